Source: an optimization exercise on an open RTL-to-GDS flow (aim: small area, a short achievable clock period and few clock cycles per item). Production flows keep margins and buffers that such runs may drop.
Function was checked by simulation only, so behaviour that the tests miss may differ from the original.
Order is by start time. A run may have started before the one above it ended, and the first run may already hold edits.
The series may have gaps, and a smaller design here may also do less where the tests do not look.
Power figures rest on the tool's default switching activity, not on a simulated workload.

File: design.v
module fir_cmem(
   input clk,
   input WEN,                     
   input [5:0] WA,                
   input [15:0] D,                
   input [5:0] RA,                
   output [15:0] Q                
);
   reg [15:0] mem [0:63];
   always @(posedge clk) begin
      if (WEN) begin
         mem[WA] <= D;
      end
   end
   assign Q = mem[RA];
endmodule
module fir_shift_imem (
	input wire clk,
	input wire rstn,
	input wire shift,		 
	input wire [15:0] data_in,
	input wire [5:0] read_addr,	 
	output reg [15:0] data_out	 
);
	reg [15:0] imem[0:63];
	integer i;
	always @(posedge clk or negedge rstn) begin
		if (!rstn) begin
			for (i = 0; i < 64; i = i + 1) begin
				imem[i] <= 16'b0;
			end
		end else begin
			if (shift) begin
				for (i = 63; i > 0; i = i - 1) begin
					imem[i] <= imem[i-1];
				end
				imem[0] <= data_in;
			end
		end
	end
	always @(*) begin
		data_out = imem[read_addr];
	end
endmodule
module fir_alu (
    input clk,
    input rstn,                     
    input mac_en,                   
    input mac_last,                 
    input signed [15:0] x_in,       
    input signed [15:0] cmem_coef,  
    output reg [15:0] y_float       
);
    reg signed [37:0] acc_sum;           
    reg signed [37:0] fx_value;
    localparam SIGN_BIT_POSITION = 15;
    localparam EXPONENT_BITS = 5;
    localparam MANTISSA_BITS = 10;
    localparam EXPONENT_BIAS = 15;
    reg sign_bit;
    reg [4:0] exponent;
    reg [9:0] mantissa;
    reg [37:0] abs_value;
    reg [37:0] shifted_value;
    integer j;
    reg found;  
    always @(posedge clk or negedge rstn) begin
        if (!rstn) begin
            acc_sum <= 0;
            fx_value <= 0;
        end else if (mac_en) begin
	    if (mac_last) begin
		fx_value <= acc_sum + (x_in * cmem_coef);
		acc_sum <= 0;
	    end else begin
		acc_sum <= acc_sum + (x_in * cmem_coef);
	    end
        end
    end
    always @(*) begin
        begin
            sign_bit = 1'b0;
            abs_value = 38'd0;
            exponent = 5'd0;
            found = 1'b0;
            shifted_value = 38'd0;
            mantissa = 10'd0;
            if (fx_value == 0) begin
                y_float = 16'b0;
            end else begin
                sign_bit = fx_value[37];
                abs_value = fx_value[37] ? -fx_value : fx_value;  
                exponent = 0;
                found = 0;  
                for (j = 0; j < 38; j = j + 1) begin
                    if (abs_value[j] == 1'b1) begin
                        exponent = j;  
                        found = 1;
                    end
                end
                shifted_value = abs_value << (38 - exponent);
                mantissa = shifted_value[37:28];  
                exponent = exponent - 20 + 15;
                y_float = {sign_bit, exponent[4:0], mantissa[9:0]};
            end
        end
    end
endmodule
module fir_core(
	input clk,
	input rstn,	 
	input [15:0] din,  
	input valid_in,
	output wire in_ready,  
	input [5:0] caddr, 
	input [15:0] cin,  
	input cload,
	output wire [15:0] dout,  
	output reg valid_out
);
	wire [15:0] Q;			 
	wire [15:0] data_out;		 
	wire [15:0] y_float;		 
	reg  [5:0]  mac_counter;	 
	wire accept;
	reg state;
	localparam IDLE		= 1'b0,	 
		   PROCESS	= 1'b1;	 
	assign in_ready = (state == IDLE);
	assign accept = valid_in && in_ready;
	always @(posedge clk or negedge rstn) begin
		if (!rstn) begin
			mac_counter <= 0;
			valid_out <= 0;
			state <= IDLE;
		end else begin
			valid_out <= 0;
			case (state)
				IDLE: begin
					if (accept) begin
						state <= PROCESS;
						mac_counter <= 0;
					end
				end
				PROCESS: begin
					mac_counter <= mac_counter + 1;
					if (mac_counter == 63) begin
						state <= IDLE;
						valid_out <= 1;
					end
				end
			endcase
		end
	end
	assign dout = y_float;
	fir_cmem u_cmem (
		.clk(clk),
		.WEN(cload),
		.WA(caddr),
		.D(cin),
		.RA(mac_counter),
		.Q(Q)
	);
	fir_shift_imem u_imem (
		.clk(clk),
		.rstn(rstn),
		.shift(accept),
		.data_in(din),
		.read_addr(mac_counter),
		.data_out(data_out)
	);
	fir_alu u_alu (
		.clk(clk),
		.rstn(rstn),
		.mac_en(state == PROCESS),
		.mac_last(mac_counter == 63),
		.x_in(data_out),
		.cmem_coef(Q),
		.y_float(y_float)
	);
endmodule
File: run.sh
#!/bin/bash
# synth_recipe.tcl (not shown) runs the flow's synth.tcl, then flattens the netlist and writes it again
# the make line also repeats each setting of config.mk as NAME=value (left out here)
make -C /OpenROAD-flow-scripts/flow DESIGN_CONFIG=/design/flow/config.mk WORK_HOME=/design/flow/orfs CLKGATE_MAP_FILE= SYNTH_SCRIPT=/design/flow/synth_recipe.tcl finish
File: config.mk
export PLATFORM = sky130hd
export DESIGN_NAME = fir_core
export DESIGN_NICKNAME = fir_core
export VERILOG_FILES = /design/flow/design.v
export SDC_FILE = /design/flow/constraint.sdc
export NUM_CORES = 4
export LEC_CHECK = 0
export CAP_MARGIN = 20
export CORE_MARGIN = 2
export CORE_UTILIZATION = 40
export SLEW_MARGIN = 20
File: constraint.sdc
create_clock -name core_clock -period 15.0 [get_ports {clk}]
set_input_delay 3.0000 -clock core_clock [delete_from_list [all_inputs] [get_ports {clk}]]
set_output_delay 3.0000 -clock core_clock [all_outputs]
set_load 0.01 [all_outputs]
==> results of run 1 <==
## layout make-up
cell class | count | area, µm²
flip-flops and latches | 2132 | 58500
diodes | 8 | 20.0
repair buffers | 312 | 2620
multi-input cells | 6092 | 41200
clock inverters | 111 | 1340
clock buffers | 288 | 5960
inverters | 330 | 1240
well taps | 3366 | 4210
fillers | 23000 | 140000
## path summary, 6_finish.rpt
path | slack (ns) | end | cells after the start
max | 1.66 | u_alu.acc_sum[37] | 43
min in group asynchronous | 2.18 | u_imem.imem[21][4] | 1
min reg2reg | 0.45 | u_imem.imem[61][15] | 2
max in group asynchronous | 9.95 | u_alu.acc_sum[28] | 4
max reg2reg | 1.66 | u_alu.acc_sum[37] | 43
min | 0.45 | u_imem.imem[61][15] | 2
## metrics by stage
| step | setup slack [ns] | std cells | area [µm²] |
|---|---|---|---|
| after floorplan | 0.922 | 9073 | 103000 |
| after global placement | 1.41 | 12200 | 108000 |
| after detailed placement | 1.68 | 12200 | 108000 |
| after CTS | 1.65 | 12600 | 115000 |
| after global routing | 0.716 | 12600 | 115000 |
| final | 1.66 | 12600 | 115000 |
## routing by layer
| metal | global-route usage (%) | up-vias | routed length [µm] |
|---|---|---|---|
| met5 | 0 | - | 80 |
| met4 | 10.1 | 14 | 15000 |
| met3 | 5.79 | 795 | 32100 |
| met2 | 36.3 | 3720 | 140000 |
| met1 | 34.1 | 36900 | 132000 |
| li1 | - | 31500 | - |
## cell usage in the layout, fill, tap and decap left out, types with 41 or more instances in the layout
cell / Yosys / final
sky130_fd_sc_hd__fa_1: 264 / 264
sky130_fd_sc_hd__mux4_2: 339 / 339
sky130_fd_sc_hd__o21ai_0: 125 / 119
sky130_fd_sc_hd__nand3_1: 79 / 79
sky130_fd_sc_hd__xor2_1: 41 / 41
sky130_fd_sc_hd__clkbuf_1: 428 / 45
sky130_fd_sc_hd__xnor2_1: 70 / 70
sky130_fd_sc_hd__buf_4: 5 / 248
sky130_fd_sc_hd__a221oi_1: 98 / 98
sky130_fd_sc_hd__clkdlybuf4s50_1: 0 / 42
sky130_fd_sc_hd__nor3_1: 48 / 46
sky130_fd_sc_hd__nor2_2: 0 / 81
sky130_fd_sc_hd__a21oi_1: 93 / 93
sky130_fd_sc_hd__a22oi_1: 289 / 289
sky130_fd_sc_hd__mux2i_1: 52 / 45
sky130_fd_sc_hd__inv_1: 328 / 327
sky130_fd_sc_hd__nor2_1: 365 / 271
sky130_fd_sc_hd__edfxtp_1: 1024 / 1024
sky130_fd_sc_hd__ha_1: 127 / 126
sky130_fd_sc_hd__dfrtp_1: 1108 / 1102
sky130_fd_sc_hd__a22o_1: 102 / 102
sky130_fd_sc_hd__nand2_1: 3290 / 3289
sky130_fd_sc_hd__or2_2: 93 / 93
sky130_fd_sc_hd__nand4_1: 90 / 90
sky130_fd_sc_hd__clkbuf_16: 0 / 217
## logic make-up (layout without fill, tap and decap cells)
logic type / after synthesis / count (layout) / synth area share [%]
and+or+nand+nor: 4151 / 4151 / 16.4
adders and majority gates: 391 / 391 / 6.70
xor gates and xnor gates: 114 / 114 / 0.995
DFF: 2132 / 2132 / 57.0
muxes: 414 / 414 / 8.20
buffers and inverters: 849 / 1041 / 3.24
other: 0 / 8 / 0
AOI/OAI and AO/OA: 1022 / 1022 / 7.51
## registers in the layout (all words and copies together) (netlist names)
signal,count
mac_counter,6
state,1
u_alu.acc_sum,38
u_alu.fx_value,38
u_cmem.mem,1024
u_imem.imem,1024
valid_out,1
## worst max-delay path, delay by kind of cell (launching register included)
kind,cells,cell delay [ns]
AO/OA/AOI/OAI,16,3.93
flip-flops,1,0.99
adder cells (fa/ha/maj),9,4.08
XOR/XNOR,2,0.39
multiplexers,1,0.84
AND/OR/NAND/NOR,8,2.05
buffers and inverters,7,0.87
==> Flow_metrics.wiki, run 1 <==
{| class="wikitable"
! Metric !! Value
|-
| Post-route worst hold slack || approximately 0.45 ns
|-
| Nets || 9517
|-
| Startpoint of the worst register-to-register path || mac_counter[0]
|-
| Final count of negative-setup-slack endpoints || 0
|-
| Share of async-settable or async-resettable flops after synthesis || 52.0%
|-
| Number of placement rows || roughly 190
|-
| H-tree Lvls || 4
|-
| Sequential share of the synthesized area || roughly 57%
|-
| DR WL/cell || 25.3 µm
|-
| Total die area || 261000 µm²
|-
| Final count of pins violating max slew || 0
|-
| Number of design-rule violations left by the first detailed-router iteration || 10300
|-
| Utilization after layout || 45.2%
|-
| Combined area of all synthesized cells || between 100000 and 150000 µm²
|-
| Worst Clk Skew || around 0.09 ns
|-
| Clock latency reported for the late side of the worst-skew pair || 0.89 ns
|-
| Post-layout minimum cycle time || 13.34 ns
|-
| Width of the chip || about 510 µm
|-
| Run status || finished clean
|-
| Commonest cells in the synthesized netlist || 3290 x sky130_fd_sc_hd__nand2_1, 1108 x sky130_fd_sc_hd__dfrtp_1, 1024 x sky130_fd_sc_hd__edfxtp_1
|-
| Number of endpoints with negative hold slack in the final report || 0
|-
| Total via count in the routed design || about 73000
|-
| Hold WC Path Type || reg2reg
|-
| Flip-flop and latch count after synthesis || 2132
|-
| Post-synth top area cell || sky130_fd_sc_hd__edfxtp_1
|-
| Largest cells by area after synthesis || sky130_fd_sc_hd__edfxtp_1 30%, sky130_fd_sc_hd__dfrtp_1 27%, sky130_fd_sc_hd__nand2_1 12%, sky130_fd_sc_hd__mux4_2 7.4%, sky130_fd_sc_hd__fa_1 5.1%
|-
| Final worst path period share || 88.9%
|-
| Clock tree from TritonCTS || done
|-
| Global-route usage over all layers || 24.3%
|-
| Number of enable flip-flop cells after synthesis || 1024
|-
| Bufs on Longest Clock Path || 3
|-
| Vertical die dimension || 511 µm
|-
| Worst path max stage delay || around 0.99 ns
|-
| Input/output buffers || a little under 60
|-
| Number of global-route vias before repair || 70900
|-
| RSZ-0062 raised after global routing || false
|-
| Core area || 255000 µm²
|-
| Top cell type's share of synthesized area || 30.0%
|-
| Headroom to the max-slew limit || 22.8%
|-
| Via density || 5.78
|-
| Number of sinks handled by clock tree synthesis || 2132
|-
| Share of cells above drive strength 1 || 13.2%
|-
| Inserted Clock Buffers || 216
|-
| Signal arrival time at the worst endpoint || about 14 ns
|-
| Register clock-pin slew on the reported worst setup and hold paths || 0.06 ns
|-
| Number of max-capacitance violations reported || 0
|-
| Number of top-level pins || 60
|-
| PostCTS Resize Cnt || 0
|-
| # hold bufs at CTS || 0
|-
| Maximum clock frequency || approximately 75 MHz
|-
| Total wire length after detailed routing || 319 mm
|-
| Count of unique library cells instantiated by Yosys || 108
|-
| Total gr overflow || 0
|-
| Post-DP HPWL || 204 mm
|-
| Count of mapped cells out of synthesis || between 9000 and 10000
|-
| Synth-to-layout area growth || 12.1%
|-
| Most used flip-flop cell after synthesis || sky130_fd_sc_hd__dfrtp_1
|-
| CP Data Required Time || 15.74 ns
|-
| Initial core utilization || between 40% and 50%
|-
| Critical Path Slowest Stage Cell || sky130_fd_sc_hd__dfrtp_4
|-
| Highest fanout seen on the critical path || 41
|-
| Pre-Repair DR Iteration Count || 8
|-
| First-pass GRT wire length || 474 mm
|-
| Final routed DRC violation total || 0
|-
| Buffer type at the clock tree root || sky130_fd_sc_hd__clkbuf_16
|-
| Syn avg cell area || 11.3 µm²
|-
| Sum of negative setup slack || 0 ns
|-
| CP Launch Type || flip-flop
|-
| Worst-margin pin slew || 1.16 ns
|-
| Min-delay src || u_imem.imem[60][15]
|-
| Crit Path Category || reg2reg
|-
| Kind of capture point of the worst setup path || flip-flop
|-
| Count of yosys warnings during synthesis || 5
|-
| Number of antenna violations at the first check in global routing || 13
|-
| Launch point of the worst path || mac_counter[0]
|-
| Most frequently used cell type in the post-synthesis netlist || sky130_fd_sc_hd__nand2_1
|-
| Maximum number of pins on one net before global-route repair || 228
|-
| Antenna-violating nets left || 0
|-
| Setup repair bufs after CTS || 0
|-
| Final GP Congestion || 0.962
|}
Testbench counts, summed over its fixed seeds: cycles 133,128, items 2,048.
Power of run 1 is not shown: default switching activity piles up to over one toggle a cycle in this logic, so the estimate is an artifact.
## Run 2: large edit since run 1, in outline
design.v: 181 -> 9336 lines; modules unchanged: 0
  fir_cmem: edited, 16 -> 16 lines
  dadec: new, 5 lines
  da2: new, 3 lines
  da2p: new, 3 lines
  da3: new, 4 lines
  dan: new, 3 lines
  fir_shift_imem: edited, 28 -> 33 lines
  fa: new, 4 lines
  ha: new, 4 lines
  fir_alu_s1: new, 7569 lines, shown in part
  fir_alu_s2: new, 1447 lines, not shown
  fir_alu_s3: new, 113 lines
  fir_alu_s4: new, 4 lines
  fir_alu_add: new, 7 lines
  fir_alu: edited, 64 -> 19 lines
  fir_core: edited, 73 -> 102 lines
==> module fir_cmem as of run 2 <==
module fir_cmem(
   input WEN,
   input [5:0] WA,
   input [15:0] D,
   input [1023:0] C,     
   output [63:0] WE,
   output [16:0] S
);
   genvar k;
   generate for (k = 0; k < 64; k = k + 1) begin : g_we
      assign WE[k] = WEN && (WA == k);
   end endgenerate
   wire [5:0] pa = {WA[5:1], ~WA[0]};
   wire [15:0] partner = C[16*pa +: 16];
   assign S = {D[15], D} + {partner[15], partner};
endmodule
==> module dadec as of run 2 <==
module dadec(input xa, input xb, output sa, output sb, output sab);
	assign sa = xa & ~xb;
	assign sb = ~xa & xb;
	assign sab = xa & xb;
endmodule
==> module da2 as of run 2 <==
module da2(input sa, input sb, input sab, input [1:0] ca, input [1:0] cb, input [1:0] cab, output [1:0] n);
	assign n = ~(({2{sa}} & ca) | ({2{sb}} & cb) | ({2{sab}} & cab));
endmodule
==> module da2p as of run 2 <==
module da2p(input sa, input sb, input sab, input [1:0] ca, input [1:0] cb, input [1:0] cab, output [1:0] v);
	assign v = ({2{sa}} & ca) | ({2{sb}} & cb) | ({2{sab}} & cab);
endmodule
==> module da3 as of run 2 <==
module da3(input sa, input sb, input sab, input [2:0] ca, input [2:0] cb, input [2:0] cab, output [2:0] n);
	assign n[1:0] = ~(({2{sa}} & ca[1:0]) | ({2{sb}} & cb[1:0]) | ({2{sab}} & cab[1:0]));
	assign n[2] = (sa & ca[2]) | (sb & cb[2]) | (sab & cab[2]);
endmodule
==> module dan as of run 2 <==
module dan(input sa, input sb, input sab, input ca, input cb, input cab, output n);
	assign n = ~((sa & ca) | (sb & cb) | (sab & cab));
endmodule
==> module fir_shift_imem as of run 2 <==
module fir_shift_imem (
	input [1023:0] x_flat,	 
	input [1023:0] c_flat,	 
	input [543:0] s_flat,	 
	output [8703:0] pp
);
	genvar p, t, j;
	generate for (p = 0; p < 32; p = p + 1) begin : g_pair
		wire [15:0] xa = x_flat[32*p +: 16], xb = x_flat[32*p+16 +: 16];
		wire [16:0] ca = {c_flat[32*p+15], c_flat[32*p +: 16]};
		wire [16:0] cb = {c_flat[32*p+31], c_flat[32*p+16 +: 16]};
		wire [16:0] cs = s_flat[17*p +: 17];
		for (t = 0; t < 16; t = t + 1) begin : g_bit
			wire sa, sb, sab;
			dadec u_d (.xa(xa[t]), .xb(xb[t]), .sa(sa), .sb(sb), .sab(sab));
			if (t < 15) begin : g_pos
				for (j = 0; j < 14; j = j + 2) begin : g_j
					da2 u (.sa(sa), .sb(sb), .sab(sab), .ca(ca[j +: 2]), .cb(cb[j +: 2]), .cab(cs[j +: 2]),
					       .n(pp[272*p + 17*t + j +: 2]));
				end
				da3 u3 (.sa(sa), .sb(sb), .sab(sab), .ca(ca[16:14]), .cb(cb[16:14]), .cab(cs[16:14]),
				        .n(pp[272*p + 17*t + 14 +: 3]));
			end else begin : g_neg
				for (j = 0; j < 16; j = j + 2) begin : g_j
					da2p u (.sa(sa), .sb(sb), .sab(sab), .ca(ca[j +: 2]), .cb(cb[j +: 2]), .cab(cs[j +: 2]),
					        .v(pp[272*p + 17*t + j +: 2]));
				end
				dan u3 (.sa(sa), .sb(sb), .sab(sab), .ca(ca[16]), .cb(cb[16]), .cab(cs[16]),
				        .n(pp[272*p + 17*t + 16]));
			end
		end
	end endgenerate
endmodule
==> module fa as of run 2 <==
module fa(input a, input b, input ci, output s, output co);
  assign s = a ^ b ^ ci;
  assign co = (a & b) | (a & ci) | (b & ci);
endmodule
==> module ha as of run 2 <==
module ha(input a, input b, output s, output co);
  assign s = a ^ b;
  assign co = a & b;
endmodule
==> module fir_alu_s1 as of run 2, first 36 of 7569 lines <==
module fir_alu_s1(input [8703:0] pp, output [1547:0] t1_d);
  wire [271:0] p0 = pp[271:0];
  wire [271:0] p1 = pp[543:272];
  wire [271:0] p2 = pp[815:544];
  wire [271:0] p3 = pp[1087:816];
  wire [271:0] p4 = pp[1359:1088];
  wire [271:0] p5 = pp[1631:1360];
  wire [271:0] p6 = pp[1903:1632];
  wire [271:0] p7 = pp[2175:1904];
  wire [271:0] p8 = pp[2447:2176];
  wire [271:0] p9 = pp[2719:2448];
  wire [271:0] p10 = pp[2991:2720];
  wire [271:0] p11 = pp[3263:2992];
  wire [271:0] p12 = pp[3535:3264];
  wire [271:0] p13 = pp[3807:3536];
  wire [271:0] p14 = pp[4079:3808];
  wire [271:0] p15 = pp[4351:4080];
  wire [271:0] p16 = pp[4623:4352];
  wire [271:0] p17 = pp[4895:4624];
  wire [271:0] p18 = pp[5167:4896];
  wire [271:0] p19 = pp[5439:5168];
  wire [271:0] p20 = pp[5711:5440];
  wire [271:0] p21 = pp[5983:5712];
  wire [271:0] p22 = pp[6255:5984];
  wire [271:0] p23 = pp[6527:6256];
  wire [271:0] p24 = pp[6799:6528];
  wire [271:0] p25 = pp[7071:6800];
  wire [271:0] p26 = pp[7343:7072];
  wire [271:0] p27 = pp[7615:7344];
  wire [271:0] p28 = pp[7887:7616];
  wire [271:0] p29 = pp[8159:7888];
  wire [271:0] p30 = pp[8431:8160];
  wire [271:0] p31 = pp[8703:8432];
  wire s1,c1,s2,c2,s3,c3,s4,c4,s5,c5,s6,c6,s7,c7,s8,c8,s9,c9,s10,c10,s11,c11,s12,c12,s13,c13,s14,c14,s15,c15,s16,c16,s17,c17,s18,c18,s19,c19,s20,c20;
  wire s21,c21,s22,c22,s23,c23,s24,c24,s25,c25,s26,c26,s27,c27,s28,c28,s29,c29,s30,c30,s31,c31,s32,c32,s33,c33,s34,c34,s35,c35,s36,c36,s37,c37,s38,c38,s39,c39,s40,c40;
  wire s41,c41,s42,c42,s43,c43,s44,c44,s45,c45,s46,c46,s47,c47,s48,c48,s49,c49,s50,c50,s51,c51,s52,c52,s53,c53,s54,c54,s55,c55,s56,c56,s57,c57,s58,c58,s59,c59,s60,c60;
==> module fir_alu_s3 as of run 2 <==
module fir_alu_s3(input [173:0] t2, output [73:0] t3_d);
  wire s8550,c8550,s8551,c8551,s8552,c8552,s8553,c8553,s8554,c8554,s8555,c8555,s8556,c8556,s8557,c8557,s8558,c8558,s8559,c8559,s8560,c8560,s8561,c8561,s8562,c8562,s8563,c8563,s8564,c8564,s8565,c8565,s8566,c8566,s8567,c8567,s8568,c8568,s8569,c8569;
  wire s8570,c8570,s8571,c8571,s8572,c8572,s8573,c8573,s8574,c8574,s8575,c8575,s8576,c8576,s8577,c8577,s8578,c8578,s8579,c8579,s8580,c8580,s8581,c8581,s8582,c8582,s8583,c8583,s8584,c8584,s8585,c8585,s8586,c8586,s8587,c8587,s8588,c8588,s8589,c8589;
  wire s8590,c8590,s8591,c8591,s8592,c8592,s8593,c8593,hs2,hc2,s8594,c8594,s8595,c8595,s8596,c8596,s8597,c8597,s8598,c8598,s8599,c8599,s8600,c8600,s8601,c8601,s8602,c8602,s8603,c8603,s8604,c8604,s8605,c8605,s8606,c8606,s8607,c8607,s8608,c8608;
  wire s8609,c8609,s8610,c8610,s8611,c8611,s8612,c8612,s8613,c8613,s8614,c8614,s8615,c8615,s8616,c8616,s8617,c8617,s8618,c8618,s8619,c8619,s8620,c8620,s8621,c8621,s8622,c8622,s8623,c8623,s8624,c8624,s8625,c8625,s8626,c8626,s8627,c8627,s8628,c8628;
  wire s8629,c8629,s8630,c8630,s8631,c8631,s8632,c8632,s8633,c8633,s8634,c8634,s8635,c8635,s8636,c8636,s8637,c8637,s8638,c8638,s8639,c8639,s8640,c8640,s8641,c8641,s8642,c8642,s8643,c8643,s8644,c8644,s8645,c8645,s8646,c8646,s8647,c8647,s8648,c8648;
  wire s8649,c8649,hs3,hc3,hs4,hc4,hs5,hc5;
  fa f8550(t2[16],t2[17],t2[18],s8550,c8550);
  fa f8551(t2[20],t2[21],t2[22],s8551,c8551);
  fa f8552(t2[23],t2[24],t2[25],s8552,c8552);
  fa f8553(t2[26],t2[27],c8551,s8553,c8553);
  fa f8554(t2[28],t2[29],t2[30],s8554,c8554);
  fa f8555(t2[31],c8552,s8554,s8555,c8555);
  fa f8556(t2[32],t2[33],t2[34],s8556,c8556);
  fa f8557(t2[35],t2[36],t2[37],s8557,c8557);
  fa f8558(c8554,s8556,s8557,s8558,c8558);
  fa f8559(t2[38],t2[39],t2[40],s8559,c8559);
  fa f8560(t2[41],t2[42],c8556,s8560,c8560);
  fa f8561(c8557,s8559,s8560,s8561,c8561);
  fa f8562(t2[43],t2[44],t2[45],s8562,c8562);
  fa f8563(t2[46],t2[47],c8559,s8563,c8563);
  fa f8564(s8562,c8560,s8563,s8564,c8564);
  fa f8565(t2[48],t2[49],t2[50],s8565,c8565);
  fa f8566(t2[51],t2[52],t2[53],s8566,c8566);
  fa f8567(t2[54],c8562,s8565,s8567,c8567);
  fa f8568(s8566,c8563,s8567,s8568,c8568);
  fa f8569(t2[55],t2[56],t2[57],s8569,c8569);
  fa f8570(t2[58],t2[59],t2[60],s8570,c8570);
  fa f8571(c8565,c8566,s8569,s8571,c8571);
  fa f8572(s8570,c8567,s8571,s8572,c8572);
  fa f8573(t2[61],t2[62],t2[63],s8573,c8573);
  fa f8574(t2[64],t2[65],t2[66],s8574,c8574);
  fa f8575(t2[67],t2[68],c8569,s8575,c8575);
  fa f8576(c8570,s8573,s8574,s8576,c8576);
  fa f8577(s8575,c8571,s8576,s8577,c8577);
  fa f8578(t2[69],t2[70],t2[71],s8578,c8578);
  fa f8579(t2[72],t2[73],t2[74],s8579,c8579);
  fa f8580(t2[75],c8573,c8574,s8580,c8580);
  fa f8581(s8578,s8579,c8575,s8581,c8581);
  fa f8582(c8576,s8580,s8581,s8582,c8582);
  fa f8583(t2[76],t2[77],t2[78],s8583,c8583);
  fa f8584(t2[79],t2[80],t2[81],s8584,c8584);
  fa f8585(t2[82],t2[83],t2[84],s8585,c8585);
  fa f8586(c8578,c8579,s8583,s8586,c8586);
  fa f8587(s8584,s8585,c8580,s8587,c8587);
  fa f8588(s8586,c8581,s8587,s8588,c8588);
  fa f8589(t2[85],t2[86],t2[87],s8589,c8589);
  fa f8590(t2[88],t2[89],t2[90],s8590,c8590);
  fa f8591(t2[91],c8583,c8584,s8591,c8591);
  fa f8592(c8585,s8589,s8590,s8592,c8592);
  fa f8593(c8586,s8591,s8592,s8593,c8593);
  ha h2(c8587,s8593,hs2,hc2);
  fa f8594(t2[92],t2[93],t2[94],s8594,c8594);
  fa f8595(t2[95],t2[96],t2[97],s8595,c8595);
  fa f8596(t2[98],t2[99],t2[100],s8596,c8596);
  fa f8597(c8589,c8590,s8594,s8597,c8597);
  fa f8598(s8595,s8596,c8591,s8598,c8598);
  fa f8599(c8592,s8597,s8598,s8599,c8599);
  fa f8600(c8593,hc2,s8599,s8600,c8600);
  fa f8601(t2[101],t2[102],t2[103],s8601,c8601);
  fa f8602(t2[104],t2[105],t2[106],s8602,c8602);
  fa f8603(t2[107],t2[108],t2[109],s8603,c8603);
  fa f8604(c8594,c8595,c8596,s8604,c8604);
  fa f8605(s8601,s8602,s8603,s8605,c8605);
  fa f8606(c8597,s8604,s8605,s8606,c8606);
  fa f8607(c8598,s8606,c8599,s8607,c8607);
  fa f8608(t2[110],t2[111],t2[112],s8608,c8608);
  fa f8609(t2[113],t2[114],t2[115],s8609,c8609);
  fa f8610(t2[116],c8601,c8602,s8610,c8610);
  fa f8611(c8603,s8608,s8609,s8611,c8611);
  fa f8612(c8604,c8605,s8610,s8612,c8612);
  fa f8613(s8611,c8606,s8612,s8613,c8613);
  fa f8614(t2[117],t2[118],t2[119],s8614,c8614);
  fa f8615(t2[120],t2[121],t2[122],s8615,c8615);
  fa f8616(t2[123],t2[124],c8608,s8616,c8616);
  fa f8617(c8609,s8614,s8615,s8617,c8617);
  fa f8618(s8616,c8610,c8611,s8618,c8618);
  fa f8619(s8617,c8612,s8618,s8619,c8619);
  fa f8620(t2[125],t2[126],t2[127],s8620,c8620);
  fa f8621(t2[128],t2[129],t2[130],s8621,c8621);
  fa f8622(c8614,c8615,s8620,s8622,c8622);
  fa f8623(s8621,c8616,c8617,s8623,c8623);
  fa f8624(s8622,c8618,s8623,s8624,c8624);
  fa f8625(t2[131],t2[132],t2[133],s8625,c8625);
  fa f8626(t2[134],t2[135],t2[136],s8626,c8626);
  fa f8627(t2[137],c8620,c8621,s8627,c8627);
  fa f8628(s8625,s8626,c8622,s8628,c8628);
  fa f8629(s8627,s8628,c8623,s8629,c8629);
  fa f8630(t2[138],t2[139],t2[140],s8630,c8630);
  fa f8631(t2[141],t2[142],c8625,s8631,c8631);
  fa f8632(c8626,s8630,s8631,s8632,c8632);
  fa f8633(c8627,c8628,s8632,s8633,c8633);
  fa f8634(t2[143],t2[144],t2[145],s8634,c8634);
  fa f8635(t2[146],t2[147],t2[148],s8635,c8635);
  fa f8636(c8630,s8634,s8635,s8636,c8636);
  fa f8637(c8631,s8636,c8632,s8637,c8637);
  fa f8638(t2[149],t2[150],t2[151],s8638,c8638);
  fa f8639(t2[152],c8634,c8635,s8639,c8639);
  fa f8640(s8638,c8636,s8639,s8640,c8640);
  fa f8641(t2[153],t2[154],t2[155],s8641,c8641);
  fa f8642(t2[156],t2[157],c8638,s8642,c8642);
  fa f8643(s8641,s8642,c8639,s8643,c8643);
  fa f8644(t2[158],t2[159],t2[160],s8644,c8644);
  fa f8645(t2[161],t2[162],c8641,s8645,c8645);
  fa f8646(s8644,c8642,s8645,s8646,c8646);
  fa f8647(t2[163],t2[164],t2[165],s8647,c8647);
  fa f8648(c8644,s8647,c8645,s8648,c8648);
  fa f8649(t2[166],t2[167],c8647,s8649,c8649);
  ha h3(t2[168],t2[169],hs3,hc3);
  ha h4(t2[170],t2[171],hs4,hc4);
  ha h5(t2[172],t2[173],hs5,hc5);
  assign t3_d = {hc5,hs5,hc4,hs4,hc3,c8649,hs3,c8648,s8649,c8646,s8648,s8646,c8643,c8640,s8643,c8637,s8640,c8633,s8637,s8633,c8629,s8629,c8624,s8624,c8619,s8619,c8613,c8607,s8613,s8607,c8600,s8600,hs2,c8588,s8588,c8582,s8582,c8577,s8577,c8572,s8572,c8568,s8568,c8564,s8564,c8561,s8561,c8558,s8558,c8555,s8555,c8553,s8553,s8552,s8551,c8550,s8550,t2[19],t2[15],t2[14],t2[13],t2[12],t2[11],t2[10],t2[9],t2[8],t2[7],t2[6],t2[5],t2[4],t2[3],t2[2],t2[1],t2[0]};
endmodule
==> module fir_alu_s4 as of run 2 <==
module fir_alu_s4(input [73:0] t3, output [37:0] opa, output [37:0] opb);
  assign opa = {1'b1,t3[71],t3[69],t3[67],t3[65],t3[63],t3[61],t3[59],t3[57],t3[55],t3[53],t3[51],t3[49],t3[47],t3[45],t3[43],t3[42],t3[40],t3[38],t3[36],t3[34],t3[32],t3[30],t3[28],t3[26],t3[24],t3[22],t3[20],t3[18],t3[16],t3[14],t3[12],t3[10],t3[8],t3[6],t3[4],t3[2],t3[0]};
  assign opb = {t3[73],t3[72],t3[70],t3[68],t3[66],t3[64],t3[62],t3[60],t3[58],t3[56],t3[54],t3[52],t3[50],t3[48],t3[46],t3[44],1'b0,t3[41],t3[39],t3[37],t3[35],t3[33],t3[31],t3[29],t3[27],t3[25],t3[23],t3[21],t3[19],t3[17],t3[15],t3[13],t3[11],t3[9],t3[7],t3[5],t3[3],t3[1]};
endmodule
==> module fir_alu_add as of run 2 <==
module fir_alu_add(input [37:0] opa, input [37:0] opb, output sign, output [37:0] mag);
  wire [37:0] na = ~opa, nb = ~opb;
  wire [37:0] s = na + nb;
  wire [37:0] sm1 = na + nb + 38'h3fffffffff;
  assign sign = s[37];
  assign mag = s[37] ? ~sm1 : s;
endmodule
==> module fir_alu as of run 2 <==
module fir_alu (
  input sign,
  input [37:0] mag,
  output reg [15:0] y_float
);
  reg [37:0] shifted_value;
  reg [5:0] msb;
  reg [4:0] exponent;
  integer j;
  always @(*) begin
    msb = 6'd0;
    for (j = 0; j < 38; j = j + 1)
      if (mag[j]) msb = j;
    exponent = msb[4:0];
    shifted_value = mag << (6'd38 - {1'b0, exponent});
    if (mag == 38'd0) y_float = 16'd0;
    else y_float = {sign, exponent - 5'd5, shifted_value[37:28]};
  end
endmodule
==> module fir_core as of run 2 <==
module fir_core(
	input clk,
	input rstn,
	input [15:0] din,
	input valid_in,
	output wire in_ready,
	input [5:0] caddr,
	input [15:0] cin,
	input cload,
	output wire [15:0] dout,
	output wire valid_out
);
	localparam LAT = 5;
	reg ready_r;		 
	reg [LAT:0] vpipe;	 
	reg [15:0] din_r;
	reg cload_r;
	reg [5:0] caddr_r;
	reg [15:0] cin_r;
	reg [15:0] coef [0:63];	 
	reg [16:0] csum [0:31];	 
	reg [15:0] hist [1:63];	 
	wire [63:0] cwe;
	wire [16:0] cpair;
	wire [1023:0] x_flat;
	wire [1023:0] c_flat;
	wire [543:0] s_flat;
	wire [8703:0] pp;
	integer i;
	assign in_ready = ready_r;
	assign valid_out = vpipe[LAT];
	always @(posedge clk or negedge rstn) begin
		if (!rstn) begin
			ready_r <= 1'b0;
			vpipe <= 0;
		end else begin
			ready_r <= 1'b1;
			vpipe <= {vpipe[LAT-1:0], valid_in & ready_r};
		end
	end
	always @(posedge clk) begin
		din_r <= din;
		cload_r <= cload;
		caddr_r <= caddr;
		cin_r <= cin;
	end
	fir_cmem u_cmem (.WEN(cload_r), .WA(caddr_r), .D(cin_r), .C(c_flat), .WE(cwe), .S(cpair));
	genvar k;
	generate for (k = 0; k < 64; k = k + 1) begin : g_c
		always @(posedge clk)
			if (cwe[k]) coef[k] <= cin_r;
		assign c_flat[16*k +: 16] = coef[k];
	end endgenerate
	generate for (k = 0; k < 32; k = k + 1) begin : g_s
		always @(posedge clk)
			if (cwe[2*k] || cwe[2*k+1]) csum[k] <= cpair;
		assign s_flat[17*k +: 17] = csum[k];
	end endgenerate
	always @(posedge clk) begin
		if (!ready_r) begin
			for (i = 1; i < 64; i = i + 1)
				hist[i] <= 16'd0;
		end else if (vpipe[0]) begin
			for (i = 63; i > 1; i = i - 1)
				hist[i] <= hist[i-1];
			hist[1] <= din_r;
		end
	end
	assign x_flat[15:0] = din_r;
	generate for (k = 1; k < 64; k = k + 1) begin : g_x
		assign x_flat[16*k +: 16] = hist[k];
	end endgenerate
	fir_shift_imem u_pp (.x_flat(x_flat), .c_flat(c_flat), .s_flat(s_flat), .pp(pp));
	reg [1547:0] t1;
	wire [1547:0] t1_d;
	fir_alu_s1 u_s1 (.pp(pp), .t1_d(t1_d));
	always @(posedge clk) t1 <= t1_d;
	reg [173:0] t2;
	wire [173:0] t2_d;
	fir_alu_s2 u_s2 (.t1(t1), .t2_d(t2_d));
	always @(posedge clk) t2 <= t2_d;
	reg [73:0] t3;
	wire [73:0] t3_d;
	fir_alu_s3 u_s3 (.t2(t2), .t3_d(t3_d));
	always @(posedge clk) t3 <= t3_d;
	wire [37:0] opa, opb;
	fir_alu_s4 u_s4 (.t3(t3), .opa(opa), .opb(opb));
	wire sign_d;
	wire [37:0] mag_d;
	reg sign_r;
	reg [37:0] mag_r;
	fir_alu_add u_add (.opa(opa), .opb(opb), .sign(sign_d), .mag(mag_d));
	always @(posedge clk) begin
		sign_r <= sign_d;
		mag_r <= mag_d;
	end
	wire [15:0] y_d;
	reg [15:0] y_r;
	fir_alu u_alu (.sign(sign_r), .mag(mag_r), .y_float(y_d));
	always @(posedge clk) y_r <= y_d;
	assign dout = y_r;
endmodule
removed: run.sh
==> flow/run.sh (new file) <==
#!/bin/bash
# Own flow: the standard layout (standard.sh: the standard synthesis,
# floorplan, placement, CTS and routing, unchanged) with two settings:
#  - ORFS's setup slack margin is raised so that its timing repair aims at a
#    shorter period than the design's clock (the clock and constraints are
#    unchanged);
#  - the port buffers that placement inserts on every input and output are
#    buf_4 cells instead of the default pick.
# Each step's full output goes to its own log here (and ORFS's own logs under
# orfs/logs).
set -euo pipefail
export SETUP_SLACK_MARGIN=10.3
export BUFFER_PORTS_ARGS="-buffer_cell sky130_fd_sc_hd__buf_4"
bash standard.sh synth > synth.log 2>&1
bash standard.sh floorplan > floorplan.log 2>&1
bash standard.sh place > place.log 2>&1
bash standard.sh cts > cts.log 2>&1
bash standard.sh route > route.log 2>&1
bash standard.sh finish > finish.log 2>&1
==> standard.sh (new file) <==
#!/bin/bash
# synth_recipe.tcl (not shown) runs the flow's synth.tcl, then flattens the netlist and writes it again
# the make line also repeats each setting of config.mk as NAME=value (left out here)
make -C /OpenROAD-flow-scripts/flow DESIGN_CONFIG=/design/flow/config.mk WORK_HOME=/design/flow/orfs CLKGATE_MAP_FILE= SYNTH_SCRIPT=/design/flow/synth_recipe.tcl "${@:-finish}"
--- a/config.mk
+++ b/config.mk
@@ -5,7 +5,11 @@
 export SDC_FILE = /design/flow/constraint.sdc
 export NUM_CORES = 4
 export LEC_CHECK = 0
+export ABC_CLOCK_PERIOD_IN_PS = 3600
 export CAP_MARGIN = 20
 export CORE_MARGIN = 2
-export CORE_UTILIZATION = 40
+export CORE_UTILIZATION = 50
 export SLEW_MARGIN = 20
+export SYNTH_HIERARCHICAL = 1
+export SYNTH_MINIMUM_KEEP_SIZE = 0
+export TNS_END_PERCENT = 10
==> run 2 against run 1 <==
Against the previous run:
- area after synthesis rose to 4.2 times the previous value
- synthesized cell count rose to 3.3 times the previous value
- the flow now stops in global routing (5_1_grt)
==> Flow_metrics.wiki, run 2 <==
{| class="wikitable"
! Metric !! Value
|-
| Run status || aborted with a tool error
|-
| Commonest cells in the synthesized netlist || 8705 x sky130_fd_sc_hd__a222oi_1, 8651 x sky130_fd_sc_hd__fa_1, 2898 x sky130_fd_sc_hd__dfxtp_1
|-
| H-tree Lvls || 6
|-
| Bufs on Longest Clock Path || 4
|-
| Flip-flop and latch count after synthesis || 4473
|-
| Post-DP HPWL || 2590 mm
|-
| Error || [ERROR GRT-0116] Global routing finished with congestion. Check the congestion regions in the DRC Viewer.
|-
| Combined area of all synthesized cells || 428000 µm²
|-
| Input/output buffers || 59
|-
| Inserted Clock Buffers || 555
|-
| Post-synth top area cell || sky130_fd_sc_hd__fa_1
|-
| Largest cells by area after synthesis || sky130_fd_sc_hd__fa_1 40%, sky130_fd_sc_hd__a222oi_1 20%, sky130_fd_sc_hd__dfxtp_1 14%, sky130_fd_sc_hd__edfxtp_1 11%, sky130_fd_sc_hd__buf_4 3.4%
|-
| Initial core utilization || 50.2%
|-
| Buffer type at the clock tree root || sky130_fd_sc_hd__clkbuf_16
|-
| Width of the chip || 929 µm
|-
| Last flow stage reached || global routing (5_1_grt)
|-
| Number of enable flip-flop cells after synthesis || 1568
|-
| Vertical die dimension || 929 µm
|-
| Maximum number of pins on one net before global-route repair || ~140
|-
| Number of sinks handled by clock tree synthesis || 4473
|-
| Top cell type's share of synthesized area || 40.5%
|-
| Most frequently used cell type in the post-synthesis netlist || sky130_fd_sc_hd__a222oi_1
|-
| Syn avg cell area || about 14 µm²
|-
| Sequential share of the synthesized area || roughly 25%
|-
| Number of placement rows || 339
|-
| Share of async-settable or async-resettable flops after synthesis || 0.156%
|-
| Number of top-level pins || 60
|-
| Count of yosys warnings during synthesis || 11
|-
| Final GP Congestion || 1.34
|-
| Count of unique library cells instantiated by Yosys || 115
|-
| Most used flip-flop cell after synthesis || sky130_fd_sc_hd__dfxtp_1
|-
| Count of mapped cells out of synthesis || approximately 30000
|}
-- run 2: cell count changes after synthesis, sizes merged, moves of 966 or more --
| cell | before | now |
|---|---|---|
| nand2 | 3290 | 145 |
| a222oi | 16 | 8705 |
| buf | 85 | 2048 |
| nor2b | 9 | 1532 |
| dfrtp | 1108 | 7 |
| mux2i | 52 | 1018 |
| fa | 264 | 8651 |
| dfxtp | 0 | 2898 |
-- run 2: cell families after synthesis --
| logic type | after synthesis | share of synthesized area, % |
|---|---|---|
| AOI/OAI and AO/OA | 9224 | 21.3 |
| xor gates and xnor gates | 69 | 0.145 |
| adders and majority gates | 8712 | 40.7 |
| buffers and inverters | 3353 | 4.67 |
| DFF | 4473 | 24.6 |
| muxes | 1304 | 3.88 |
| other | 4 | 0.00351 |
| and+or+nand+nor | 3073 | 4.78 |
-- run 2: worst max-delay path by stage --
stage | from | to | slack [ns] | depth (start not counted)
floorplan | caddr_r[0] | csum[0][13] | 10.63 | 12
global placement | caddr_r[0] | csum[15][15] | 6.44 | 16
detailed placement | caddr_r[0] | csum[17][15] | 6.53 | 16
CTS | hist[44][5] | t1[1232] | 9.60 | 7
-- run 2: repair_timing --
action | CTS
gates cloned | 34
pin swaps | 28
buffers inserted | 85
endpoints found under the hold margin | 0
gates resized for setup | 291
hold buffers | 0
setup endpoints to repair | 1465
-- run 2: modules after synthesis, one instance, submodules excluded, excerpt --
module	cell area, µm²	cells inside
fir_cmem	8840	752
fir_alu_s2	1310	174
fir_alu	2840	382
fir_core	123000	6747
da2	20.0	2
da2p	27.5	4
-- run 2: through the flow --
stage / hold WS, ns / util, % / area [µm²] / instances / worst slack (ns)
4_1_cts: 0.327 / 53.7 / 458000 / 41400 / 9.60
3_5_place_dp: 0.312 / 51.0 / 435000 / 40200 / 6.53
3_3_place_gp: 0.313 / 51.0 / 435000 / 40200 / 6.44
2_1_floorplan: 0.331 / - / 428000 / 30200 / 10.63
Testbench counts for the RTL of run 2, summed over its fixed seeds: cycles 2,096, items 2,048.
--- run 3: outline of the changes from run 2 ---
design.v: 9336 -> 9961 lines; modules unchanged: 3
  fir_cmem: edited, 16 -> 19 lines
  pp2: new, 3 lines
  ppl: new, 3 lines
  pp3: new, 4 lines
  fir_shift_imem: edited, 33 -> 21 lines
  fir_alu_s1: edited, 7569 -> 8101 lines, shown in part
  fir_alu_s2: edited, 1447 -> 1532 lines, not shown
  fir_alu_s3: edited, 113 -> 142 lines
  fir_alu_s4: edited, 4 -> 4 lines
  fir_alu_add: edited, 7 -> 6 lines
  fir_core: edited, 102 -> 99 lines
  removed: dadec, da2, da2p, da3, dan
==> module fir_cmem as of run 3 <==
module fir_cmem(
   input WEN,
   input [5:0] WA,
   input [15:0] D,
   output [63:0] WE,
   output [23:0] Q       
);
   genvar k, i;
   generate for (k = 0; k < 64; k = k + 1) begin : g_we
      assign WE[k] = WEN && (WA == k);
   end endgenerate
   wire [16:0] cc = {D, 1'b0};
   generate for (i = 0; i < 8; i = i + 1) begin : g_enc
      wire b0 = cc[2*i], b1 = cc[2*i+1], b2 = cc[2*i+2];
      assign Q[i] = b1 ^ b0;
      assign Q[8+i] = (b2 & ~b1 & ~b0) | (~b2 & b1 & b0);
      assign Q[16+i] = b2 & ~(b1 & b0);
   end endgenerate
endmodule
==> module pp2 as of run 3 <==
module pp2(input one, input two, input neg, input [2:0] x, output [1:0] p);
	assign p = (({2{one}} & x[2:1]) | ({2{two}} & x[1:0])) ^ {2{neg}};
endmodule
==> module ppl as of run 3 <==
module ppl(input one, input two, input neg, input [1:0] x, output [1:0] p);
	assign p = (({2{one}} & x) | ({2{two}} & {x[0], 1'b0})) ^ {2{neg}};
endmodule
==> module pp3 as of run 3 <==
module pp3(input one, input two, input neg, input [2:0] x, output [2:0] p);
	assign p[1:0] = (({2{one}} & x[2:1]) | ({2{two}} & x[1:0])) ^ {2{neg}};
	assign p[2] = ~(((one | two) & x[2]) ^ neg);
endmodule
==> module fir_shift_imem as of run 3 <==
module fir_shift_imem (
	input [1023:0] x_flat,
	input [1535:0] c_flat,
	output [8703:0] pp
);
	genvar k, i, j;
	generate for (k = 0; k < 64; k = k + 1) begin : g_tap
		wire [16:0] x = {x_flat[16*k +: 16], 1'b0};	 
		wire [23:0] c = c_flat[24*k +: 24];
		for (i = 0; i < 8; i = i + 1) begin : g_dig
			ppl u0 (.one(c[i]), .two(c[8+i]), .neg(c[16+i]), .x(x[2:1]),
			        .p(pp[136*k + 17*i +: 2]));
			for (j = 2; j < 14; j = j + 2) begin : g_b
				pp2 u (.one(c[i]), .two(c[8+i]), .neg(c[16+i]), .x(x[j+2:j]),
				       .p(pp[136*k + 17*i + j +: 2]));
			end
			pp3 u3 (.one(c[i]), .two(c[8+i]), .neg(c[16+i]), .x(x[16:14]),
			        .p(pp[136*k + 17*i + 14 +: 3]));
		end
	end endgenerate
endmodule
==> module fir_alu_s1, changes in run 3, first 48 of 14961 lines <==
@@ -1,36 +1,132 @@
-module fir_alu_s1(input [8703:0] pp, output [1547:0] t1_d);
-  wire [271:0] p0 = pp[271:0];
-  wire [271:0] p1 = pp[543:272];
-  wire [271:0] p2 = pp[815:544];
-  wire [271:0] p3 = pp[1087:816];
-  wire [271:0] p4 = pp[1359:1088];
-  wire [271:0] p5 = pp[1631:1360];
-  wire [271:0] p6 = pp[1903:1632];
-  wire [271:0] p7 = pp[2175:1904];
-  wire [271:0] p8 = pp[2447:2176];
-  wire [271:0] p9 = pp[2719:2448];
-  wire [271:0] p10 = pp[2991:2720];
-  wire [271:0] p11 = pp[3263:2992];
-  wire [271:0] p12 = pp[3535:3264];
-  wire [271:0] p13 = pp[3807:3536];
-  wire [271:0] p14 = pp[4079:3808];
-  wire [271:0] p15 = pp[4351:4080];
-  wire [271:0] p16 = pp[4623:4352];
-  wire [271:0] p17 = pp[4895:4624];
-  wire [271:0] p18 = pp[5167:4896];
-  wire [271:0] p19 = pp[5439:5168];
-  wire [271:0] p20 = pp[5711:5440];
-  wire [271:0] p21 = pp[5983:5712];
-  wire [271:0] p22 = pp[6255:5984];
-  wire [271:0] p23 = pp[6527:6256];
-  wire [271:0] p24 = pp[6799:6528];
-  wire [271:0] p25 = pp[7071:6800];
-  wire [271:0] p26 = pp[7343:7072];
-  wire [271:0] p27 = pp[7615:7344];
-  wire [271:0] p28 = pp[7887:7616];
-  wire [271:0] p29 = pp[8159:7888];
-  wire [271:0] p30 = pp[8431:8160];
-  wire [271:0] p31 = pp[8703:8432];
+module fir_alu_s1(input [8703:0] pp, input [511:0] ng, output [1632:0] t1_d);
+  wire [135:0] p0 = pp[135:0];
+  wire [135:0] p1 = pp[271:136];
+  wire [135:0] p2 = pp[407:272];
+  wire [135:0] p3 = pp[543:408];
+  wire [135:0] p4 = pp[679:544];
+  wire [135:0] p5 = pp[815:680];
+  wire [135:0] p6 = pp[951:816];
+  wire [135:0] p7 = pp[1087:952];
+  wire [135:0] p8 = pp[1223:1088];
+  wire [135:0] p9 = pp[1359:1224];
+  wire [135:0] p10 = pp[1495:1360];
+  wire [135:0] p11 = pp[1631:1496];
+  wire [135:0] p12 = pp[1767:1632];
==> module fir_alu_s3 as of run 3 <==
module fir_alu_s3(input [181:0] t2, output [67:0] t3_d);
  wire s9043,c9043,s9044,c9044,s9045,c9045,s9046,c9046,hs5,hc5,s9047,c9047,s9048,c9048,s9049,c9049,s9050,c9050,s9051,c9051,hs6,hc6,s9052,c9052,s9053,c9053,s9054,c9054,hs7,hc7,s9055,c9055,s9056,c9056,s9057,c9057,s9058,c9058,s9059,c9059;
  wire s9060,c9060,s9061,c9061,s9062,c9062,hs8,hc8,s9063,c9063,s9064,c9064,s9065,c9065,s9066,c9066,hs9,hc9,s9067,c9067,s9068,c9068,s9069,c9069,s9070,c9070,s9071,c9071,hs10,hc10,s9072,c9072,s9073,c9073,s9074,c9074,s9075,c9075,s9076,c9076;
  wire s9077,c9077,s9078,c9078,s9079,c9079,s9080,c9080,s9081,c9081,s9082,c9082,s9083,c9083,hs11,hc11,s9084,c9084,s9085,c9085,s9086,c9086,s9087,c9087,s9088,c9088,s9089,c9089,hs12,hc12,s9090,c9090,s9091,c9091,s9092,c9092,s9093,c9093,s9094,c9094;
  wire s9095,c9095,hs13,hc13,s9096,c9096,s9097,c9097,s9098,c9098,s9099,c9099,s9100,c9100,s9101,c9101,hs14,hc14,s9102,c9102,s9103,c9103,s9104,c9104,s9105,c9105,s9106,c9106,s9107,c9107,hs15,hc15,s9108,c9108,s9109,c9109,s9110,c9110,s9111,c9111;
  wire s9112,c9112,s9113,c9113,s9114,c9114,s9115,c9115,s9116,c9116,s9117,c9117,s9118,c9118,s9119,c9119,s9120,c9120,hs16,hc16,s9121,c9121,s9122,c9122,s9123,c9123,s9124,c9124,s9125,c9125,s9126,c9126,s9127,c9127,s9128,c9128,s9129,c9129,s9130,c9130;
  wire s9131,c9131,hs17,hc17,s9132,c9132,s9133,c9133,s9134,c9134,s9135,c9135,s9136,c9136,s9137,c9137,s9138,c9138,s9139,c9139,s9140,c9140,hs18,hc18,s9141,c9141,s9142,c9142,s9143,c9143,s9144,c9144,s9145,c9145,s9146,c9146,s9147,c9147,hs19,hc19;
  wire s9148,c9148,s9149,c9149,s9150,c9150,s9151,c9151,s9152,c9152,hs20,hc20,s9153,c9153,s9154,c9154,s9155,c9155,hs21,hc21,s9156,c9156,hs22,hc22;
  fa f9043(t2[11],t2[12],t2[13],s9043,c9043);
  fa f9044(t2[14],t2[15],t2[16],s9044,c9044);
  fa f9045(t2[17],c9043,s9044,s9045,c9045);
  fa f9046(t2[18],t2[19],t2[20],s9046,c9046);
  ha h5(c9044,s9046,hs5,hc5);
  fa f9047(t2[21],t2[22],t2[23],s9047,c9047);
  fa f9048(t2[24],t2[25],c9046,s9048,c9048);
  fa f9049(s9047,hc5,s9048,s9049,c9049);
  fa f9050(t2[26],t2[27],t2[28],s9050,c9050);
  fa f9051(t2[29],c9047,s9050,s9051,c9051);
  ha h6(c9048,s9051,hs6,hc6);
  fa f9052(t2[30],t2[31],t2[32],s9052,c9052);
  fa f9053(t2[33],t2[34],t2[35],s9053,c9053);
  fa f9054(c9050,s9052,s9053,s9054,c9054);
  ha h7(c9051,s9054,hs7,hc7);
  fa f9055(t2[36],t2[37],t2[38],s9055,c9055);
  fa f9056(t2[39],t2[40],c9052,s9056,c9056);
  fa f9057(c9053,s9055,s9056,s9057,c9057);
  fa f9058(c9054,hc7,s9057,s9058,c9058);
  fa f9059(t2[41],t2[42],t2[43],s9059,c9059);
  fa f9060(t2[44],t2[45],t2[46],s9060,c9060);
  fa f9061(t2[47],c9055,s9059,s9061,c9061);
  fa f9062(s9060,c9056,s9061,s9062,c9062);
  ha h8(c9057,s9062,hs8,hc8);
  fa f9063(t2[48],t2[49],t2[50],s9063,c9063);
  fa f9064(t2[51],t2[52],t2[53],s9064,c9064);
  fa f9065(c9059,c9060,s9063,s9065,c9065);
  fa f9066(s9064,c9061,s9065,s9066,c9066);
  ha h9(c9062,s9066,hs9,hc9);
  fa f9067(t2[54],t2[55],t2[56],s9067,c9067);
  fa f9068(t2[57],t2[58],t2[59],s9068,c9068);
  fa f9069(t2[60],t2[61],c9063,s9069,c9069);
  fa f9070(c9064,s9067,s9068,s9070,c9070);
  fa f9071(s9069,c9065,s9070,s9071,c9071);
  ha h10(c9066,s9071,hs10,hc10);
  fa f9072(t2[62],t2[63],t2[64],s9072,c9072);
  fa f9073(t2[65],t2[66],t2[67],s9073,c9073);
  fa f9074(t2[68],c9067,c9068,s9074,c9074);
  fa f9075(s9072,s9073,c9069,s9075,c9075);
  fa f9076(c9070,s9074,s9075,s9076,c9076);
  fa f9077(c9071,hc10,s9076,s9077,c9077);
  fa f9078(t2[69],t2[70],t2[71],s9078,c9078);
  fa f9079(t2[72],t2[73],t2[74],s9079,c9079);
  fa f9080(t2[75],t2[76],t2[77],s9080,c9080);
  fa f9081(c9072,c9073,s9078,s9081,c9081);
  fa f9082(s9079,s9080,c9074,s9082,c9082);
  fa f9083(s9081,c9075,s9082,s9083,c9083);
  ha h11(c9076,s9083,hs11,hc11);
  fa f9084(t2[78],t2[79],t2[80],s9084,c9084);
  fa f9085(t2[81],t2[82],t2[83],s9085,c9085);
  fa f9086(t2[84],t2[85],c9078,s9086,c9086);
  fa f9087(c9079,c9080,s9084,s9087,c9087);
  fa f9088(s9085,s9086,c9081,s9088,c9088);
  fa f9089(s9087,c9082,s9088,s9089,c9089);
  ha h12(c9083,s9089,hs12,hc12);
  fa f9090(t2[86],t2[87],t2[88],s9090,c9090);
  fa f9091(t2[89],t2[90],t2[91],s9091,c9091);
  fa f9092(t2[92],t2[93],c9084,s9092,c9092);
  fa f9093(c9085,s9090,s9091,s9093,c9093);
  fa f9094(c9086,s9092,c9087,s9094,c9094);
  fa f9095(s9093,c9088,s9094,s9095,c9095);
  ha h13(c9089,s9095,hs13,hc13);
  fa f9096(t2[94],t2[95],t2[96],s9096,c9096);
  fa f9097(t2[97],t2[98],t2[99],s9097,c9097);
  fa f9098(t2[100],t2[101],c9090,s9098,c9098);
  fa f9099(c9091,s9096,s9097,s9099,c9099);
  fa f9100(c9092,s9098,c9093,s9100,c9100);
  fa f9101(s9099,c9094,s9100,s9101,c9101);
  ha h14(c9095,s9101,hs14,hc14);
  fa f9102(t2[102],t2[103],t2[104],s9102,c9102);
  fa f9103(t2[105],t2[106],t2[107],s9103,c9103);
  fa f9104(t2[108],t2[109],c9096,s9104,c9104);
  fa f9105(c9097,s9102,s9103,s9105,c9105);
  fa f9106(c9098,s9104,c9099,s9106,c9106);
  fa f9107(s9105,c9100,s9106,s9107,c9107);
  ha h15(c9101,s9107,hs15,hc15);
  fa f9108(t2[110],t2[111],t2[112],s9108,c9108);
  fa f9109(t2[113],t2[114],t2[115],s9109,c9109);
  fa f9110(t2[116],t2[117],t2[118],s9110,c9110);
  fa f9111(c9102,c9103,s9108,s9111,c9111);
  fa f9112(s9109,s9110,c9104,s9112,c9112);
  fa f9113(c9105,s9111,s9112,s9113,c9113);
  fa f9114(c9106,s9113,c9107,s9114,c9114);
  fa f9115(t2[119],t2[120],t2[121],s9115,c9115);
  fa f9116(t2[122],t2[123],t2[124],s9116,c9116);
  fa f9117(t2[125],t2[126],c9108,s9117,c9117);
  fa f9118(c9109,c9110,s9115,s9118,c9118);
  fa f9119(s9116,s9117,c9111,s9119,c9119);
  fa f9120(s9118,c9112,s9119,s9120,c9120);
  ha h16(c9113,s9120,hs16,hc16);
  fa f9121(t2[127],t2[128],t2[129],s9121,c9121);
  fa f9122(t2[130],t2[131],t2[132],s9122,c9122);
  fa f9123(t2[133],c9115,c9116,s9123,c9123);
  fa f9124(s9121,s9122,c9117,s9124,c9124);
  fa f9125(c9118,s9123,s9124,s9125,c9125);
  fa f9126(c9119,s9125,c9120,s9126,c9126);
  fa f9127(t2[134],t2[135],t2[136],s9127,c9127);
  fa f9128(t2[137],t2[138],t2[139],s9128,c9128);
  fa f9129(t2[140],c9121,c9122,s9129,c9129);
  fa f9130(s9127,s9128,c9123,s9130,c9130);
  fa f9131(s9129,c9124,s9130,s9131,c9131);
  ha h17(c9125,s9131,hs17,hc17);
  fa f9132(t2[141],t2[142],t2[143],s9132,c9132);
  fa f9133(t2[144],t2[145],t2[146],s9133,c9133);
  fa f9134(c9127,c9128,s9132,s9134,c9134);
  fa f9135(s9133,c9129,s9134,s9135,c9135);
  fa f9136(c9130,s9135,c9131,s9136,c9136);
  fa f9137(t2[147],t2[148],t2[149],s9137,c9137);
  fa f9138(t2[150],t2[151],t2[152],s9138,c9138);
  fa f9139(c9132,c9133,s9137,s9139,c9139);
  fa f9140(s9138,c9134,s9139,s9140,c9140);
  ha h18(c9135,s9140,hs18,hc18);
  fa f9141(t2[153],t2[154],t2[155],s9141,c9141);
  fa f9142(t2[156],t2[157],c9137,s9142,c9142);
  fa f9143(c9138,s9141,s9142,s9143,c9143);
  fa f9144(c9139,s9143,c9140,s9144,c9144);
  fa f9145(t2[158],t2[159],t2[160],s9145,c9145);
  fa f9146(t2[161],t2[162],c9141,s9146,c9146);
  fa f9147(s9145,c9142,s9146,s9147,c9147);
  ha h19(c9143,s9147,hs19,hc19);
  fa f9148(t2[163],t2[164],t2[165],s9148,c9148);
  fa f9149(t2[166],c9145,s9148,s9149,c9149);
  fa f9150(c9146,s9149,c9147,s9150,c9150);
  fa f9151(t2[167],t2[168],t2[169],s9151,c9151);
  fa f9152(t2[170],c9148,s9151,s9152,c9152);
  ha h20(c9149,s9152,hs20,hc20);
  fa f9153(t2[171],t2[172],t2[173],s9153,c9153);
  fa f9154(c9151,s9153,c9152,s9154,c9154);
  fa f9155(t2[174],t2[175],t2[176],s9155,c9155);
  ha h21(c9153,s9155,hs21,hc21);
  fa f9156(t2[177],t2[178],c9155,s9156,c9156);
  ha h22(t2[179],t2[180],hs22,hc22);
  assign t3_d = {hc22,t2[181],c9156,hs22,s9156,hc21,c9154,hs21,s9154,hc20,c9150,hs20,s9150,hc19,c9144,hs19,s9144,hc18,c9136,hs18,s9136,hc17,c9126,hs17,s9126,hc16,c9114,hs16,s9114,hc15,hs15,hc14,hs14,hc13,hs13,hc12,hs12,hc11,c9077,hs11,s9077,hs10,hc9,hs9,hc8,hs8,c9058,s9058,hs7,hc6,hs6,c9049,s9049,c9045,hs5,s9045,s9043,t2[10],t2[9],t2[8],t2[7],t2[6],t2[5],t2[4],t2[3],t2[2],t2[1],t2[0]};
endmodule
==> module fir_alu_s4 as of run 3 <==
module fir_alu_s4(input [67:0] t3, output [37:0] opa, output [37:0] opb);
  assign opa = {1'b1,t3[66],t3[64],t3[62],t3[60],t3[58],t3[56],t3[54],t3[52],t3[50],t3[48],t3[46],t3[44],t3[42],t3[40],t3[38],t3[36],t3[34],t3[32],t3[30],t3[28],t3[27],t3[25],t3[23],t3[21],t3[20],t3[18],t3[16],t3[15],t3[13],t3[12],t3[11],t3[9],t3[7],t3[5],t3[3],t3[2],t3[0]};
  assign opb = {1'b0,t3[67],t3[65],t3[63],t3[61],t3[59],t3[57],t3[55],t3[53],t3[51],t3[49],t3[47],t3[45],t3[43],t3[41],t3[39],t3[37],t3[35],t3[33],t3[31],t3[29],1'b0,t3[26],t3[24],t3[22],1'b0,t3[19],t3[17],1'b0,t3[14],1'b0,1'b0,t3[10],t3[8],t3[6],t3[4],1'b0,t3[1]};
endmodule
==> module fir_alu_add as of run 3 <==
module fir_alu_add(input [37:0] opa, input [37:0] opb, output sign, output [37:0] mag);
  wire [37:0] s = opa + opb;
  wire [37:0] sm1 = opa + opb + 38'h3fffffffff;
  assign sign = s[37];
  assign mag = s[37] ? ~sm1 : s;
endmodule
==> module fir_core as of run 3 <==
module fir_core(
	input clk,
	input rstn,
	input [15:0] din,
	input valid_in,
	output wire in_ready,
	input [5:0] caddr,
	input [15:0] cin,
	input cload,
	output wire [15:0] dout,
	output wire valid_out
);
	localparam LAT = 5;
	reg ready_r;		 
	reg [LAT:0] vpipe;	 
	reg [15:0] din_r;
	reg cload_r;
	reg [5:0] caddr_r;
	reg [15:0] cin_r;
	reg [23:0] coef [0:63];	 
	reg [15:0] hist [1:63];	 
	wire [63:0] cwe;
	wire [23:0] cenc;
	wire [1023:0] x_flat;
	wire [1535:0] c_flat;
	wire [8703:0] pp;
	wire [511:0] ng;
	integer i;
	assign in_ready = ready_r;
	assign valid_out = vpipe[LAT];
	always @(posedge clk or negedge rstn) begin
		if (!rstn) begin
			ready_r <= 1'b0;
			vpipe <= 0;
		end else begin
			ready_r <= 1'b1;
			vpipe <= {vpipe[LAT-1:0], valid_in & ready_r};
		end
	end
	always @(posedge clk) begin
		din_r <= din;
		cload_r <= cload;
		caddr_r <= caddr;
		cin_r <= cin;
	end
	fir_cmem u_cmem (.WEN(cload_r), .WA(caddr_r), .D(cin_r), .WE(cwe), .Q(cenc));
	genvar k;
	generate for (k = 0; k < 64; k = k + 1) begin : g_c
		always @(posedge clk)
			if (cwe[k]) coef[k] <= cenc;
		assign c_flat[24*k +: 24] = coef[k];
	end endgenerate
	always @(posedge clk) begin
		if (!ready_r) begin
			for (i = 1; i < 64; i = i + 1)
				hist[i] <= 16'd0;
		end else if (vpipe[0]) begin
			for (i = 63; i > 1; i = i - 1)
				hist[i] <= hist[i-1];
			hist[1] <= din_r;
		end
	end
	assign x_flat[15:0] = din_r;
	generate for (k = 1; k < 64; k = k + 1) begin : g_x
		assign x_flat[16*k +: 16] = hist[k];
	end endgenerate
	fir_shift_imem u_pp (.x_flat(x_flat), .c_flat(c_flat), .pp(pp));
	generate for (k = 0; k < 64; k = k + 1) begin : g_ng
		assign ng[8*k +: 8] = coef[k][23:16];
	end endgenerate
	reg [1632:0] t1;
	wire [1632:0] t1_d;
	fir_alu_s1 u_s1 (.pp(pp), .ng(ng), .t1_d(t1_d));
	always @(posedge clk) t1 <= t1_d;
	reg [181:0] t2;
	wire [181:0] t2_d;
	fir_alu_s2 u_s2 (.t1(t1), .t2_d(t2_d));
	always @(posedge clk) t2 <= t2_d;
	reg [67:0] t3;
	wire [67:0] t3_d;
	fir_alu_s3 u_s3 (.t2(t2), .t3_d(t3_d));
	always @(posedge clk) t3 <= t3_d;
	wire [37:0] opa, opb;
	fir_alu_s4 u_s4 (.t3(t3), .opa(opa), .opb(opb));
	wire sign_d;
	wire [37:0] mag_d;
	reg sign_r;
	reg [37:0] mag_r;
	fir_alu_add u_add (.opa(opa), .opb(opb), .sign(sign_d), .mag(mag_d));
	always @(posedge clk) begin
		sign_r <= sign_d;
		mag_r <= mag_d;
	end
	wire [15:0] y_d;
	reg [15:0] y_r;
	fir_alu u_alu (.sign(sign_r), .mag(mag_r), .y_float(y_d));
	always @(posedge clk) y_r <= y_d;
	assign dout = y_r;
endmodule
removed: flow/run.sh
removed: standard.sh
==> run.sh (new file) <==
#!/bin/bash
# synth_recipe.tcl (not shown) runs the flow's synth.tcl, then flattens the netlist and writes it again
# the make line also repeats each setting of config.mk as NAME=value (left out here)
make -C /OpenROAD-flow-scripts/flow DESIGN_CONFIG=/design/flow/config.mk WORK_HOME=/design/flow/orfs CLKGATE_MAP_FILE= SYNTH_SCRIPT=/design/flow/synth_recipe.tcl finish
--- a/config.mk
+++ b/config.mk
@@ -6,10 +6,11 @@
 export NUM_CORES = 4
 export LEC_CHECK = 0
 export ABC_CLOCK_PERIOD_IN_PS = 3600
-export CAP_MARGIN = 20
+export CAP_MARGIN = 40
+export CELL_PAD_IN_SITES_DETAIL_PLACEMENT = 1
+export CELL_PAD_IN_SITES_GLOBAL_PLACEMENT = 1
 export CORE_MARGIN = 2
-export CORE_UTILIZATION = 50
-export SLEW_MARGIN = 20
+export CORE_UTILIZATION = 35
+export SLEW_MARGIN = 50
 export SYNTH_HIERARCHICAL = 1
 export SYNTH_MINIMUM_KEEP_SIZE = 0
-export TNS_END_PERCENT = 10
==> run 3 against run 2 <==
Against the previous run:
- the run now finishes clean
- synthesized cell count is 20% higher
- area after synthesis is 11% higher
==> Flow_metrics.wiki, run 3 <==
{| class="wikitable"
! Metric !! Value
|-
| Run status || finished clean
|-
| Clock latency reported for the late side of the worst-skew pair || 1.31 ns
|-
| Worst-margin pin slew || 1.36 ns
|-
| Vertical die dimension || around 1.2 mm
|-
| Input/output buffers || 59
|-
| Highest fanout seen on the critical path || 37
|-
| RSZ-0062 raised after global routing || false
|-
| Hold WC Path Type || reg2reg
|-
| Synth-to-layout area growth || 12.1%
|-
| Initial core utilization || 35.1%
|-
| First-pass GRT wire length || between 4000 and 5000 mm
|-
| Final count of negative-setup-slack endpoints || 0
|-
| Placed cells || 54800
|-
| Share of async-settable or async-resettable flops after synthesis || 0.155%
|-
| Synthesized-area fraction occupied by xor and xnor cells || 16.2%
|-
| Antenna-violating nets left || 0
|-
| DR WL/cell || 63.5 µm
|-
| Hold Path Stages || 0
|-
| Number of top-level pins || 60
|-
| Post-synth top area cell || sky130_fd_sc_hd__fa_1
|-
| Total gr overflow || 0
|-
| Via density || approximately 6.7
|-
| Number of global-route vias before repair || between 300k and 400k
|-
| Count of unique library cells instantiated by Yosys || 104
|-
| Final worst path period share || 38.0%
|-
| Leakage dissipation || between 150 and 200 nW
|-
| Number of non-filler instances in the completed layout || approximately 57000
|-
| Syn avg cell area || 13.1 µm²
|-
| H-tree Lvls || 6
|-
| Pre-CTS setup slack || 9.88 ns
|-
| Inserted Clock Buffers || roughly 640
|-
| Maximum clock frequency || 175 MHz
|-
| Share of synthesized cell area in full adder, half adder and majority cells || 38.8%
|-
| Flip-flop count of the largest register, all copies and words added || 1633
|-
| Sequential share of the synthesized area || 22.3%
|-
| Most common library cell in the layout ignoring fill and taps || sky130_fd_sc_hd__fa_1
|-
| Combinational family with the most area after synthesis || adder cells
|-
| CP Data Required Time || 12.00 ns
|-
| Commonest cells in the synthesized netlist || 9157 x sky130_fd_sc_hd__fa_1, 8224 x sky130_fd_sc_hd__xnor2_1, 6149 x sky130_fd_sc_hd__a22oi_1
|-
| Number of cells on the worst reg-to-reg path || 15
|-
| Combined area of all synthesized cells || 475000 µm²
|-
| Top cell type's share of synthesized area || about two fifths
|-
| Share of the synthesized area in compound gates (AO/OA/AOI/OAI) || about 15%
|-
| Max rail drop VDD || ~0.59 mV
|-
| Post-layout minimum cycle time || 5.70 ns
|-
| Power per Cell Area || around 170 nW/µm²
|-
| Cells traversed along the worst timing path || clkdlybuf4s50_1
|-
| Number of enable flip-flop cells after synthesis || 1536
|-
| Total wire length after detailed routing || about 3600 mm
|-
| Number of design-rule violations left by the first detailed-router iteration || 62500
|-
| Relative contribution of combinational cells to total power || 59.9%
|-
| # hold bufs at CTS || 0
|-
| Number of max-capacitance violations reported || 0
|-
| Kind of capture point of the worst setup path || primary output
|-
| Largest cells by area after synthesis || sky130_fd_sc_hd__fa_1 39%, sky130_fd_sc_hd__xnor2_1 15%, sky130_fd_sc_hd__dfxtp_1 13%, sky130_fd_sc_hd__a22oi_1 9.7%, sky130_fd_sc_hd__edfxtp_1 9.7%
|-
| Nets || about 47000
|-
| Bufs on Longest Clock Path || 5
|-
| Number of sinks handled by clock tree synthesis || approximately 4500
|-
| Flip-flop and latch count after synthesis || 4528
|-
| Net switching power || 45.9 mW
|-
| Width of the chip || between 1 and 1.5 mm
|-
| Registers with the most flip-flops || t1 (1633), coef (1536), hist (1008)
|-
| Basic-gate share of the synthesized area counting and, or, nand and nor cells || 2.20%
|-
| Utilization after layout || 39.4%
|-
| Maximum number of pins on one net before global-route repair || 149
|-
| Clock power share || about a fifth
|-
| Most used flip-flop cell after synthesis || sky130_fd_sc_hd__dfxtp_1
|-
| Critical Path Slowest Stage Cell || sky130_fd_sc_hd__dfrtp_4
|-
| Number of placement rows || roughly 430
|-
| Buffer type at the clock tree root || sky130_fd_sc_hd__clkbuf_16
|-
| Biggest register || t1
|-
| Total via count in the routed design || roughly 380k
|-
| Placed Area || 505000 µm²
|-
| Crit path buf inv count || 1
|-
| Final GP Congestion || between 1 and 1.5
|-
| Final Instance Area || 532000 µm²
|-
| Pre-Repair DR Iteration Count || 6
|-
| Global-route usage over all layers || 51.8%
|-
| Most used cells in the layout excluding fill and tap cells || 8561 x sky130_fd_sc_hd__fa_1, 8209 x sky130_fd_sc_hd__xnor2_1, 6149 x sky130_fd_sc_hd__a22oi_1, 2581 x sky130_fd_sc_hd__dfxtp_1, 2484 x sky130_fd_sc_hd__buf_4
|-
| Launch point of the worst path || ready_r
|-
| Crit Path Category || reg2out
|-
| Design internal power || 43.9 mW
|-
| Number of antenna violations at the first check in global routing || 634
|-
| Worst path max stage delay || 0.78 ns
|-
| Kind of cell adding the most delay to the critical path || flip-flops
|-
| Cell depth of the worst setup path || 1
|-
| Share of power burned in registers || 21.3%
|-
| Slack of the worst reg-to-reg path || 9.65 ns
|-
| Final count of pins violating max slew || 0
|-
| Post-DP HPWL || 3070 mm
|-
| Worst Clk Skew || 0.117 ns
|-
| Share of cells above drive strength 1 || around 17%
|-
| Clock tree from TritonCTS || done
|-
| Setup repair bufs after CTS || 0
|-
| Startpoint of the worst register-to-register path || mag_r[14]
|-
| Capturing point of the worst reg2reg path || y_r[4]
|-
| Headroom to the max-slew limit || a little under a tenth
|-
| Total die area || 1370000 µm²
|-
| Count of yosys warnings during synthesis || 10
|-
| Register clock-pin slew on the reported worst setup and hold paths || 0.07 ns
|-
| PostCTS Resize Cnt || 0
|-
| Count of mapped cells out of synthesis || between 30000 and 40000
|-
| Signal arrival time at the worst endpoint || ~2.7 ns
|-
| Proportion of synthesized area in mux cells || 2.29%
|-
| Most frequently used cell type in the post-synthesis netlist || sky130_fd_sc_hd__fa_1
|-
| Sum of negative setup slack || 0 ns
|-
| Switching part of the total || 51.1%
|-
| Final routed DRC violation total || 0
|-
| Number of endpoints with negative hold slack in the final report || 0
|-
| Critical Path Sink || in_ready
|-
| Final critical-path setup slack || 9.30 ns
|-
| CP Launch Type || flip-flop
|-
| Core area || ~1400000 µm²
|}
run 3: cell count changes after synthesis, moves of 510 or more:
cell and change:
sky130_fd_sc_hd__inv_1 -1066, sky130_fd_sc_hd__xor2_1 +527, sky130_fd_sc_hd__a22oi_1 +6062, sky130_fd_sc_hd__xnor2_1 +8176
sky130_fd_sc_hd__o21ai_1 +510, sky130_fd_sc_hd__a22oi_2 +1536, sky130_fd_sc_hd__and2_2 -512, sky130_fd_sc_hd__and2b_2 -512
sky130_fd_sc_hd__a222oi_1 -8705
run 3: layout make-up:
type,count,area (µm²)
well taps,18000,22500
flip-flops and latches,4528,107000
clock inverters,306,3650
inverters,36,138
repair buffers,2862,23300
multi-input cells,29500,355000
clock buffers,874,18300
fillers,140000,820000
diodes,1011,2530
run 3: power by group through the flow:
stage / combinational (mW) / sequential, mW / clock [mW]
final: 53.8 / 19.1 / 16.9
after global routing: 53.5 / 18.8 / 17.3
after CTS: 50.9 / 18.9 / 16.9
after detailed placement: 50.4 / 19.1 / 0
after global placement: 50.9 / 19.2 / 0
after floorplan: 36.0 / 16.4 / 0
run 3: per-module statistics from Yosys (local to each module, per instance), excerpt:
module	times used	cell area (µm²)
fir_alu_s1	1	12300
pp3	512	56.3
fir_alu_s4	1	578
fir_cmem	1	744
fir_alu_s2	1	1370
fir_alu_s3	1	510
fir_alu	1	2840
ha	22	12.5
ppl	512	33.8
fir_alu_add	1	3090
run 3: cells by family after synthesis:
logic type      after synthesis
fa+ha+maj                  9226
flops                      4528
xor+xnor                   8771
other cells                   5
compound gates             8490
mux                        1049
buf+inv                    2277
simple gates               1943
run 3: layer usage:
| layer | up-vias | part of all wire [%] | global-route usage [%] |
|---|---|---|---|
| met5 | - | 0.043 | 0 |
| met4 | 224 | 10 | 43.1 |
| met3 | 6920 | 13 | 20.4 |
| met2 | 32000 | 40 | 70.4 |
| met1 | 213000 | 37 | 64.4 |
| li1 | 131000 | - | - |
run 3: metrics by stage:
step	hold WS (ns)	total power, mW
2_1_floorplan	0.331	52.4
3_3_place_gp	0.322	70.1
3_5_place_dp	0.320	69.5
4_1_cts	0.336	86.8
5_1_grt	0.335	89.6
6_report	0.341	89.8
run 3: worst min-delay path by stage:
stage / endpoint / from / slack [ns]
final: t2[1] / t1[1] / 0.34
after global routing: t2[1] / t1[1] / 0.34
after CTS: t2[1] / t1[1] / 0.34
after detailed placement: t2[1] / t1[1] / 0.32
after global placement: t2[1] / t1[1] / 0.32
after floorplan: vpipe[2] / vpipe[1] / 0.33
Testbench counts for the RTL of run 3, summed over its fixed seeds: cycles 2,096, items 2,048.
--- run 4: outline of the changes from run 3 ---
design.v: 9961 -> 9368 lines; modules unchanged: 2
  fir_cmem: edited, 19 -> 18 lines
  dadec: new, 5 lines
  da2: new, 3 lines
  da2p: new, 3 lines
  da3: new, 4 lines
  dan: new, 3 lines
  fir_shift_imem: edited, 21 -> 33 lines
  fir_alu_s1: edited, 8101 -> 7569 lines, shown in part
  fir_alu_s2: edited, 1532 -> 1447 lines, not shown
  fir_alu_s3: edited, 142 -> 113 lines
  fir_alu_s4: edited, 4 -> 4 lines
  fir_alu_add: edited, 6 -> 7 lines
  fir_alu_lzc: new, 11 lines
  fir_alu: edited, 19 -> 10 lines
  fir_core: edited, 99 -> 130 lines
  removed: pp2, ppl, pp3
==> module fir_cmem as of run 4 <==
module fir_cmem(
   input WEN,
   input [5:0] WA,
   input [1023:0] C,     
   input [15:0] PD,
   input [15:0] PP,
   output [63:0] WE,
   output [15:0] P,
   output [16:0] S
);
   genvar k;
   generate for (k = 0; k < 64; k = k + 1) begin : g_we
      assign WE[k] = WEN && (WA == k);
   end endgenerate
   wire [5:0] pa = {WA[5:1], ~WA[0]};
   assign P = C[16*pa +: 16];
   assign S = {PD[15], PD} + {PP[15], PP};
endmodule
==> module dadec as of run 4 <==
module dadec(input xa, input xb, output sa, output sb, output sab);
	assign sa = xa & ~xb;
	assign sb = ~xa & xb;
	assign sab = xa & xb;
endmodule
==> module da2 as of run 4 <==
module da2(input sa, input sb, input sab, input [1:0] ca, input [1:0] cb, input [1:0] cab, output [1:0] n);
	assign n = ~(({2{sa}} & ca) | ({2{sb}} & cb) | ({2{sab}} & cab));
endmodule
==> module da2p as of run 4 <==
module da2p(input sa, input sb, input sab, input [1:0] ca, input [1:0] cb, input [1:0] cab, output [1:0] v);
	assign v = ({2{sa}} & ca) | ({2{sb}} & cb) | ({2{sab}} & cab);
endmodule
==> module da3 as of run 4 <==
module da3(input sa, input sb, input sab, input [2:0] ca, input [2:0] cb, input [2:0] cab, output [2:0] n);
	assign n[1:0] = ~(({2{sa}} & ca[1:0]) | ({2{sb}} & cb[1:0]) | ({2{sab}} & cab[1:0]));
	assign n[2] = (sa & ca[2]) | (sb & cb[2]) | (sab & cab[2]);
endmodule
==> module dan as of run 4 <==
module dan(input sa, input sb, input sab, input ca, input cb, input cab, output n);
	assign n = ~((sa & ca) | (sb & cb) | (sab & cab));
endmodule
==> module fir_shift_imem as of run 4 <==
module fir_shift_imem (
	input [1023:0] x_flat,	 
	input [1023:0] c_flat,	 
	input [543:0] s_flat,	 
	output [8703:0] pp
);
	genvar p, t, j;
	generate for (p = 0; p < 32; p = p + 1) begin : g_pair
		wire [15:0] xa = x_flat[32*p +: 16], xb = x_flat[32*p+16 +: 16];
		wire [16:0] ca = {c_flat[32*p+15], c_flat[32*p +: 16]};
		wire [16:0] cb = {c_flat[32*p+31], c_flat[32*p+16 +: 16]};
		wire [16:0] cs = s_flat[17*p +: 17];
		for (t = 0; t < 16; t = t + 1) begin : g_bit
			wire sa, sb, sab;
			dadec u_d (.xa(xa[t]), .xb(xb[t]), .sa(sa), .sb(sb), .sab(sab));
			if (t < 15) begin : g_pos
				for (j = 0; j < 14; j = j + 2) begin : g_j
					da2 u (.sa(sa), .sb(sb), .sab(sab), .ca(ca[j +: 2]), .cb(cb[j +: 2]), .cab(cs[j +: 2]),
					       .n(pp[272*p + 17*t + j +: 2]));
				end
				da3 u3 (.sa(sa), .sb(sb), .sab(sab), .ca(ca[16:14]), .cb(cb[16:14]), .cab(cs[16:14]),
				        .n(pp[272*p + 17*t + 14 +: 3]));
			end else begin : g_neg
				for (j = 0; j < 16; j = j + 2) begin : g_j
					da2p u (.sa(sa), .sb(sb), .sab(sab), .ca(ca[j +: 2]), .cb(cb[j +: 2]), .cab(cs[j +: 2]),
					        .v(pp[272*p + 17*t + j +: 2]));
				end
				dan u3 (.sa(sa), .sb(sb), .sab(sab), .ca(ca[16]), .cb(cb[16]), .cab(cs[16]),
				        .n(pp[272*p + 17*t + 16]));
			end
		end
	end endgenerate
endmodule
==> module fir_alu_s1 as of run 4, first 36 of 7569 lines <==
module fir_alu_s1(input [8703:0] pp, output [1547:0] t1_d);
  wire [271:0] p0 = pp[271:0];
  wire [271:0] p1 = pp[543:272];
  wire [271:0] p2 = pp[815:544];
  wire [271:0] p3 = pp[1087:816];
  wire [271:0] p4 = pp[1359:1088];
  wire [271:0] p5 = pp[1631:1360];
  wire [271:0] p6 = pp[1903:1632];
  wire [271:0] p7 = pp[2175:1904];
  wire [271:0] p8 = pp[2447:2176];
  wire [271:0] p9 = pp[2719:2448];
  wire [271:0] p10 = pp[2991:2720];
  wire [271:0] p11 = pp[3263:2992];
  wire [271:0] p12 = pp[3535:3264];
  wire [271:0] p13 = pp[3807:3536];
  wire [271:0] p14 = pp[4079:3808];
  wire [271:0] p15 = pp[4351:4080];
  wire [271:0] p16 = pp[4623:4352];
  wire [271:0] p17 = pp[4895:4624];
  wire [271:0] p18 = pp[5167:4896];
  wire [271:0] p19 = pp[5439:5168];
  wire [271:0] p20 = pp[5711:5440];
  wire [271:0] p21 = pp[5983:5712];
  wire [271:0] p22 = pp[6255:5984];
  wire [271:0] p23 = pp[6527:6256];
  wire [271:0] p24 = pp[6799:6528];
  wire [271:0] p25 = pp[7071:6800];
  wire [271:0] p26 = pp[7343:7072];
  wire [271:0] p27 = pp[7615:7344];
  wire [271:0] p28 = pp[7887:7616];
  wire [271:0] p29 = pp[8159:7888];
  wire [271:0] p30 = pp[8431:8160];
  wire [271:0] p31 = pp[8703:8432];
  wire s1,c1,s2,c2,s3,c3,s4,c4,s5,c5,s6,c6,s7,c7,s8,c8,s9,c9,s10,c10,s11,c11,s12,c12,s13,c13,s14,c14,s15,c15,s16,c16,s17,c17,s18,c18,s19,c19,s20,c20;
  wire s21,c21,s22,c22,s23,c23,s24,c24,s25,c25,s26,c26,s27,c27,s28,c28,s29,c29,s30,c30,s31,c31,s32,c32,s33,c33,s34,c34,s35,c35,s36,c36,s37,c37,s38,c38,s39,c39,s40,c40;
  wire s41,c41,s42,c42,s43,c43,s44,c44,s45,c45,s46,c46,s47,c47,s48,c48,s49,c49,s50,c50,s51,c51,s52,c52,s53,c53,s54,c54,s55,c55,s56,c56,s57,c57,s58,c58,s59,c59,s60,c60;
==> module fir_alu_s3 as of run 4 <==
module fir_alu_s3(input [173:0] t2, output [73:0] t3_d);
  wire s8550,c8550,s8551,c8551,s8552,c8552,s8553,c8553,s8554,c8554,s8555,c8555,s8556,c8556,s8557,c8557,s8558,c8558,s8559,c8559,s8560,c8560,s8561,c8561,s8562,c8562,s8563,c8563,s8564,c8564,s8565,c8565,s8566,c8566,s8567,c8567,s8568,c8568,s8569,c8569;
  wire s8570,c8570,s8571,c8571,s8572,c8572,s8573,c8573,s8574,c8574,s8575,c8575,s8576,c8576,s8577,c8577,s8578,c8578,s8579,c8579,s8580,c8580,s8581,c8581,s8582,c8582,s8583,c8583,s8584,c8584,s8585,c8585,s8586,c8586,s8587,c8587,s8588,c8588,s8589,c8589;
  wire s8590,c8590,s8591,c8591,s8592,c8592,s8593,c8593,hs2,hc2,s8594,c8594,s8595,c8595,s8596,c8596,s8597,c8597,s8598,c8598,s8599,c8599,s8600,c8600,s8601,c8601,s8602,c8602,s8603,c8603,s8604,c8604,s8605,c8605,s8606,c8606,s8607,c8607,s8608,c8608;
  wire s8609,c8609,s8610,c8610,s8611,c8611,s8612,c8612,s8613,c8613,s8614,c8614,s8615,c8615,s8616,c8616,s8617,c8617,s8618,c8618,s8619,c8619,s8620,c8620,s8621,c8621,s8622,c8622,s8623,c8623,s8624,c8624,s8625,c8625,s8626,c8626,s8627,c8627,s8628,c8628;
  wire s8629,c8629,s8630,c8630,s8631,c8631,s8632,c8632,s8633,c8633,s8634,c8634,s8635,c8635,s8636,c8636,s8637,c8637,s8638,c8638,s8639,c8639,s8640,c8640,s8641,c8641,s8642,c8642,s8643,c8643,s8644,c8644,s8645,c8645,s8646,c8646,s8647,c8647,s8648,c8648;
  wire s8649,c8649,hs3,hc3,hs4,hc4,hs5,hc5;
  fa f8550(t2[16],t2[17],t2[18],s8550,c8550);
  fa f8551(t2[20],t2[21],t2[22],s8551,c8551);
  fa f8552(t2[23],t2[24],t2[25],s8552,c8552);
  fa f8553(t2[26],t2[27],c8551,s8553,c8553);
  fa f8554(t2[28],t2[29],t2[30],s8554,c8554);
  fa f8555(t2[31],c8552,s8554,s8555,c8555);
  fa f8556(t2[32],t2[33],t2[34],s8556,c8556);
  fa f8557(t2[35],t2[36],t2[37],s8557,c8557);
  fa f8558(c8554,s8556,s8557,s8558,c8558);
  fa f8559(t2[38],t2[39],t2[40],s8559,c8559);
  fa f8560(t2[41],t2[42],c8556,s8560,c8560);
  fa f8561(c8557,s8559,s8560,s8561,c8561);
  fa f8562(t2[43],t2[44],t2[45],s8562,c8562);
  fa f8563(t2[46],t2[47],c8559,s8563,c8563);
  fa f8564(s8562,c8560,s8563,s8564,c8564);
  fa f8565(t2[48],t2[49],t2[50],s8565,c8565);
  fa f8566(t2[51],t2[52],t2[53],s8566,c8566);
  fa f8567(t2[54],c8562,s8565,s8567,c8567);
  fa f8568(s8566,c8563,s8567,s8568,c8568);
  fa f8569(t2[55],t2[56],t2[57],s8569,c8569);
  fa f8570(t2[58],t2[59],t2[60],s8570,c8570);
  fa f8571(c8565,c8566,s8569,s8571,c8571);
  fa f8572(s8570,c8567,s8571,s8572,c8572);
  fa f8573(t2[61],t2[62],t2[63],s8573,c8573);
  fa f8574(t2[64],t2[65],t2[66],s8574,c8574);
  fa f8575(t2[67],t2[68],c8569,s8575,c8575);
  fa f8576(c8570,s8573,s8574,s8576,c8576);
  fa f8577(s8575,c8571,s8576,s8577,c8577);
  fa f8578(t2[69],t2[70],t2[71],s8578,c8578);
  fa f8579(t2[72],t2[73],t2[74],s8579,c8579);
  fa f8580(t2[75],c8573,c8574,s8580,c8580);
  fa f8581(s8578,s8579,c8575,s8581,c8581);
  fa f8582(c8576,s8580,s8581,s8582,c8582);
  fa f8583(t2[76],t2[77],t2[78],s8583,c8583);
  fa f8584(t2[79],t2[80],t2[81],s8584,c8584);
  fa f8585(t2[82],t2[83],t2[84],s8585,c8585);
  fa f8586(c8578,c8579,s8583,s8586,c8586);
  fa f8587(s8584,s8585,c8580,s8587,c8587);
  fa f8588(s8586,c8581,s8587,s8588,c8588);
  fa f8589(t2[85],t2[86],t2[87],s8589,c8589);
  fa f8590(t2[88],t2[89],t2[90],s8590,c8590);
  fa f8591(t2[91],c8583,c8584,s8591,c8591);
  fa f8592(c8585,s8589,s8590,s8592,c8592);
  fa f8593(c8586,s8591,s8592,s8593,c8593);
  ha h2(c8587,s8593,hs2,hc2);
  fa f8594(t2[92],t2[93],t2[94],s8594,c8594);
  fa f8595(t2[95],t2[96],t2[97],s8595,c8595);
  fa f8596(t2[98],t2[99],t2[100],s8596,c8596);
  fa f8597(c8589,c8590,s8594,s8597,c8597);
  fa f8598(s8595,s8596,c8591,s8598,c8598);
  fa f8599(c8592,s8597,s8598,s8599,c8599);
  fa f8600(c8593,hc2,s8599,s8600,c8600);
  fa f8601(t2[101],t2[102],t2[103],s8601,c8601);
  fa f8602(t2[104],t2[105],t2[106],s8602,c8602);
  fa f8603(t2[107],t2[108],t2[109],s8603,c8603);
  fa f8604(c8594,c8595,c8596,s8604,c8604);
  fa f8605(s8601,s8602,s8603,s8605,c8605);
  fa f8606(c8597,s8604,s8605,s8606,c8606);
  fa f8607(c8598,s8606,c8599,s8607,c8607);
  fa f8608(t2[110],t2[111],t2[112],s8608,c8608);
  fa f8609(t2[113],t2[114],t2[115],s8609,c8609);
  fa f8610(t2[116],c8601,c8602,s8610,c8610);
  fa f8611(c8603,s8608,s8609,s8611,c8611);
  fa f8612(c8604,c8605,s8610,s8612,c8612);
  fa f8613(s8611,c8606,s8612,s8613,c8613);
  fa f8614(t2[117],t2[118],t2[119],s8614,c8614);
  fa f8615(t2[120],t2[121],t2[122],s8615,c8615);
  fa f8616(t2[123],t2[124],c8608,s8616,c8616);
  fa f8617(c8609,s8614,s8615,s8617,c8617);
  fa f8618(s8616,c8610,c8611,s8618,c8618);
  fa f8619(s8617,c8612,s8618,s8619,c8619);
  fa f8620(t2[125],t2[126],t2[127],s8620,c8620);
  fa f8621(t2[128],t2[129],t2[130],s8621,c8621);
  fa f8622(c8614,c8615,s8620,s8622,c8622);
  fa f8623(s8621,c8616,c8617,s8623,c8623);
  fa f8624(s8622,c8618,s8623,s8624,c8624);
  fa f8625(t2[131],t2[132],t2[133],s8625,c8625);
  fa f8626(t2[134],t2[135],t2[136],s8626,c8626);
  fa f8627(t2[137],c8620,c8621,s8627,c8627);
  fa f8628(s8625,s8626,c8622,s8628,c8628);
  fa f8629(s8627,s8628,c8623,s8629,c8629);
  fa f8630(t2[138],t2[139],t2[140],s8630,c8630);
  fa f8631(t2[141],t2[142],c8625,s8631,c8631);
  fa f8632(c8626,s8630,s8631,s8632,c8632);
  fa f8633(c8627,c8628,s8632,s8633,c8633);
  fa f8634(t2[143],t2[144],t2[145],s8634,c8634);
  fa f8635(t2[146],t2[147],t2[148],s8635,c8635);
  fa f8636(c8630,s8634,s8635,s8636,c8636);
  fa f8637(c8631,s8636,c8632,s8637,c8637);
  fa f8638(t2[149],t2[150],t2[151],s8638,c8638);
  fa f8639(t2[152],c8634,c8635,s8639,c8639);
  fa f8640(s8638,c8636,s8639,s8640,c8640);
  fa f8641(t2[153],t2[154],t2[155],s8641,c8641);
  fa f8642(t2[156],t2[157],c8638,s8642,c8642);
  fa f8643(s8641,s8642,c8639,s8643,c8643);
  fa f8644(t2[158],t2[159],t2[160],s8644,c8644);
  fa f8645(t2[161],t2[162],c8641,s8645,c8645);
  fa f8646(s8644,c8642,s8645,s8646,c8646);
  fa f8647(t2[163],t2[164],t2[165],s8647,c8647);
  fa f8648(c8644,s8647,c8645,s8648,c8648);
  fa f8649(t2[166],t2[167],c8647,s8649,c8649);
  ha h3(t2[168],t2[169],hs3,hc3);
  ha h4(t2[170],t2[171],hs4,hc4);
  ha h5(t2[172],t2[173],hs5,hc5);
  assign t3_d = {hc5,hs5,hc4,hs4,hc3,c8649,hs3,c8648,s8649,c8646,s8648,s8646,c8643,c8640,s8643,c8637,s8640,c8633,s8637,s8633,c8629,s8629,c8624,s8624,c8619,s8619,c8613,c8607,s8613,s8607,c8600,s8600,hs2,c8588,s8588,c8582,s8582,c8577,s8577,c8572,s8572,c8568,s8568,c8564,s8564,c8561,s8561,c8558,s8558,c8555,s8555,c8553,s8553,s8552,s8551,c8550,s8550,t2[19],t2[15],t2[14],t2[13],t2[12],t2[11],t2[10],t2[9],t2[8],t2[7],t2[6],t2[5],t2[4],t2[3],t2[2],t2[1],t2[0]};
endmodule
==> module fir_alu_s4 as of run 4 <==
module fir_alu_s4(input [73:0] t3, output [37:0] opa, output [37:0] opb);
  assign opa = {1'b1,t3[71],t3[69],t3[67],t3[65],t3[63],t3[61],t3[59],t3[57],t3[55],t3[53],t3[51],t3[49],t3[47],t3[45],t3[43],t3[42],t3[40],t3[38],t3[36],t3[34],t3[32],t3[30],t3[28],t3[26],t3[24],t3[22],t3[20],t3[18],t3[16],t3[14],t3[12],t3[10],t3[8],t3[6],t3[4],t3[2],t3[0]};
  assign opb = {t3[73],t3[72],t3[70],t3[68],t3[66],t3[64],t3[62],t3[60],t3[58],t3[56],t3[54],t3[52],t3[50],t3[48],t3[46],t3[44],1'b0,t3[41],t3[39],t3[37],t3[35],t3[33],t3[31],t3[29],t3[27],t3[25],t3[23],t3[21],t3[19],t3[17],t3[15],t3[13],t3[11],t3[9],t3[7],t3[5],t3[3],t3[1]};
endmodule
==> module fir_alu_add as of run 4 <==
module fir_alu_add(input [37:0] opa, input [37:0] opb, output sign, output [37:0] mag);
  wire [37:0] na = ~opa, nb = ~opb;
  wire [37:0] s = na + nb;
  wire [37:0] sm1 = na + nb + 38'h3fffffffff;
  assign sign = s[37];
  assign mag = s[37] ? ~sm1 : s;
endmodule
==> module fir_alu_lzc as of run 4 <==
module fir_alu_lzc(input [37:0] mag, output [4:0] e, output nz);
  reg [5:0] msb;
  integer j;
  always @(*) begin
    msb = 6'd0;
    for (j = 0; j < 38; j = j + 1)
      if (mag[j]) msb = j;
  end
  assign e = msb[4:0];
  assign nz = |mag;
endmodule
==> module fir_alu as of run 4 <==
module fir_alu (
  input sign,
  input nz,
  input [4:0] e,
  input [37:0] mag,
  output [15:0] y_float
);
  wire [37:0] shifted_value = mag << (6'd38 - {1'b0, e});
  assign y_float = nz ? {sign, e - 5'd5, shifted_value[37:28]} : 16'd0;
endmodule
==> module fir_core as of run 4 <==
module fir_core(
	input clk,
	input rstn,
	input [15:0] din,
	input valid_in,
	output wire in_ready,
	input [5:0] caddr,
	input [15:0] cin,
	input cload,
	output wire [15:0] dout,
	output wire valid_out
);
	localparam LAT = 7;
	reg ready_r;		 
	reg hclr;		 
	reg [LAT:0] vpipe;	 
	reg [15:0] din_r;
	reg cload_r;
	reg [5:0] caddr_r;
	reg [15:0] cin_r;
	reg [15:0] coef [0:63];	 
	reg [16:0] csum [0:31];	 
	reg [15:0] hist [1:63];	 
	wire [63:0] cwe;
	wire [15:0] cpart;
	wire [16:0] cpair;
	reg pw_en;		 
	reg [4:0] pw_pair;
	reg [15:0] pw_d, pw_p;
	reg [15:0] xq;		 
	wire [1023:0] x_flat;
	wire [1023:0] c_flat;
	wire [543:0] s_flat;
	wire [8703:0] pp;
	integer i;
	assign in_ready = ready_r;
	assign valid_out = vpipe[LAT];
	always @(posedge clk or negedge rstn) begin
		if (!rstn) begin
			ready_r <= 1'b0;
			hclr <= 1'b1;
			vpipe <= 0;
		end else begin
			ready_r <= 1'b1;
			hclr <= 1'b0;
			vpipe <= {vpipe[LAT-1:0], valid_in & ready_r};
		end
	end
	always @(posedge clk) begin
		din_r <= din;
		xq <= din_r;
		cload_r <= cload;
		caddr_r <= caddr;
		cin_r <= cin;
	end
	fir_cmem u_cmem (.WEN(cload_r), .WA(caddr_r), .C(c_flat), .PD(pw_d), .PP(pw_p),
		.WE(cwe), .P(cpart), .S(cpair));
	always @(posedge clk) begin
		pw_en <= cload_r;
		pw_pair <= caddr_r[5:1];
		pw_d <= cin_r;
		pw_p <= cpart;
	end
	genvar k;
	generate for (k = 0; k < 64; k = k + 1) begin : g_c
		always @(posedge clk)
			if (cwe[k]) coef[k] <= cin_r;
		assign c_flat[16*k +: 16] = coef[k];
	end endgenerate
	generate for (k = 0; k < 32; k = k + 1) begin : g_s
		always @(posedge clk)
			if (pw_en && pw_pair == k) csum[k] <= cpair;
		assign s_flat[17*k +: 17] = csum[k];
	end endgenerate
	always @(posedge clk) begin
		if (hclr) begin
			for (i = 1; i < 64; i = i + 1)
				hist[i] <= 16'd0;
		end else if (vpipe[1]) begin
			for (i = 63; i > 1; i = i - 1)
				hist[i] <= hist[i-1];
			hist[1] <= xq;
		end
	end
	assign x_flat[15:0] = xq;
	generate for (k = 1; k < 64; k = k + 1) begin : g_x
		assign x_flat[16*k +: 16] = hist[k];
	end endgenerate
	fir_shift_imem u_pp (.x_flat(x_flat), .c_flat(c_flat), .s_flat(s_flat), .pp(pp));
	reg [1547:0] t1;
	wire [1547:0] t1_d;
	fir_alu_s1 u_s1 (.pp(pp), .t1_d(t1_d));
	always @(posedge clk) t1 <= t1_d;
	reg [173:0] t2;
	wire [173:0] t2_d;
	fir_alu_s2 u_s2 (.t1(t1), .t2_d(t2_d));
	always @(posedge clk) t2 <= t2_d;
	reg [73:0] t3;
	wire [73:0] t3_d;
	fir_alu_s3 u_s3 (.t2(t2), .t3_d(t3_d));
	always @(posedge clk) t3 <= t3_d;
	wire [37:0] opa, opb;
	fir_alu_s4 u_s4 (.t3(t3), .opa(opa), .opb(opb));
	wire sign_d;
	wire [37:0] mag_d;
	reg sign_r;
	reg [37:0] mag_r;
	fir_alu_add u_add (.opa(opa), .opb(opb), .sign(sign_d), .mag(mag_d));
	always @(posedge clk) begin
		sign_r <= sign_d;
		mag_r <= mag_d;
	end
	wire [4:0] e_d;
	wire nz_d;
	reg sign2_r, nz2_r;
	reg [4:0] e2_r;
	reg [37:0] mag2_r;
	fir_alu_lzc u_lzc (.mag(mag_r), .e(e_d), .nz(nz_d));
	always @(posedge clk) begin
		sign2_r <= sign_r;
		nz2_r <= nz_d;
		e2_r <= e_d;
		mag2_r <= mag_r;
	end
	wire [15:0] y_d;
	reg [15:0] y_r;
	fir_alu u_alu (.sign(sign2_r), .nz(nz2_r), .e(e2_r), .mag(mag2_r), .y_float(y_d));
	always @(posedge clk) y_r <= y_d;
	assign dout = y_r;
endmodule
removed: run.sh
==> flow/run.sh (new file) <==
#!/bin/bash
# Own flow: the standard layout (standard.sh: the standard synthesis,
# floorplan, placement, CTS and routing, unchanged) with these settings:
#  - ORFS's setup slack margin is raised so that its timing repair aims at a
#    shorter period than the design's clock (the clock and constraints are
#    unchanged);
#  - the port buffers that placement inserts on every input and output are
#    buf_4 cells instead of the default pick;
#  - global routing keeps more spare tracks on met1/met2 (flow/fastroute.tcl);
#  - routing runs on 6 threads.
# Each step's full output goes to its own log here (and ORFS's own logs under
# orfs/logs).
set -euo pipefail
export SETUP_SLACK_MARGIN=10.3
export BUFFER_PORTS_ARGS="-buffer_cell sky130_fd_sc_hd__buf_4"
export FASTROUTE_TCL="$PWD/flow/fastroute.tcl"
bash standard.sh synth > synth.log 2>&1
bash standard.sh floorplan > floorplan.log 2>&1
bash standard.sh place > place.log 2>&1
bash standard.sh cts > cts.log 2>&1
sed 's/"\${@:-finish}"/NUM_CORES=6 "${@:-finish}"/' standard.sh > standard6.sh
bash standard6.sh route > route.log 2>&1
bash standard.sh finish > finish.log 2>&1
==> flow/fastroute.tcl (new file) <==
# Global routing layers: met1 and met2 keep more spare tracks so that the
# global router moves more wiring to met3-met5 and detailed routing converges.
set_global_routing_layer_adjustment met1 0.5
set_global_routing_layer_adjustment met2 0.35
set_global_routing_layer_adjustment met3-met5 0.2
set_routing_layers -clock met3-met5
set_routing_layers -signal met1-met5
==> standard.sh (new file) <==
#!/bin/bash
# synth_recipe.tcl (not shown) runs the flow's synth.tcl, then flattens the netlist and writes it again
# the make line also repeats each setting of config.mk as NAME=value (left out here)
make -C /OpenROAD-flow-scripts/flow DESIGN_CONFIG=/design/flow/config.mk WORK_HOME=/design/flow/orfs CLKGATE_MAP_FILE= SYNTH_SCRIPT=/design/flow/synth_recipe.tcl "${@:-finish}"
--- a/config.mk
+++ b/config.mk
@@ -14,3 +14,4 @@
 export SLEW_MARGIN = 50
 export SYNTH_HIERARCHICAL = 1
 export SYNTH_MINIMUM_KEEP_SIZE = 0
+export TNS_END_PERCENT = 30
==> run 4 against run 3 <==
Against the previous run:
- the run now fails in global routing (5_1_grt)
- area after synthesis fell by 9.9%
- synthesized cell count fell by 17%
==> Flow_metrics.wiki, run 4 <==
{| class="wikitable"
! Metric !! Value
|-
| Last flow stage reached || global routing (5_1_grt)
|-
| Final GP Congestion || 1.30
|-
| Syn avg cell area || 14.1 µm²
|-
| Flip-flop and latch count after synthesis || 4575
|-
| Top cell type's share of synthesized area || slightly above 40%
|-
| Count of mapped cells out of synthesis || 30200
|-
| Number of placement rows || 406
|-
| Vertical die dimension || 1.11 mm
|-
| Commonest cells in the synthesized netlist || 8704 x sky130_fd_sc_hd__a222oi_1, 8651 x sky130_fd_sc_hd__fa_1, 2997 x sky130_fd_sc_hd__dfxtp_1
|-
| Share of async-settable or async-resettable flops after synthesis || 0.219%
|-
| Width of the chip || 1.11 mm
|-
| Maximum number of pins on one net before global-route repair || between 80 and 90
|-
| Bufs on Longest Clock Path || 5
|-
| Pre-CTS setup slack || 9.73 ns
|-
| H-tree Lvls || 6
|-
| Combined area of all synthesized cells || 427000 µm²
|-
| Number of sinks handled by clock tree synthesis || 4575
|-
| Count of yosys warnings during synthesis || 11
|-
| Sequential share of the synthesized area || about 25%
|-
| Post-synth top area cell || sky130_fd_sc_hd__fa_1
|-
| Number of enable flip-flop cells after synthesis || ~1600
|-
| Post-DP HPWL || 3220 mm
|-
| Largest cells by area after synthesis || sky130_fd_sc_hd__fa_1 41%, sky130_fd_sc_hd__a222oi_1 20%, sky130_fd_sc_hd__dfxtp_1 14%, sky130_fd_sc_hd__edfxtp_1 11%, sky130_fd_sc_hd__buf_4 3.5%
|-
| Run status || aborted with a tool error
|-
| Count of unique library cells instantiated by Yosys || 104
|-
| Error || [ERROR GRT-0116] Global routing finished with congestion. Check the congestion regions in the DRC Viewer.
|-
| Most used flip-flop cell after synthesis || sky130_fd_sc_hd__dfxtp_1
|-
| Buffer type at the clock tree root || sky130_fd_sc_hd__clkbuf_16
|-
| Inserted Clock Buffers || 625
|-
| Input/output buffers || roughly 60
|-
| Most frequently used cell type in the post-synthesis netlist || sky130_fd_sc_hd__a222oi_1
|-
| Initial core utilization || 35.0%
|-
| Number of top-level pins || 60
|-
| # hold bufs at CTS || 0
|}
==> run 4: worst max path at each step <==
| stage | slack, ns | endpoint | start | depth (start not counted) |
|---|---|---|---|---|
| after floorplan | 10.87 | csum[0][12] | pw_d[0] | 7 |
| after global placement | 8.56 | t1[61] | hist[24][2] | 8 |
| after detailed placement | 9.73 | t1[1226] | hist[44][13] | 8 |
| after CTS | 10.13 | t1[1459] | hist[7][9] | 9 |
==> run 4: cell families after synthesis <==
group	count (synthesis)	share of synthesized area, %
AOI/OAI and AO/OA	9159	21.2
adders and majority gates	8712	40.7
DFF	4575	25.1
buffers and inverters	3328	4.73
and+or+nand+nor	3022	4.14
muxes	1348	3.99
xor gates and xnor gates	76	0.161
other	5	0.00439
==> run 4: repair_timing <==
item | 4_1_cts
gates resized for setup | 182
setup buffers | 31
setup endpoints to repair | 244
pin swaps | 45
==> run 4: per-stage QoR <==
| stage | area [µm²] | utilization, % | instances |
|---|---|---|---|
| after floorplan | 427000 | - | 30200 |
| after global placement | 445000 | 36.5 | 45900 |
| after detailed placement | 459000 | 37.6 | 47100 |
| after CTS | 481000 | 39.4 | 48300 |
==> run 4: modules after synthesis (local to each module, per instance), a selection <==
module       times used  cells  area [µm²]
dadec               512      3        22.5
fir_alu               1    230        2120
fa                 8649      1        20.0
ha                    5      1        12.5
fir_alu_s3            1     74         556
fir_alu_lzc           1     76         443
fir_core              1   6865      123000
da2                3360      2        20.0
fir_alu_s1            1   1549       11600
fir_alu_s4            1     78         578
dan                  32      1        10.0
da3                 480      4        33.8
da2p                256      4        27.5
fir_alu_s2            1    174        1310
fir_alu_add           1    538        3560
fir_cmem              1    755        8890
Testbench counts for the RTL of run 4, summed over its fixed seeds: cycles 2,112, items 2,048.

static timing again, ports no longer ideal:
Ports are ideal in the flow. The routed layouts listed here were re-timed in OpenROAD. Step 1 (the two cells are an assumption about what drives the block):
set clk [get_ports {clk}]
set_driving_cell -lib_cell sky130_fd_sc_hd__clkbuf_16 $clk
set_driving_cell -lib_cell sky130_fd_sc_hd__buf_2 [delete_from_list [all_inputs] $clk]
Step 2 times the ports against the registers' clock, not the clock port: input delays grow and output delays shrink by t, the midpoint of the rising clock arrivals with the driver on. Slacks: ideal / step 1 / step 2; pairs: ideal / step 1.
| run | t (ns) | slack for setup (ns) | worst setup path at the end |
|---|---|---|---|
| run 1 | 0.939 | 1.663 / 1.663 / 1.663 | register to register |
| run 3 | 1.462 | 9.295 / 9.082 / 9.646 | register to register |
After both steps every run listed still meets setup and hold.
